Context: an optimization exercise on an open-source flow, tuned for small area. The choices shown serve that exercise and are no tape-out recipe. RTL that was checked went through simulation tests only; none was proved equivalent to the original. Runs are listed by start time; runs that overlapped did not see each other's results, and the first one shown may already differ from the original design. Not every run is shown, and edits may drop behaviour that the tests do not exercise. Function not checked in runs 2 to 5 and 8: the RTL went through the layout flow alone. No driver is modelled on the clock port, so clocking that relies on it looks cheaper here than on a real chip.

<file path="flow/run.sh">
#!/bin/bash
# synth_recipe.tcl (not shown) runs the flow's synth.tcl, then flattens the netlist and writes it again
# the make line also repeats each setting of config.mk as NAME=value (left out here)
make -C /OpenROAD-flow-scripts/flow DESIGN_CONFIG=/design/flow/config.mk WORK_HOME=/design/flow/orfs CLKGATE_MAP_FILE= SYNTH_SCRIPT=/design/flow/synth_recipe.tcl finish
</file>
<file path="flow/config.mk">
export PLATFORM = sky130hd
export DESIGN_NAME = usb_tx
export DESIGN_NICKNAME = usb_tx
export VERILOG_FILES = /design/flow/design.v
export SDC_FILE = /design/flow/constraint.sdc
export NUM_CORES = 4
export LEC_CHECK = 0
export CAP_MARGIN = 20
export CORE_MARGIN = 2
export CORE_UTILIZATION = 40
export PLACE_DENSITY = 0.6
export SLEW_MARGIN = 20
</file>
<file path="flow/constraint.sdc">
create_clock -name core_clock -period 5.0 [get_ports {clk}]
set_input_delay 1.0000 -clock core_clock [delete_from_list [all_inputs] [get_ports {clk}]]
set_output_delay 1.0000 -clock core_clock [all_outputs]
set_load 0.01 [all_outputs]
</file>
<file path="flow/design.v">
module control_fsm
(
	input logic clk,
	input logic n_rst, 
	input logic [7:0] tx_packet_data,
	input logic [6:0] tx_packet_data_size,
	input logic [1:0] tx_packet,
	input logic rollover_flag8,
	input logic rollover_flag64,
	input logic rollover_flag512,
	input logic stuffing,
	input logic [15:0] calculated_crc,
	output logic timer_count_enable,
	output logic timer_clear,
	output logic timer_latch_packet_size,
	output logic crc_clear,
	output logic crc_shift,
	output logic get_tx_packet_data,
	output logic pts_shift,
	output logic pts_load,
	output logic [7:0] data_out,
	output logic eop
);
typedef enum logic [3:0] {IDLE, START_TRANSFER, SYNC_BYTE, LOAD_PID, DATA_PID, LOAD_DATA, SEND_BYTE, CRC0, CRC1, ACK_PID, NACK_PID, DELAY, EOP} State;
State state, next_state;
localparam tx_packet_IDLE 	    = 2'b00;
localparam tx_packet_DATA = 2'b01;
localparam tx_packet_SEND_ACK 	    = 2'b10;
localparam tx_packet_SEND_NACK 	    = 2'b11;
always_ff @(posedge clk, negedge n_rst) begin
	if (!n_rst) begin
		state <= IDLE;
	end else begin
		state <= next_state;
	end
end
always_comb begin
	next_state = state;
	case(state)
		IDLE: begin
			if(tx_packet != tx_packet_IDLE) next_state = START_TRANSFER;
		end
		START_TRANSFER: begin
			next_state = SYNC_BYTE;
		end
		SYNC_BYTE: begin
			if(rollover_flag64) next_state = LOAD_PID;
		end
		LOAD_PID: begin
			if (tx_packet == tx_packet_DATA) next_state = DATA_PID;
			else if (tx_packet == tx_packet_SEND_ACK) next_state = ACK_PID;
			else next_state = NACK_PID;
		end
		DATA_PID: begin
			if(rollover_flag64) next_state = LOAD_DATA;
		end
		LOAD_DATA: begin
			next_state = SEND_BYTE;
			if (rollover_flag512) next_state = CRC0;
		end
		SEND_BYTE: begin
			if (rollover_flag64) next_state = LOAD_DATA;
		end
		CRC0: begin 
			if (rollover_flag64) next_state = CRC1;
		end
		CRC1: begin 
			if (rollover_flag64) next_state = DELAY;
		end
		ACK_PID: begin 
			if (rollover_flag64) next_state = DELAY;
		end
		NACK_PID: begin 
			if (rollover_flag64) next_state = DELAY;
		end
		DELAY: begin
			if(rollover_flag8 || rollover_flag64) next_state = EOP;
		end
		EOP: begin
			next_state = IDLE;
		end
	endcase
	if (stuffing)
		next_state = state;
end
always_comb begin
	timer_count_enable = 1;
	timer_clear = 0;
	data_out = '0;
	eop = 0;
	get_tx_packet_data = 0;
	crc_clear = 0;
	crc_shift = 0;
	timer_latch_packet_size = 0;
	pts_load = 0;
	pts_shift = rollover_flag8 && !stuffing && state != IDLE;
	case(state)
		IDLE: begin
		end
		START_TRANSFER: begin
			pts_load = 1;
			data_out = 8'b10000000;
			timer_clear = 1;
			timer_latch_packet_size = 1;
		end
		SYNC_BYTE: begin
		end
		LOAD_PID: begin
			pts_load = 1;
			if (tx_packet == tx_packet_DATA) data_out = 8'b00111100;
			else if (tx_packet == tx_packet_SEND_ACK) data_out = 8'b10110100; 
			else data_out = 8'b10100101;
		end
		DATA_PID: begin
			if(rollover_flag64) begin 
				timer_clear = 1;
				get_tx_packet_data = 1;
			end
			crc_clear = 1;
		end
		LOAD_DATA: begin
			data_out = tx_packet_data;
			if(rollover_flag512) begin
				data_out = calculated_crc[7:0];
			end
			pts_load = 1;
		end
		SEND_BYTE: begin
			if(rollover_flag64 && !stuffing)
				get_tx_packet_data = 1;
			if(rollover_flag8)
				crc_shift = 1;
		end
		CRC0: begin 
			if(rollover_flag64) begin
				data_out = calculated_crc[15:8];
				pts_load = 1;
			end
		end
		CRC1: begin 
		end
		ACK_PID: begin 
			data_out = 8'b10110100;
		end
		NACK_PID: begin 
			data_out = 8'b10100101;
		end
		EOP: eop = 1;
	endcase
end
endmodule
module encoder
(
    input logic clk,
    input logic n_rst,
    input logic serial_in,
    input logic rollover_flag8,
	input logic rollover_flag64,
    input logic EOP,
    output logic dplus,
    output logic dminus
);
typedef enum {IDLE, ZERO1, ZERO2, ONE1, ONE2, EOP1, EOP2} State;
State state, next_state;
logic next_dplus, next_dminus;
always_ff @(posedge clk, negedge n_rst) begin
    if (!n_rst) begin
        state <= IDLE;
        dplus <= 1;
        dminus <= 0;
    end else begin
        state <= next_state;
        dplus <= next_dplus;
        dminus <= next_dminus;
    end
end
always_comb begin
    next_state = state;
    case(state)
        IDLE: begin
		if(rollover_flag8) begin
            	if (serial_in == 0)
                	next_state = ZERO1;
            	else
                	next_state = ONE1;
			end
        end
        ZERO1: begin
			next_state = IDLE;
        end
        ONE1: begin
			next_state = IDLE;
        end
        EOP1: begin
	    	if(rollover_flag8)
                 next_state = EOP2;
        end
        EOP2: begin
	    	if(rollover_flag8)
                 next_state = IDLE;
        end
    endcase
    if (EOP)
        next_state = EOP1;
end
always_comb begin
    next_dplus = !dminus;
    next_dminus = !dplus;
    case(state)
        IDLE: begin
			if(dplus == dminus) begin
				next_dplus = 1;
				next_dminus = 0;
			end
		end
        ZERO1: begin
            next_dplus = !dplus;
            next_dminus = !dminus;
        end
        ONE1: begin
            next_dplus = dplus;
            next_dminus = dminus;
        end
        EOP1: begin
            next_dplus = 0;
            next_dminus = 0;
        end
        EOP2: begin
            next_dplus = 0;
            next_dminus = 0;
        end
    endcase
end
endmodule
module bit_stuffer 
(
    input logic clk,
    input logic n_rst,
    input logic serial_in,
    input logic rollover_flag64,
    output logic stuffing,
    output logic stuffed_serial_out
);
typedef enum {IDLE, ONE1, ONE2, ONE3, ONE4, ONE5, ONE6, ZERO} State;
State state, next_state;
always_ff @(posedge clk, negedge n_rst) begin
    if(!n_rst) begin
        state <= IDLE;
    end else begin
        state <= next_state;
    end
end
always_comb begin
    next_state = state;
    case(state)
        IDLE: begin
            if (serial_in == 1 && rollover_flag64)
                next_state = ONE1;
        end
        ONE1: begin
            if (serial_in == 1 && rollover_flag64)
                next_state = ONE2;
        end
        ONE2: begin
            if (serial_in == 1 && rollover_flag64)
                next_state = ONE3;
        end
        ONE3: begin
            if (serial_in == 1 && rollover_flag64)
                next_state = ONE4;
        end
        ONE4: begin
            if (serial_in == 1 && rollover_flag64)
                next_state = ONE5;
        end
        ONE5: begin
            if (serial_in == 1 && rollover_flag64)
                next_state = ZERO;
        end
        ZERO: begin
            if(rollover_flag64)
                next_state = IDLE;
        end
    endcase
    if (serial_in == 0 && rollover_flag64) 
        next_state = IDLE;
end
always_comb begin
    stuffing = 0;
    stuffed_serial_out = serial_in;
    if (state == ZERO) begin
        stuffing = 1;
        stuffed_serial_out = 0;
    end
end
endmodule
module timer
(
    input logic clk,
    input logic n_rst,
    input logic count_enable,
    input logic [6:0] tx_packet_size,
    input logic latch_packet_size,
    input logic clear,
    output logic rollover_flag8,
    output logic rollover_flag64,
    output logic rollover_flag512
);
logic [6:0] saved_packet_size;
logic [3:0] counter8, counter64;
logic [6:0] counter512;
always_ff @(posedge clk, negedge n_rst) begin
	if(!n_rst)
		saved_packet_size <= '0;
	else begin
		saved_packet_size <= saved_packet_size;
		if(latch_packet_size)
			saved_packet_size <= tx_packet_size;
	end
end
flex_counter #(.NUM_CNT_BITS(4)) count8 (.clk(clk), .n_rst(n_rst),
    .clear(clear), .count_enable(count_enable), .rollover_val(4'd8),
    .count_out(counter8), .rollover_flag(rollover_flag8));
flex_counter #(.NUM_CNT_BITS(4)) count64 (.clk(clk), .n_rst(n_rst),
    .clear(clear), .count_enable(rollover_flag8), .rollover_val(4'd8),
    .count_out(counter64), .rollover_flag(rollover_flag64));
flex_counter #(.NUM_CNT_BITS(7)) count512 (.clk(clk), .n_rst(n_rst),
    .clear(clear), .count_enable(rollover_flag64), .rollover_val(saved_packet_size),
    .count_out(counter512), .rollover_flag(rollover_flag512));
endmodule
module pts_shift
(
	input wire clk,
	input wire n_rst,
	input wire shift_enable,
	input wire load_enable,
	input wire [7:0] parallel_in,
	output reg serial_out
);
flex_pts_sr #(.NUM_BITS(8), .SHIFT_MSB(0)) pts (.clk(clk), .n_rst(n_rst), .shift_enable(shift_enable), 
	.load_enable(load_enable), .parallel_in(parallel_in), .serial_out(serial_out));
endmodule
module flex_pts_sr
#(
	parameter NUM_BITS = 4,
	parameter SHIFT_MSB = 1
)
(
	input wire clk,
	input wire n_rst,
	input wire shift_enable,
	input wire load_enable,
	input wire [NUM_BITS-1:0] parallel_in,
	output reg serial_out
);
	reg [NUM_BITS - 1:0] next_state;
	reg [NUM_BITS - 1:0] out_state;
	always_comb begin
		if (load_enable == 1) begin
			next_state = parallel_in;
		end else if (shift_enable == 1 && load_enable == 0) begin
			if (SHIFT_MSB == 1) begin
				next_state = {out_state[NUM_BITS - 2:0], 1'b1};
			end else begin
				next_state = {1'b1, out_state[NUM_BITS - 1:1]};
			end
		end else begin
			next_state = out_state;
		end
	end
	always_comb begin
		if (SHIFT_MSB == 1) begin
			serial_out = out_state[NUM_BITS - 1];
		end else begin
			serial_out = out_state[0];
		end
	end
	always_ff @(posedge clk, negedge n_rst) begin
		if (n_rst == 0) begin
			out_state <= '1;
		end else begin
			out_state <= next_state;
		end
	end
endmodule
module flex_counter
#(
parameter NUM_CNT_BITS = 4
)
(
input logic clk,
input logic n_rst,
input logic clear,
input logic count_enable,
input logic [(NUM_CNT_BITS - 1):0] rollover_val,
output logic [(NUM_CNT_BITS - 1):0] count_out,
output logic rollover_flag
);
logic [(NUM_CNT_BITS - 1):0] next_count_out;
logic next_rollover_flag;
always_ff @(posedge clk, negedge n_rst) begin
	if(!n_rst) begin
		count_out <= '0;
                rollover_flag <= '0;
	end
	else begin
		count_out <= next_count_out;
                rollover_flag <= next_rollover_flag;
	end
end
always_comb begin
	next_rollover_flag = 1'b0; 
	next_count_out = count_out;
	if (clear) begin
		next_count_out = '0;
		next_rollover_flag = '0;
	end
	else if (count_enable) begin
		next_count_out = count_out + 1;
		if(count_out == rollover_val)
			next_count_out = 1;
		next_rollover_flag = 0;
		if(count_out == rollover_val - 1)
			next_rollover_flag = 1'b1;
	end        
end
endmodule
module crc_generator_16bit (
	input wire clk,
	input wire nRst,
	input wire din,
	input wire shiftEn,
	input wire clear,
	output reg [15:0] crc
);
wire xor1, xor2, xor3;
assign xor3 = din ^ crc[15];
assign xor2 = crc[14] ^ xor3;
assign xor1 = crc[1] ^ xor3;
always_ff @(posedge clk, negedge nRst) begin
	if (nRst == 1'b0) begin
		crc <= '0;
	end else begin
		if (clear == 1'b1) begin
			crc <= '0;
		end else begin
			if (shiftEn == 1'b1) begin
				crc[15] <= xor2;
				crc[14] <= crc[13];
				crc[13] <= crc[12];
				crc[12] <= crc[11];
				crc[11] <= crc[10];
				crc[10] <= crc[9];
				crc[9]  <= crc[8];
				crc[8]  <= crc[7];
				crc[7]  <= crc[6];
				crc[6]  <= crc[5];
				crc[5]  <= crc[4];
				crc[4]  <= crc[3];
				crc[3]  <= crc[2];
				crc[2]  <= xor1;
				crc[1]  <= crc[0];
				crc[0]  <= xor3;
			end else begin
				crc <= crc;
			end
		end
	end
end
endmodule
module usb_tx
(
	input logic clk,
	input logic n_rst, 
	input logic [7:0] tx_packet_data,
	input logic [6:0] tx_packet_data_size,
	input logic [1:0] tx_packet,
	output logic tx_status,
	output logic get_tx_packet_data,
	output logic dplus_out,
	output logic dminus_out
);
logic rollover_flag8, rollover_flag64, rollover_flag512, timer_count_enable, timer_clear, timer_latch_packet_size, crc_clear, crc_shift;
logic pts_shift_en, pts_load, pts_serial_out, stuffing, stuffed_serial_out;
logic [15:0] calculated_crc;
logic [7:0] fsm_data_out;
control_fsm fsm (.clk(clk), .n_rst(n_rst),  .tx_packet_data(tx_packet_data), .tx_packet_data_size(tx_packet_data_size), 
	.tx_packet(tx_packet), .rollover_flag8(rollover_flag8), .rollover_flag64(rollover_flag64), .rollover_flag512(rollover_flag512), 
	.stuffing(stuffing), .calculated_crc(calculated_crc), .timer_count_enable(timer_count_enable), .timer_clear(timer_clear), 
	.timer_latch_packet_size(timer_latch_packet_size), .crc_clear(crc_clear), .crc_shift(crc_shift), 
	.get_tx_packet_data(get_tx_packet_data), .pts_shift(pts_shift_en), .pts_load(pts_load), .data_out(fsm_data_out), .eop(tx_status));
encoder encoder (.clk(clk), .n_rst(n_rst), .serial_in(stuffed_serial_out), .rollover_flag8(rollover_flag8), .rollover_flag64(rollover_flag64), .EOP(tx_status), .dplus(dplus_out), .dminus(dminus_out));
bit_stuffer bit_stuffer(.clk(clk), .n_rst(n_rst), .serial_in(pts_serial_out), .rollover_flag64(rollover_flag64), .stuffing(stuffing), .stuffed_serial_out(stuffed_serial_out));
timer timer (.clk(clk), .n_rst(n_rst), .count_enable(timer_count_enable), .tx_packet_size(tx_packet_data_size), 
	.latch_packet_size(timer_latch_packet_size), .clear(timer_clear), .rollover_flag8(rollover_flag8), 
	.rollover_flag64(rollover_flag64), .rollover_flag512(rollover_flag512));
pts_shift pts_shift (.clk(clk), .n_rst(n_rst), .shift_enable(pts_shift_en), .load_enable(pts_load), .parallel_in(fsm_data_out), .serial_out(pts_serial_out));
crc_generator_16bit crc (.clk(clk), .nRst(n_rst), .din(pts_serial_out), .shiftEn(crc_shift), .clear(crc_clear), .crc(calculated_crc));
endmodule
</file>
==> summary.txt, run 1 <==
outcome: no timing/DRC/antenna violations
Top Metal Used: met4
final worst-path cycle share: 66.3%
most common cell in the netlist: nand2_1
Die Ht: 98.2 um
clock latency (worst-skew pair): 340 ps
Top FF cell, synth: dfrtp_1
CP Launch Type: flop
Synth area leaders: dfrtp_1 37%, dfstp_2 6.7%, nand2_1 5.7%, nor2_1 3.9%, a21oi_1 3.2%
met2 WL: 3.56 mm
worst-path fanout max: 15
total wire length: 7.57 mm
root buf cell: clkbuf_8
RSZ-0062 raised after global routing: no
largest net degree at the start of global routing: 62
boundary pin count: 23
GRT Resource Usage Total: 16.6%
Worst Setup End Kind: output pin
EDFF count, synth: 0
Placer Congestion: 0.888
Num CTS Buffers: 9
syn avg cell area: 9.03 um^2
nets: 435
core area: 8680 um^2
Cell variety after synth: 62
Slew HR: 39.4%
antenna-violating nets left: 0
starting density of the core: 40.9%
initial antenna violation count: 0
clk slew on worst S/H paths: 70 ps
clk_skew: 5.06 ps
Routed WL per cell: 14.6 um
area leader, netlist: dfrtp_1
Mapped Nets: 421
hold crit path type: reg -> reg
Clock H-tree levels: 3
final hold vios: 0
Clock Sinks: 61
min cycle time layout: 3310 ps
clock buffer depth: 2
sequential fraction of the synthesis area: 43.3%
post-cts sizing count: 0
Detail Placement HPWL: 5.18 mm
max_cap viols: 0
Die W: 98.2 um
DRC: 0
Slew @ Worst Pin: 908 ps
GRT overflow: 0
vias: 2,846
Initial DRC Count: 124
Post-synth ARST share: 100%
Critical Path RT: 4000 ps
#FFs+latches synth: 61
drt via density: 5.47
most common library cells after synthesis: 54 x nand2_1, 52 x dfrtp_1, 37 x nor2_1
Finish-stage setup viols: 0
global-route wire length before repair: 13.1 mm
Detailed Routing Iterations Pass 1: 4
final core utilization: 46.1%
CTS tree: yes
Netlist Area Pre-Place: 3550 um^2
Mapped Cells: 393
Site Rows: 34
YS warnings: 8
# Post-CTS Setup Buffers: 0
WL met3: 237 um
area share of the largest cell type after synthesis: 36.7%
hold_buf cts: 0
Slew Viols, Final: 0
kind of critical path: reg -> out
Worst Path Arrival: 2310 ps
port bufs: 22
Setup TNS: 0 ps
Die Area: 9640 um^2
number of global-route vias before repair: 2,707
Layout area overhead: 12.8%
fmax: 302 MHz
met1 wire length: 3.64 mm
layout cells sized above 1: 10.9%
diodes inserted: 0
worst hold slack: 500 ps
logic make-up after synthesis:
logic type	count (synthesis)	synth area share, %
multiplexers	19	5.64
adder cells (fa/ha/maj)	9	3.17
XOR/XNOR	21	5.18
flip-flops	61	43.3
buffers and inverters	37	4.51
AND/OR/NAND/NOR	151	21.2
AO/OA/AOI/OAI	95	17.0
through the flow:
step / cells / area, um^2 / setup WS (ps)
floorplan: 393 / 3550 / 2830
global placement: 504 / 3810 / 1870
detailed placement: 504 / 3810 / 1820
CTS: 520 / 3990 / 1440
global route: 520 / 4000 / 1500
finish: 520 / 4000 / 1690
registers in the layout, summed over array words and instances, names as in the netlist, 3 cells and up:
name                      cells
crc.crc                      16
pts_shift.pts.out_state       8
timer.count512.count_out      7
timer.saved_packet_size       7
fsm.state                     4
timer.count64.count_out       4
timer.count8.count_out        4
bit_stuffer.state             3
encoder.state                 3
per-layer routing:
metal	vias up	global-route usage (%)
li1	1421	-
met1	1361	22.3
met2	51	27.0
met3	13	2.86
met4	0	6.43
met5	-	0
cell usage in the layout, fill, tap and decap left out, types with 10 or more instances in the layout:
cell	netlist	routed
nor2_1	37	37
a21oi_1	23	23
xnor2_1	11	11
clkbuf_8	0	11
o21ai_0	18	18
clkdlybuf4s50_1	0	21
nand2_1	54	54
mux2i_1	11	11
xor2_1	10	10
inv_1	15	15
o21ai_1	16	16
dfrtp_1	52	51
path summary, 6_finish.rpt:
kind,from,endpoint,slack [ps],depth (start not counted)
max,fsm.state[2],tx_status,1690,3
min,pts_shift.pts.out_state[2],pts_shift.pts.out_state[2],500,2
max reg2reg,fsm.state[3],pts_shift.pts.out_state[3],2720,4
min reg2reg,pts_shift.pts.out_state[2],pts_shift.pts.out_state[2],500,2
max in group asynchronous,n_rst,fsm.state[1],3630,2
min in group asynchronous,n_rst,encoder.dminus,820,2
final cells by class:
class / instances / area [um^2]
clock buffers: 12 / 155
clock inverters: 4 / 22.5
fillers: 872 / 4680
inverters: 16 / 60.1
multi-input cells: 295 / 1860
flip-flops and latches: 61 / 1540
well taps: 108 / 135
repair buffers: 24 / 230
worst max-delay path, stage by stage (launching register included):
cell	delay, ps
dfrtp_1	670
nand2b_1	240
nor3b_1	450
clkdlybuf4s50_1	620
Power of run 1 is not shown: the default activity estimate is doubtful for this run.
==> run 2, diff against run 1 <==
==> flow/design.v (replaced) <==
module usb_tx
(
	input logic clk,
	input logic n_rst,
	input logic [7:0] tx_packet_data,
	input logic [6:0] tx_packet_data_size,
	input logic [1:0] tx_packet,
	output logic tx_status,
	output logic get_tx_packet_data,
	output logic dplus_out,
	output logic dminus_out
);
localparam logic [3:0] S_IDLE  = 4'd0,  S_START = 4'd1, S_SYNC  = 4'd2, S_LPID = 4'd3,
                       S_DPID  = 4'd4,  S_LDATA = 4'd5, S_SEND  = 4'd6, S_CRC0 = 4'd7,
                       S_WAIT  = 4'd8,  S_DELAY = 4'd9, S_EOP   = 4'd10;
logic [3:0] st, st_n;
logic [5:0] ph;         
logic       pre;        
logic [6:0] saved;      
logic [6:0] rem;        
logic       f512;
logic [2:0] bs;         
logic [7:0] pts;
logic [15:0] crc;
logic [1:0] es;         
logic       dp, dm;
wire f8       = ~pre & (ph[2:0] == 3'd1);
wire f64      = ~pre & (ph == 6'd2);
wire stuffing = bs[2] & bs[1];
wire ser      = pts[0];
wire in_start = (st == S_START);
wire in_dpid  = (st == S_DPID);
wire in_send  = (st == S_SEND);
wire clr      = in_start | (in_dpid & f64);
always_comb begin
	st_n = st;
	case (st)
		S_IDLE:  if (tx_packet != 2'b00) st_n = S_START;
		S_START: st_n = S_SYNC;
		S_SYNC:  if (f64) st_n = S_LPID;
		S_LPID:  st_n = (tx_packet == 2'b01) ? S_DPID : S_WAIT;
		S_DPID:  if (f64) st_n = S_LDATA;
		S_LDATA: st_n = f512 ? S_CRC0 : S_SEND;
		S_SEND:  if (f64) st_n = S_LDATA;
		S_CRC0:  if (f64) st_n = S_WAIT;
		S_WAIT:  if (f64) st_n = S_DELAY;
		S_DELAY: if (f8 | f64) st_n = S_EOP;
		S_EOP:   st_n = S_IDLE;
		default: st_n = 'x;
	endcase
	if (stuffing) st_n = st;
end
logic       load;
logic [7:0] dout;
always_comb begin
	load = 1'b0;
	dout = 'x;
	case (st)
		S_START: begin load = 1'b1; dout = 8'b10000000; end
		S_LPID:  begin load = 1'b1;
			if (tx_packet == 2'b01) dout = 8'b00111100;
			else if (tx_packet == 2'b10) dout = 8'b10110100;
			else dout = 8'b10100101;
		end
		S_LDATA: begin load = 1'b1; dout = f512 ? crc[7:0] : tx_packet_data; end
		S_CRC0:  begin load = f64; dout = crc[15:8]; end
		default: ;
	endcase
end
wire shift = f8 & ~stuffing & (st != S_IDLE);
assign tx_status = (st == S_EOP);
assign get_tx_packet_data = f64 & (in_dpid | (in_send & ~stuffing));
assign dplus_out = dp;
assign dminus_out = dm;
always_ff @(posedge clk, negedge n_rst) begin
	if (!n_rst) begin
		st <= S_IDLE;
		ph <= 6'd1;
		pre <= 1'b1;
		saved <= '0;
		rem <= '0;
		f512 <= 1'b0;
		bs <= '0;
		pts <= '1;
		crc <= '0;
		es <= 2'd0;
		dp <= 1'b1;
		dm <= 1'b0;
	end else begin
		st <= st_n;
		if (clr) begin
			ph <= 6'd1;
			pre <= 1'b1;
		end else begin
			ph <= ph + 6'd1;
			pre <= pre & ~ph[1];
		end
		if (in_start) saved <= tx_packet_data_size;
		if (in_dpid & f64) rem <= saved;
		else if (f64) rem <= ((rem == 7'd0) ? saved : rem) - 7'd1;
		f512 <= f64 & ~in_dpid & (rem == 7'd1) & (saved != 7'd0);
		if (f64) bs <= (~ser | stuffing) ? 3'd0 : bs + 3'd1;
		if (load) pts <= dout;
		else if (shift) pts <= {1'b1, pts[7:1]};
		if (in_dpid) crc <= '0;
		else if (in_send & f8)
			crc <= {crc[14] ^ ser ^ crc[15], crc[13:2], crc[1] ^ ser ^ crc[15], crc[0], ser ^ crc[15]};
		case (es)
			2'd0: begin
				if (dp == dm) begin dp <= 1'b1; dm <= 1'b0; end
				if (f8 & ~(ser & ~stuffing)) es <= 2'd1;
			end
			2'd1: begin dp <= ~dp; dm <= ~dm; es <= 2'd0; end
			2'd2: begin dp <= 1'b0; dm <= 1'b0; if (f8) es <= 2'd3; end
			2'd3: begin dp <= 1'b0; dm <= 1'b0; if (f8) es <= 2'd0; end
		endcase
		if (tx_status) es <= 2'd2;
	end
end
endmodule
--- a/flow/config.mk
+++ b/flow/config.mk
@@ -7,2 +7,3 @@
 export LEC_CHECK = 0
+export ABC_AREA = 1
 export CAP_MARGIN = 20
==> summary.txt, run 2 <==
Fillers: 822 (-5.7%)
root buf cell: clkbuf_8
starting density of the core: 40.8% (-0.072 points)
# Post-CTS Setup Buffers: 0 (unchanged)
outcome: no timing/DRC/antenna violations
FF/Latch Area: 1440 um^2 (-6.4%)
Largest Register: crc
hold_sp: pts[2]
clock buffer depth: 2 (unchanged)
final hold vios: 0 (unchanged)
most common cell in the netlist: nand2_1
Top FF cell, synth: dfrtp_1
Synth area leaders: dfrtp_1 35%, nand2_1 12%, dfstp_2 8.8%, inv_1 7.2%, o21ai_0 5.6%
drt via density: 4.95 (-9.5%)
CP Cell Sequence: inv_1 -> ha_1 -> inv_1 -> nor3_2 -> nand2_2 -> a211oi_1 -> clkdlybuf4s50_1
Worst Path Arrival: 2320 ps (about the same)
layout cells sized above 1: 11.1% (+0.16 points)
Mapped Nets: 459 (+9.0%)
RSZ-0062 raised after global routing: no
post-cts sizing count: 0 (unchanged)
EDFF count, synth: 0 (unchanged)
core area: 8090 um^2 (-6.7%)
Worst path max stage delay: 600 ps (-70 ps)
Num CTS Buffers: 9 (unchanged)
boundary pin count: 23 (unchanged)
nets: 486 (+12%)
Clock H-tree levels: 3 (unchanged)
final worst-path cycle share: 66.4% (+0.14 points)
biggest regs: crc x16, pts x8
worst-path fanout max: 14 (-1)
RR Startpoint: ph[0]
largest net degree at the start of global routing: 58 (-6.5%)
worst hold slack: 471 ps (-29.5 ps)
Finish-stage setup viols: 0 (unchanged)
number of global-route vias before repair: 2,624 (-3.1%)
Site Rows: 33 (-2.9%)
YS warnings: 1 (-7)
Critical R2R Capture: pts[0]
Worst Setup End Kind: output pin
global-route wire length before repair: 12.2 mm (-6.6%)
diodes inserted: 0 (unchanged)
hold crit path type: reg -> reg
Die W: 94.9 um (-3.4%)
Crit-path slowest cell: clkdlybuf4s50_1
Critical Path End: get_tx_packet_data
Slew HR: 53.0% (+14 points)
clock latency (worst-skew pair): 340 ps (about the same)
port bufs: 22 (unchanged)
vias: 2,799 (-1.7%)
Cell variety after synth: 39 (-37%)
clk slew on worst S/H paths: 70 ps (about the same)
max reg flops: 16 (unchanged)
Layout area overhead: 15.4%
Mapped Cells: 428 (+8.9%)
GRT overflow: 0 (unchanged)
Initial DRC Count: 169 (+36%)
Slew Viols, Final: 0 (unchanged)
Die Area: 9000 um^2 (-6.6%)
fmax: 301 MHz (-0.21%)
syn avg cell area: 7.72 um^2 (-15%)
worst reg-to-reg path cell count: 11 (+7)
multi-input logic area: 1570 um^2 (-15%)
pre-CTS worst setup slack: 2010 ps (+193 ps)
commonest non-fill, non-tap cells in the layout: 102 x nand2_1, 63 x inv_1, 46 x dfrtp_1
Placer Congestion: 0.805 (-9.4%)
kind of critical path: reg -> out
Die Ht: 94.9 um (-3.4%)
Routed WL per cell: 12.7 um (-13%)
worst path buffer plus inverter count: 3 (+2)
CP Launch Type: flop
CTS tree: yes
GRT Resource Usage Total: 17.6% (+0.95 points)
hold_buf cts: 0 (unchanged)
most common cell after layout, fill and taps aside: nand2_1
total wire length: 7.16 mm (-5.5%)
Netlist Area Pre-Place: 3300 um^2 (-6.9%)
initial antenna violation count: 0 (unchanged)
Levels on crit path: 7 (+4)
Detailed Routing Iterations Pass 1: 4 (unchanged)
area share of the largest cell type after synthesis: 34.8% (-1.8 points)
CP most frequent cell: inv_1
final worst slack: 1680 ps (-6.87 ps)
most common library cells after synthesis: 102 x nand2_1, 63 x inv_1, 46 x dfrtp_1
Critical Path RT: 4000 ps (about the same)
Post-synth ARST share: 100% (unchanged)
Clock Sinks: 57 (-6.6%)
antenna-violating nets left: 0 (unchanged)
Slew @ Worst Pin: 705 ps (-203 ps)
min cycle time layout: 3320 ps (+6.87 ps)
max_cap viols: 0 (unchanged)
DRC: 0 (unchanged)
crit path from: ph[0]
sequential fraction of the synthesis area: 43.6% (+0.26 points)
area leader, netlist: dfrtp_1
CP top delay family: buffers and inverters
Setup TNS: 0 ps (unchanged)
reg2reg setup slack: 2940 ps (+220 ps)
#FFs+latches synth: 57 (-6.6%)
Detail Placement HPWL: 5.14 mm (-0.90%)
clk_skew: 8.41 ps (+3.35 ps)
==> run 2: cell types whose count changed after synthesis, sizes merged, moves of 9 or more <==
cell / change
a21oi: -9
inv: +53
mux2i: -10
nand2: +51
nand2b: -9
nand3: +27
o21ai: +13
xnor2: -10
==> run 2: routing by layer <==
layer	vias up	part of all wire, %	wire [um]	GRT usage (%)
li1	1446	-	-	-
met2	53	46	3320	27.4
met1	1296	49	3480	24.3
met3	4	4.1	297	2.95
met5	-	0	0	0
met4	0	0.78	56	7.25
==> run 2: stage by stage <==
stage,instance area (um^2),cells,utilization [%]
2_1_floorplan,3300,428,-
3_3_place_gp,3620,549,44.8
3_5_place_dp,3620,549,44.8
4_1_cts,3800,565,47.0
5_1_grt,3810,565,47.1
6_report,3810,565,47.1
==> run 2: kinds of logic after synthesis <==
kind of cell	count (synthesis)	share of synthesized area [%]
adders and majority gates	12	4.55
AOI/OAI and AO/OA	85	15.1
buffers and inverters	77	8.98
muxes	2	0.644
and+or+nand+nor	188	25.3
DFF	57	43.6
xor gates and xnor gates	7	1.86
==> run 2: tightest hold or removal path, cell delays in order, from the launching register on <==
cell and delay, ps:
dfstp_2 370, nand2_1 50, nand2_1 50
==> run 2: area by class of cell <==
type                            instances  area share [%]
Clock buffer                           12            3.54
Clock inverter                          4            1.18
Inverter                               70            6.92
Multi-Input combinational cell        294            41.3
Sequential cell                        57            37.8
Tap cell                              105            3.45
Timing Repair Buffer                   23            5.84
==> run 2: worst min path at each step <==
stage                  end  cells after the start
floorplan            bs[0]                      1
global placement    pts[5]                      2
detailed placement  pts[2]                      2
CTS                 pts[2]                      2
global route        pts[2]                      2
finish              pts[2]                      2
Power of run 2 is not shown: the default activity estimate is doubtful for this run.
==> run 3, diff against run 2 <==
--- a/flow/config.mk
+++ b/flow/config.mk
@@ -10,4 +10,6 @@
 export CORE_MARGIN = 2
-export CORE_UTILIZATION = 40
-export PLACE_DENSITY = 0.6
+export CORE_UTILIZATION = 70
+export CTS_BUF_LIST = sky130_fd_sc_hd__clkbuf_2 sky130_fd_sc_hd__clkbuf_4
+export CTS_CLUSTER_SIZE = 30
+export PLACE_DENSITY = 0.85
 export SLEW_MARGIN = 20
==> summary.txt, run 3 <==
outcome: no timing/DRC/antenna violations
commonest non-fill, non-tap cells in the layout: 102 x nand2_1, 63 x inv_1, 46 x dfrtp_1
CP Launch Type: flop
GRT Resource Usage Total: 30.9% (+13 points)
Min-Delay Path Depth: 2 (unchanged)
Detail Placement HPWL: 5.46 mm (+6.2%)
Detailed Routing Iterations Pass 1: 7 (+3)
Worst path max stage delay: 570 ps (-30 ps)
Crit-path slowest cell: clkdlybuf4s50_1
Largest Register: crc
final worst-path cycle share: 65.3% (-1.1 points)
Synth area leaders: dfrtp_1 35%, nand2_1 12%, dfstp_2 8.8%, inv_1 7.2%, o21ai_0 5.6%
Fillers: 293 (-64%)
crit path from: ph[1]
YS warnings: 1 (unchanged)
WL met3: 502 um (+69%)
worst path buffer plus inverter count: 2 (-1)
met2 WL: 3.49 mm (+5.1%)
max_cap viols: 0 (unchanged)
Worst Path Arrival: 2270 ps (-50 ps)
Initial DRC Count: 274 (+62%)
met1 wire length: 3.20 mm (-8.0%)
GRT overflow: 0 (unchanged)
Clock H-tree levels: 3 (unchanged)
Netlist Area Pre-Place: 3300 um^2 (unchanged)
antenna-violating nets left: 0 (unchanged)
sequential fraction of the synthesis area: 43.6% (unchanged)
Die W: 72.7 um (-23%)
Layout area overhead: 11.1%
Routed WL per cell: 14.4 um (+14%)
hold crit path type: reg -> reg
drt via density: 5.73 (+16%)
CP Cell Sequence: ha_1 -> inv_1 -> nor3_2 -> nand2_2 -> a211oi_1 -> clkdlybuf4s50_1
worst-path fanout max: 14 (unchanged)
biggest regs: crc x16, pts x8
FF/Latch Area: 1440 um^2 (unchanged)
Finish-stage setup viols: 0 (unchanged)
final worst slack: 1730 ps (+53.8 ps)
area leader, netlist: dfrtp_1
root buf cell: clkbuf_4
Top FF cell, synth: dfrtp_1
clock latency (worst-skew pair): 410 ps (+70 ps)
RSZ-0062 raised after global routing: no
Die Area: 5280 um^2 (-41%)
global-route wire length before repair: 12.4 mm (+1.4%)
Post-synth ARST share: 100% (unchanged)
post-cts sizing count: 0 (unchanged)
most common library cells after synthesis: 102 x nand2_1, 63 x inv_1, 46 x dfrtp_1
Setup TNS: 0 ps (unchanged)
Slew HR: 51.6% (-1.4 points)
Slew @ Worst Pin: 726 ps (+21.2 ps)
Levels on crit path: 6 (-1)
starting density of the core: 74.3% (+34 points)
number of global-route vias before repair: 2,731 (+4.1%)
clock buffer depth: 2 (unchanged)
total wire length: 7.37 mm (+2.9%)
CP top delay family: buffers and inverters
# Post-CTS Setup Buffers: 0 (unchanged)
largest net degree at the start of global routing: 34 (-41%)
clk slew on worst S/H paths: 90 ps (+20 ps)
worst reg-to-reg path cell count: 12 (+1)
Top Metal Used: met4
Placer Congestion: 0.920 (+14%)
most common cell in the netlist: nand2_1
max reg flops: 16 (unchanged)
pre-CTS worst setup slack: 2170 ps (+165 ps)
min cycle time layout: 3270 ps (-53.8 ps)
clk_skew: 14.2 ps (+5.80 ps)
port bufs: 22 (unchanged)
Die Ht: 72.7 um (-23%)
CTS tree: yes
boundary pin count: 23 (unchanged)
vias: 2,934 (+4.8%)
Mapped Cells: 428 (unchanged)
Critical Path RT: 4000 ps (about the same)
initial antenna violation count: 0 (unchanged)
RR Startpoint: rem[6]
hold_buf cts: 0 (unchanged)
Mapped Nets: 459 (unchanged)
Site Rows: 24 (-27%)
most common cell after layout, fill and taps aside: nand2_1
nets: 486 (unchanged)
Clock Sinks: 57 (unchanged)
#FFs+latches synth: 57 (unchanged)
syn avg cell area: 7.72 um^2 (unchanged)
EDFF count, synth: 0 (unchanged)
hold_sp: pts[2]
diodes inserted: 0 (unchanged)
layout cells sized above 1: 11.3% (+0.22 points)
final hold vios: 0 (unchanged)
DRC: 0 (unchanged)
Worst Setup End Kind: output pin
area share of the largest cell type after synthesis: 34.8% (unchanged)
Slew Viols, Final: 0 (unchanged)
fmax: 306 MHz (+1.6%)
kind of critical path: reg -> out
multi-input logic area: 1570 um^2 (unchanged)
Num CTS Buffers: 9 (unchanged)
core area: 4440 um^2 (-45%)
Cell variety after synth: 39 (unchanged)
==> run 3: cell count changes in the layout (fill, tap and decap cells not counted) <==
cell | previous run | this run
clkbuf_8 | 9 | 0
bufinv_16 | 1 | 0
clkbuf_4 | 0 | 11
clkinv_1 | 0 | 2
clkbuf_1 | 3 | 0
==> run 3: per-layer routing <==
metal,global-route usage (%),vias up
met4,12.1,0
met1,41.3,1338
met5,0,-
met3,6.49,18
li1,-,1449
met2,49.7,129
==> run 3: cell type report <==
type                    instances  area share (%)
multi-input cells             294            42.9
clock buffers                  11            2.25
inverters                      70            7.19
flip-flops and latches         57            39.2
repair buffers                 23            6.07
well taps                      52            1.77
clock inverters                 5           0.613
==> run 3: kinds of logic (layout without fill, tap and decap cells) <==
group / after synthesis / in the layout / share of synthesized area [%]
simple gates: 188 / 188 / 25.3
compound gates: 85 / 85 / 15.1
buf+inv: 77 / 109 / 8.98
flops: 57 / 57 / 43.6
fa+ha+maj: 12 / 12 / 4.55
xor+xnor: 7 / 7 / 1.86
mux: 2 / 2 / 0.644
==> run 3: path summary, 6_finish.rpt <==
path / end / slack [ps]
setup / recovery: get_tx_packet_data / 1730
hold / removal: pts[2] / 480
setup reg to reg: rem[6] / 2930
hold reg to reg: pts[2] / 480
max in group asynchronous: ph[0] / 3520
min in group asynchronous: crc[1] / 620
==> run 3: through the flow <==
step | hold slack (ps) | std cells | utilization, % | area, um^2
global route | 496 | 512 | 82.6 | 3670
floorplan | 447 | 428 | - | 3300
finish | 477 | 512 | 82.6 | 3670
global placement | 459 | 496 | 80.1 | 3560
CTS | 476 | 512 | 82.4 | 3660
detailed placement | 461 | 496 | 80.1 | 3560
==> run 3: worst min-delay path, stage by stage (launching register included) <==
cell and delay, ps:
dfstp_2 380, nand2_1 60, nand2_1 50
Power of run 3 is not shown: the default activity estimate is doubtful for this run.
==> run 4, diff against run 3 <==
==> flow/flow/run.sh (new file) <==
#!/bin/bash
# Own flow: the standard layout, with every tool's output kept in a log here.
set -e
cp standard.sh synth_recipe.tcl config.mk flow/ 2>/dev/null || true
bash standard.sh > standard.log 2>&1
==> flow/flow/synth_recipe.tcl (new file) <==
proc synth {args} { yosys synth -nofsm -noshare {*}$args }
source $::env(SCRIPTS_DIR)/synth.tcl
# left out here: clear keep_hierarchy, flatten, clean up, hide names made inside functions, write 1_2_yosys.v
==> flow/flow/config.mk (new file) <==
export PLATFORM = sky130hd
export DESIGN_NAME = usb_tx
export DESIGN_NICKNAME = bench
export VERILOG_FILES = /design/flow/design.v
export SDC_FILE = /design/flow/constraint.sdc
export NUM_CORES = 4
export LEC_CHECK = 0
export ABC_AREA = 1
export CAP_MARGIN = 20
export CORE_MARGIN = 2
export CORE_UTILIZATION = 70
export CTS_BUF_LIST = sky130_fd_sc_hd__clkbuf_2 sky130_fd_sc_hd__clkbuf_4
export CTS_CLUSTER_SIZE = 30
export PLACE_DENSITY = 0.85
export SLEW_MARGIN = 20
==> flow/flow/standard.sh (new file) <==
#!/bin/bash
# The standard flow's own layout of this design, on the ORFS make targets given (by default finish). After
# finish it leaves the final layout's DEF at /design/flow/out/final.def.
set -euo pipefail
make -C /OpenROAD-flow-scripts/flow DESIGN_CONFIG=/design/flow/config.mk WORK_HOME=/design/flow/orfs CLKGATE_MAP_FILE= SYNTH_SCRIPT=/design/flow/synth_recipe.tcl ABC_AREA=1 CAP_MARGIN=20 CORE_MARGIN=2 CORE_UTILIZATION=70 'CTS_BUF_LIST=sky130_fd_sc_hd__clkbuf_2 sky130_fd_sc_hd__clkbuf_4' CTS_CLUSTER_SIZE=30 PLACE_DENSITY=0.85 SLEW_MARGIN=20 "${@:-finish}"
if [[ -f /design/flow/orfs/results/sky130hd/usb_tx/base/6_final.odb ]]; then
  : # left out here: write the final layout as DEF
fi
==> flow/standard.sh (new file) <==
#!/bin/bash
# synth_recipe.tcl (not shown) runs the flow's synth.tcl, then flattens the netlist and writes it again
# the make line also repeats each setting of config.mk as NAME=value (left out here)
make -C /OpenROAD-flow-scripts/flow DESIGN_CONFIG=/design/flow/config.mk WORK_HOME=/design/flow/orfs CLKGATE_MAP_FILE= SYNTH_SCRIPT=/design/flow/synth_recipe.tcl "${@:-finish}"
removed: flow/run.sh
==> summary.txt, run 4 <==
#FFs+latches synth: 57 (unchanged)
Critical Path RT: 4000 ps (about the same)
Die Area: 5280 um^2 (unchanged)
drt via density: 5.73 (unchanged)
antenna-violating nets left: 0 (unchanged)
final hold vios: 0 (unchanged)
clock latency (worst-skew pair): 410 ps (about the same)
min cycle time layout: 3270 ps (unchanged)
starting density of the core: 74.3% (unchanged)
Initial DRC Count: 274 (unchanged)
most common cell in the netlist: nand2_1
multi-input logic area: 1570 um^2 (unchanged)
biggest regs: crc x16, pts x8
YS warnings: 1 (unchanged)
Worst Path Arrival: 2270 ps (about the same)
Die Ht: 72.7 um (unchanged)
Worst Hold End: pts[2]
nets: 486 (unchanged)
Mapped Nets: 459 (unchanged)
worst reg-to-reg path cell count: 12 (unchanged)
outcome: no timing/DRC/antenna violations
global-route wire length before repair: 12.4 mm (unchanged)
most common cell after layout, fill and taps aside: nand2_1
max_cap viols: 0 (unchanged)
Clock Sinks: 57 (unchanged)
Slew Viols, Final: 0 (unchanged)
number of global-route vias before repair: 2,731 (unchanged)
GRT Max-Usage Layer: met2
most common library cells after synthesis: 102 x nand2_1, 63 x inv_1, 46 x dfrtp_1
GRT overflow: 0 (unchanged)
Mapped Cells: 428 (unchanged)
worst-path fanout max: 14 (unchanged)
Largest Register: crc
FF/Latch Area: 1440 um^2 (unchanged)
largest net degree at the start of global routing: 34 (unchanged)
Finish-stage setup viols: 0 (unchanged)
CP top delay family: buffers and inverters
Detail Placement HPWL: 5.46 mm (unchanged)
Placer Congestion: 0.920 (unchanged)
post-cts sizing count: 0 (unchanged)
met1 GRT Util: 41.3% (unchanged)
hold_buf cts: 0 (unchanged)
M3 GR Usage: 6.49% (unchanged)
hold crit path type: reg -> reg
vias: 2,934 (unchanged)
Worst Setup End Kind: output pin
sequential fraction of the synthesis area: 43.6% (unchanged)
Cell variety after synth: 39 (unchanged)
clk slew on worst S/H paths: 90 ps (about the same)
clk_skew: 14.2 ps (unchanged)
layout cells sized above 1: 11.3% (unchanged)
total wire length: 7.37 mm (unchanged)
Worst path max stage delay: 570 ps (about the same)
CTS tree: yes
reg2reg setup slack: 2930 ps (about the same)
clock buffer depth: 2 (unchanged)
GR Layer Usage met2: 49.7% (unchanged)
boundary pin count: 23 (unchanged)
root buf cell: clkbuf_4
CP Cell Sequence: ha_1 -> inv_1 -> nor3_2 -> nand2_2 -> a211oi_1 -> clkdlybuf4s50_1
RSZ-0062 raised after global routing: no
initial antenna violation count: 0 (unchanged)
Slew @ Worst Pin: 726 ps (unchanged)
Slew HR: 51.6% (unchanged)
Detailed Routing Iterations Pass 1: 7 (unchanged)
worst path buffer plus inverter count: 2 (unchanged)
Die W: 72.7 um (unchanged)
core area: 4440 um^2 (unchanged)
area leader, netlist: dfrtp_1
Setup TNS: 0 ps (unchanged)
diodes inserted: 0 (unchanged)
Top FF cell, synth: dfrtp_1
Netlist Area Pre-Place: 3300 um^2 (unchanged)
Synth area leaders: dfrtp_1 35%, nand2_1 12%, dfstp_2 8.8%, inv_1 7.2%, o21ai_0 5.6%
Post-synth ARST share: 100% (unchanged)
GRT Resource Usage Total: 30.9% (unchanged)
Routed WL per cell: 14.4 um (unchanged)
final worst-path cycle share: 65.3% (unchanged)
port bufs: 22 (unchanged)
hold_sp: pts[2]
DRC: 0 (unchanged)
RR Startpoint: rem[6]
max reg flops: 16 (unchanged)
fmax: 306 MHz (unchanged)
# Post-CTS Setup Buffers: 0 (unchanged)
Critical R2R Capture: rem[6]
Layout area overhead: 11.1% (unchanged)
Clock H-tree levels: 3 (unchanged)
syn avg cell area: 7.72 um^2 (unchanged)
EDFF count, synth: 0 (unchanged)
Num CTS Buffers: 9 (unchanged)
kind of critical path: reg -> out
commonest non-fill, non-tap cells in the layout: 102 x nand2_1, 63 x inv_1, 46 x dfrtp_1
Min-Delay Path Depth: 2 (unchanged)
area share of the largest cell type after synthesis: 34.8% (unchanged)
CP Launch Type: flop
Crit-path slowest cell: clkdlybuf4s50_1
Site Rows: 24 (unchanged)
Fillers: 293 (unchanged)
run 4: cell counts after synthesis:
Identical to the previous run, type by type.
run 4: how the worst max path moves through the flow:
stage | startpoint | cells past startpoint | slack [ps] | end
after detailed placement | ph[0] | 7 | 2170 | get_tx_packet_data
final | ph[1] | 6 | 1730 | get_tx_packet_data
after global placement | ph[0] | 7 | 2180 | get_tx_packet_data
after global routing | ph[1] | 6 | 1550 | get_tx_packet_data
after CTS | ph[0] | 7 | 1730 | get_tx_packet_data
after floorplan | ph[0] | 7 | 2590 | get_tx_packet_data
run 4: logic make-up (layout without fill, tap and decap cells):
family	count (synthesis)	in the layout	synth area share (%)
DFF	57	57	43.6
buffers and inverters	77	109	8.98
xor gates and xnor gates	7	7	1.86
and+or+nand+nor	188	188	25.3
adders and majority gates	12	12	4.55
AOI/OAI and AO/OA	85	85	15.1
muxes	2	2	0.644
run 4: area by class of cell:
type                       count  area share [%]
clock inverter                 5           0.613
tap                           52            1.77
timing repair buffer          23            6.07
multi-input combinational    294            42.9
sequential                    57            39.2
inverter                      70            7.19
clock buffer                  11            2.25
run 4: routing by layer:
layer / vias up / wire length (um)
li1: 1449 / -
met1: 1338 / 3200
met2: 129 / 3490
met3: 18 / 502
met4: 0 / 167
met5: - / 0
run 4: through the flow:
step | cells | area (um^2) | hold WS (ps) | setup WS [ps] | utilization [%]
global route | 512 | 3670 | 496 | 1550 | 82.6
detailed placement | 496 | 3560 | 461 | 2170 | 80.1
finish | 512 | 3670 | 477 | 1730 | 82.6
floorplan | 428 | 3300 | 447 | 2590 | -
global placement | 496 | 3560 | 459 | 2180 | 80.1
CTS | 512 | 3660 | 476 | 1730 | 82.4
run 4: worst reg2reg max path, cell delays in order (launching register included):
cell,delay (ps)
dfrtp_1,400
inv_1,70
nand3_1,90
nor2_1,100
a21oi_1,420
ha_1,300
nand3_1,90
nor2_1,220
nand2_1,80
nand2_1,70
nand2_1,40
nand2_1,50
nand2_1,40
Power of run 4 is not shown: the default activity estimate is doubtful for this run.
==> run 5, diff against run 4 <==
==> flow/flow/run.sh (replaced) <==
#!/bin/bash
# Own flow: the standard layout (standard.sh) with
#  - synthesis through flow/my_synth.tcl (area-oriented ABC mapping),
#  - the smallest buffer on every input and output port,
#  - a small clock tree (small buffers, no dummy loads).
# Each tool's full output goes to the ORFS logs under orfs/logs; make's output to standard.log.
set -e
F=$(pwd)/flow
export MY_ABC_SCRIPT=$F/area.abc
bash standard.sh \
  SYNTH_SCRIPT=$F/my_synth.tcl \
  "BUFFER_PORTS_ARGS=-buffer_cell sky130_fd_sc_hd__buf_1" \
  "CTS_ARGS=-sink_clustering_enable -repair_clock_nets -dont_use_dummy_load -sink_clustering_size 40 -sink_clustering_max_diameter 150 -buf_list sky130_fd_sc_hd__clkbuf_4 -root_buf sky130_fd_sc_hd__clkbuf_4" \
  finish > standard.log 2>&1
mkdir -p logs
cp -r orfs/logs/* logs/ 2>/dev/null || true
==> flow/flow/area.abc (new file) <==
strash
&get -n
&deepsyn -T 60
&put
dch -f
amap
strash
&get -n
&deepsyn -T 30
&put
dch -f
amap
==> flow/flow/my_synth.tcl (new file) <==
# The standard flow's synthesis script (synth_recipe.tcl) with one change: the technology
# mapping step runs an area-oriented ABC script (flow/area.abc) instead of
# ORFS's, so only the combinational logic differs; registers are untouched.
proc synth {args} { yosys synth -nofsm -noshare {*}$args }
proc abc {args} {
  set new {}
  set skip 0
  foreach a $args {
    if { $skip } { set skip 0; continue }
    if { $a eq "-script" } { set skip 1; continue }
    lappend new $a
  }
  yosys abc -script $::env(MY_ABC_SCRIPT) {*}$new
}
source $::env(SCRIPTS_DIR)/synth.tcl
# left out here: clear keep_hierarchy, flatten, clean up, hide names made inside functions, write 1_2_yosys.v
--- a/flow/config.mk
+++ b/flow/config.mk
@@ -7,3 +7,2 @@
 export LEC_CHECK = 0
-export ABC_AREA = 1
 export CAP_MARGIN = 20
@@ -11,4 +10,2 @@
 export CORE_UTILIZATION = 70
-export CTS_BUF_LIST = sky130_fd_sc_hd__clkbuf_2 sky130_fd_sc_hd__clkbuf_4
-export CTS_CLUSTER_SIZE = 30
 export PLACE_DENSITY = 0.85
removed: flow/flow/synth_recipe.tcl
removed: flow/flow/config.mk
removed: flow/flow/standard.sh
==> summary.txt, run 5 <==
outcome: no timing/DRC/antenna violations
multi-input logic area: 1250 um^2 (-21%)
Cell variety after synth: 33 (-15%)
Num CTS Buffers: 9 (unchanged)
clock buffer depth: 2 (unchanged)
number of global-route vias before repair: 2,390 (-12%)
area share of the largest cell type after synthesis: 40.0% (+5.2 points)
Site Rows: 23 (-4.2%)
total wire length: 6.44 mm (-13%)
Finish-stage setup viols: 0 (unchanged)
Top FF cell, synth: dfrtp_1
final worst-path cycle share: 78.6% (+13 points)
clk_skew: 26.1 ps (+11.9 ps)
nets: 391 (-20%)
Netlist Area Pre-Place: 2880 um^2 (-13%)
boundary pin count: 23 (unchanged)
# Post-CTS Setup Buffers: 0 (unchanged)
GRT overflow: 0 (unchanged)
Slew Viols, Final: 0 (unchanged)
most common library cells after synthesis: 51 x clkinv_1, 47 x nor2_1, 46 x dfrtp_1
Detailed Routing Iterations Pass 1: 5 (-2)
sequential fraction of the synthesis area: 50.0% (+6.4 points)
RR Startpoint: ph[0]
Synth area leaders: dfrtp_1 40%, dfstp_2 10%, clkinv_1 6.7%, nor2_1 6.1%, ha_1 5.2%
RSZ-0062 raised after global routing: no
Routed WL per cell: 15.8 um (+9.7%)
syn avg cell area: 8.83 um^2 (+14%)
FF/Latch Area: 1440 um^2 (unchanged)
biggest regs: crc x16, pts x8
post-route insts no fill: 408 (-20%)
Initial DRC Count: 360 (+31%)
initial antenna violation count: 0 (unchanged)
clk slew on worst S/H paths: 70 ps (-20 ps)
min cycle time layout: 3930 ps (+663 ps)
Worst Setup End Kind: output pin
Slew @ Worst Pin: 998 ps (+271 ps)
CP Launch Type: flop
Post-synth ARST share: 100% (unchanged)
commonest non-fill, non-tap cells in the layout: 51 x clkinv_1, 47 x nor2_1, 46 x dfrtp_1
Die Area: 4640 um^2 (-12%)
Mapped Cells: 326 (-24%)
Clock Sinks: 57 (unchanged)
Placer Congestion: 0.885 (-3.8%)
# placed instances: 399 (-20%)
post-cts sizing count: 0 (unchanged)
Worst Path Arrival: 2930 ps (+660 ps)
max reg flops: 16 (unchanged)
area leader, netlist: dfrtp_1
clock latency (worst-skew pair): 400 ps (about the same)
CTS tree: yes
port bufs: 22 (unchanged)
max_cap viols: 0 (unchanged)
kind of critical path: reg -> out
hold_buf cts: 0 (unchanged)
Detail Placement HPWL: 4.75 mm (-13%)
YS warnings: 1 (unchanged)
Slew HR: 32.8% (-19 points)
global-route wire length before repair: 10.6 mm (-15%)
fmax: 254 MHz (-17%)
final hold vios: 0 (unchanged)
core area: 3970 um^2 (-11%)
Fillers: 281 (-4.1%)
Mapped Nets: 357 (-22%)
hold_sp: ph[0]
#FFs+latches synth: 57 (unchanged)
Die W: 68.1 um (-6.3%)
most common cell in the netlist: clkinv_1
DRC: 0 (unchanged)
GRT Resource Usage Total: 31.2% (+0.26 points)
crit path from: ph[0]
Die Ht: 68.1 um (-6.3%)
hold crit path type: reg -> reg
Critical Path RT: 4000 ps (about the same)
diodes inserted: 0 (unchanged)
layout cells sized above 1: 6.15% (-5.2 points)
Setup TNS: 0 ps (unchanged)
starting density of the core: 72.5% (-1.9 points)
worst hold slack: 474 ps (-2.89 ps)
vias: 2,580 (-12%)
EDFF count, synth: 0 (unchanged)
antenna-violating nets left: 0 (unchanged)
most common cell after layout, fill and taps aside: clkinv_1
Largest Register: crc
largest net degree at the start of global routing: 58 (+71%)
worst-path fanout max: 8 (-6)
root buf cell: clkbuf_4
Clock H-tree levels: 3 (unchanged)
drt via density: 6.32 (+10%)
Layout area overhead: 7.70%
-- run 5: stage by stage --
step / setup slack (ps) / util [%] / area (um^2)
floorplan: 2080 / - / 2880
global placement: 1690 / 76.3 / 3030
detailed placement: 1550 / 76.3 / 3030
CTS: 1120 / 78.0 / 3100
global route: 822 / 78.0 / 3100
finish: 1070 / 78.0 / 3100
-- run 5: worst max-delay path, cell delays in order (launching register included) --
cell and delay, ps:
dfstp_2 390, clkinv_1 60, ha_1 130, nand4_1 100
nor3_1 570, clkinv_1 390, nor2_1 300, o21ai_0 170
o21ai_0 250, buf_1 180
-- run 5: logic make-up (layout without fill, tap and decap cells) --
family	count (synthesis)	count (layout)	synth area share, %
and+or+nand+nor	109	109	16.3
xor gates and xnor gates	1	1	0.304
AOI/OAI and AO/OA	96	96	21.5
DFF	57	57	50.0
adders and majority gates	12	12	5.22
buffers and inverters	51	83	6.65
-- run 5: metal layers --
metal | vias to the layer above | track usage (%) | part of all wire, %
met5 | - | 0 | 0
met4 | 0 | 13.5 | 1.9
met3 | 15 | 8.39 | 7.9
met2 | 135 | 49.5 | 48
met1 | 1214 | 40.3 | 42
li1 | 1216 | - | -
-- run 5: final cells by class --
type                       count  area share [%]
timing repair buffer          23            2.95
inverter                      51            6.18
tap                           50            2.02
multi-input combinational    218            40.2
clock buffer                   9            2.18
sequential                    57            46.5
-- run 5: final timing paths --
kind / endpoint / slack (ps) / cells past startpoint
min in group asynchronous: crc[9] / 730 / 2
max in group asynchronous: ph[3] / 3830 / 2
worst min-delay path: ph[0] / 470 / 1
worst max-delay path: get_tx_packet_data / 1070 / 9
worst max register to register: pts[3] / 2120 / 9
worst min register to register: ph[0] / 470 / 1
Power of run 5 is not shown: the default activity estimate is doubtful for this run.
==> run 6, diff against run 5 <==
--- a/flow/design.v
+++ b/flow/design.v
@@ -65,3 +65,3 @@
 		S_LDATA: begin load = 1'b1; dout = f512 ? crc[7:0] : tx_packet_data; end
-		S_CRC0:  begin load = f64; dout = crc[15:8]; end
+		S_CRC0:  begin load = f64; dout = crc[7:0]; end
 		default: ;
@@ -79,8 +79,4 @@
 		pre <= 1'b1;
-		saved <= '0;
-		rem <= '0;
-		f512 <= 1'b0;
 		bs <= '0;
 		pts <= '1;
-		crc <= '0;
 		es <= 2'd0;
@@ -97,6 +93,2 @@
 		end
-		if (in_start) saved <= tx_packet_data_size;
-		if (in_dpid & f64) rem <= saved;
-		else if (f64) rem <= ((rem == 7'd0) ? saved : rem) - 7'd1;
-		f512 <= f64 & ~in_dpid & (rem == 7'd1) & (saved != 7'd0);
 		if (f64) bs <= (~ser | stuffing) ? 3'd0 : bs + 3'd1;
@@ -104,5 +96,2 @@
 		else if (shift) pts <= {1'b1, pts[7:1]};
-		if (in_dpid) crc <= '0;
-		else if (in_send & f8)
-			crc <= {crc[14] ^ ser ^ crc[15], crc[13:2], crc[1] ^ ser ^ crc[15], crc[0], ser ^ crc[15]};
 		case (es)
@@ -119,2 +108,15 @@
 end
+wire       in_crc0 = (st == S_CRC0);
+wire       crc_en  = in_dpid | (f8 & (in_send | (in_crc0 & ~stuffing)));
+wire       cx      = in_send & (ser ^ crc[15]);
+wire       c0      = in_send ? (ser ^ crc[15]) : (in_crc0 & crc[15]);
+wire       rz   = (rem == 7'd0);
+wire [6:0] rsel = (in_dpid | (rz & f64)) ? saved : rem;
+always_ff @(posedge clk) begin
+	if (in_start) saved <= tx_packet_data_size;
+	rem <= rsel - {6'd0, f64 & ~in_dpid};
+	f512 <= f64 & ~in_dpid & (rem == 7'd1) & (saved != 7'd0);
+	if (crc_en)
+		crc <= {crc[14] ^ cx, crc[13:2], crc[1] ^ cx, crc[0], c0};
+end
 endmodule
==> flow/flow/run.sh (replaced) <==
#!/bin/bash
# Own flow: the standard layout (standard.sh) with
#  - synthesis through flow/my_synth.tcl (area-oriented ABC mapping, no hard adder cells),
#  - the smallest buffer on every input and output port,
#  - a small clock tree (flow/cts_args.txt: small buffers, no dummy loads).
# Each tool's full output goes to the ORFS logs under orfs/logs; make's output to standard.log.
set -e
F=$(pwd)/flow
export MY_ABC_SCRIPT=$F/area.abc
bash standard.sh \
  SYNTH_SCRIPT=$F/my_synth.tcl ADDER_MAP_FILE= \
  "BUFFER_PORTS_ARGS=-buffer_cell sky130_fd_sc_hd__buf_1" \
  "CTS_ARGS=$(cat $F/cts_args.txt)" \
  finish > standard.log 2>&1
mkdir -p logs
cp -r orfs/logs/* logs/ 2>/dev/null || true
==> flow/flow/cts_args.txt (new file) <==
-sink_clustering_enable -repair_clock_nets -dont_use_dummy_load -sink_clustering_size 60 -sink_clustering_max_diameter 400 -buf_list sky130_fd_sc_hd__clkbuf_8 -root_buf sky130_fd_sc_hd__clkbuf_8
--- a/flow/config.mk
+++ b/flow/config.mk
@@ -9,4 +9,4 @@
 export CORE_MARGIN = 2
-export CORE_UTILIZATION = 70
-export PLACE_DENSITY = 0.85
+export CORE_UTILIZATION = 85
+export PLACE_DENSITY = 0.95
 export SLEW_MARGIN = 20
==> summary.txt, run 6 <==
Top FF cell, synth: edfxtp_1
outcome: did not finish
YS warnings: 1 (unchanged)
Stop stage: 3_3_place_gp
Mapped Cells: 241 (-26%)
starting density of the core: 89.2% (+17 points)
most common cell in the netlist: nor2_1
most common library cells after synthesis: 40 x nor2_1, 39 x clkinv_1, 23 x edfxtp_1
syn avg cell area: 10.2 um^2 (+16%)
sequential fraction of the synthesis area: 61.6% (+12 points)
boundary pin count: 23 (unchanged)
Mapped Nets: 260 (-27%)
Cell variety after synth: 34 (+3.0%)
Die W: 57.8 um (-15%)
port bufs: 22 (unchanged)
Die Ht: 57.8 um (-15%)
area share of the largest cell type after synthesis: 28.1% (-12 points)
First Err: [ERROR GPL-0301] Utilization 100.776 % exceeds 100%.
EDFF count, synth: 23 (+23)
Post-synth ARST share: 45.6% (-54 points)
Netlist Area Pre-Place: 2460 um^2 (-15%)
#FFs+latches synth: 57 (unchanged)
area leader, netlist: edfxtp_1
Site Rows: 19 (-17%)
Synth area leaders: edfxtp_1 28%, dfrtp_1 15%, dfstp_2 12%, dfxtp_1 6.5%, nor2_1 6.1%
run 6: cell count changes after synthesis, sizes merged, moves of 10 or more:
cell	delta
clkinv	-12
edfxtp	+23
ha	-12
dfrtp	-31
nand2	-13
a21oi	-10
o21ai	-14
run 6: cell families after synthesis:
family | Yosys count | synth area share (%)
and+or+nand+nor | 82 | 14.9
DFF | 57 | 61.6
buffers and inverters | 39 | 5.95
AOI/OAI and AO/OA | 63 | 17.5
==> run 7, diff against run 6 <==
==> flow/flow/cts_args.txt (replaced) <==
-sink_clustering_enable -repair_clock_nets -dont_use_dummy_load -sink_clustering_size 40 -sink_clustering_max_diameter 150 -buf_list sky130_fd_sc_hd__clkbuf_4 -root_buf sky130_fd_sc_hd__clkbuf_4
--- a/flow/config.mk
+++ b/flow/config.mk
@@ -9,4 +9,4 @@
 export CORE_MARGIN = 2
-export CORE_UTILIZATION = 85
-export PLACE_DENSITY = 0.95
+export CORE_UTILIZATION = 70
+export PLACE_DENSITY = 0.85
 export SLEW_MARGIN = 20
==> summary.txt, run 7 <==
outcome: no timing/DRC/antenna violations
CP Cell Sequence: clkinv_1 -> nor2_1 -> clkinv_1 -> nor3_1 -> clkinv_1 -> nor2_1 -> clkinv_1 -> nor4_1 -> o22ai_1 -> o22ai_1 -> o2111ai_1 -> nand4b_1 -> nor2_1 -> a21oi_1 -> o22a_1
CTS tree: yes
Placer Congestion: 0.889
post-cts sizing count: 0
clock buffer depth: 2
starting density of the core: 73.1% (-16 points)
most common library cells after synthesis: 40 x nor2_1, 39 x clkinv_1, 23 x edfxtp_1
Post-synth ARST share: 45.6% (unchanged)
Die W: 63.3 um (+9.5%)
Layout area overhead: 8.96%
drt via density: 5.93
Worst path max stage delay: 480 ps
hold crit path type: reg -> reg
Finish-stage setup viols: 0
max reg flops: 16
Slew HR: 47.0%
CP top delay family: simple AND/OR/NAND/NOR gates
diodes inserted: 0
Worst Path Arrival: 3890 ps
global-route wire length before repair: 7.72 mm
Cell variety after synth: 34 (unchanged)
Die Ht: 63.3 um (+9.5%)
largest net degree at the start of global routing: 27
final hold vios: 0
DRC: 0
area share of the largest cell type after synthesis: 28.1% (unchanged)
post-route insts no fill: 319
# placed instances: 310
area leader, netlist: edfxtp_1
Slew Viols, Final: 0
biggest regs: crc x16, pts x8
core area: 3360 um^2
Worst Setup End Kind: flop
Clock Sinks: 57
Synth area leaders: edfxtp_1 28%, dfrtp_1 15%, dfstp_2 12%, dfxtp_1 6.5%, nor2_1 6.1%
RSZ-0062 raised after global routing: no
worst path buffer plus inverter count: 4
Die Area: 4000 um^2
YS warnings: 1 (unchanged)
worst reg-to-reg path cell count: 15
EDFF count, synth: 23 (unchanged)
most common cell in the netlist: nor2_1
kind of critical path: reg -> reg
boundary pin count: 23 (unchanged)
Slew @ Worst Pin: 787 ps
Levels on crit path: 15
total wire length: 4.45 mm
Largest Register: crc
# Post-CTS Setup Buffers: 0
CP Launch Type: flop
number of global-route vias before repair: 1,763
antenna-violating nets left: 0
worst-path fanout max: 7
Detail Placement HPWL: 3.22 mm
Num CTS Buffers: 9
max_cap viols: 0
layout cells sized above 1: 8.06%
syn avg cell area: 10.2 um^2 (unchanged)
Netlist Area Pre-Place: 2460 um^2 (unchanged)
commonest non-fill, non-tap cells in the layout: 40 x nor2_1, 39 x clkinv_1, 23 x edfxtp_1
GRT Resource Usage Total: 26.1%
Routed WL per cell: 13.9 um
Critical Path RT: 5280 ps
Setup TNS: 0 ps
Fillers: 236
Top FF cell, synth: edfxtp_1
vias: 1,891
initial antenna violation count: 0
clock latency (worst-skew pair): 400 ps
final worst-path cycle share: 72.2%
sequential fraction of the synthesis area: 61.6% (unchanged)
GRT overflow: 0
min cycle time layout: 3610 ps
hold_buf cts: 0
CP most frequent cell: clkinv_1
clk_skew: 20.6 ps
most common cell after layout, fill and taps aside: nor2_1
Detailed Routing Iterations Pass 1: 4
Clock H-tree levels: 3
Mapped Nets: 260 (unchanged)
clk slew on worst S/H paths: 90 ps
Site Rows: 21 (+2)
Min-Delay Path Depth: 0
port bufs: 22 (unchanged)
#FFs+latches synth: 57 (unchanged)
fmax: 277 MHz
worst hold slack: 399 ps
root buf cell: clkbuf_4
Initial DRC Count: 121
Crit-path slowest cell: nor3_1
nets: 294
Mapped Cells: 241 (unchanged)
==> run 7: cell counts after synthesis <==
Identical to the previous run, type by type.
==> run 7: final cells by class <==
type                       instances  area, um^2  share of cell area, %
clock buffer                       9        67.6                   2.52
inverter                          39         146                   5.46
multi-input combinational        145         802                   29.9
sequential                        57        1520                   56.6
tap                               46        57.6                   2.15
timing repair buffer              23        90.1                   3.36
==> run 7: worst paths after layout <==
kind | start | endpoint | slack (ps)
worst max register to register | ph[1] | rem[6] | 1390
worst min register to register | crc[8] | crc[9] | 400
worst min-delay path | crc[8] | crc[9] | 400
worst max-delay path | ph[1] | rem[6] | 1390
min in group asynchronous | n_rst | st[2] | 570
max in group asynchronous | n_rst | pts[3] | 4120
==> run 7: worst reg2reg max path: cells and delay by family, from the launching register on <==
kind | cells | cell delay, ps
and+or+nand+nor | 6 | 1610
buffers and inverters | 4 | 550
DFF | 1 | 390
AOI/OAI and AO/OA | 5 | 960
==> run 7: kinds of logic (layout without fill, tap and decap cells) <==
group	after synthesis	count (layout)	synth area share (%)
buffers and inverters	39	71	5.95
and+or+nand+nor	82	82	14.9
DFF	57	57	61.6
AOI/OAI and AO/OA	63	63	17.5
==> run 7: metrics by stage <==
| step | instance area [um^2] | setup WS, ps | utilization [%] |
|---|---|---|---|
| final | 2680 | 1390 | 79.7 |
| after global routing | 2680 | 844 | 79.7 |
| after floorplan | 2460 | 1970 | - |
| after CTS | 2670 | 1400 | 79.5 |
| after global placement | 2610 | 1520 | 77.5 |
| after detailed placement | 2610 | 1490 | 77.5 |
==> run 7: layer usage <==
metal | GRT usage (%) | share of wire (%)
met3 | 11.6 | 6.4
met2 | 37.5 | 46
met5 | 0 | 0
met4 | 11.7 | 1.8
met1 | 34.4 | 46
Power of run 7 is not shown: the default activity estimate is doubtful for this run.
==> run 8, diff against run 7 <==
--- a/flow/design.v
+++ b/flow/design.v
@@ -22,3 +22,4 @@
 logic [2:0] bs;         
-logic [7:0] pts;
+logic [7:1] ptsh;       
+logic       pts0;
 logic [15:0] crc;
@@ -29,3 +30,3 @@
 wire stuffing = bs[2] & bs[1];
-wire ser      = pts[0];
+wire ser      = pts0;
 wire in_start = (st == S_START);
@@ -80,3 +81,3 @@
 		bs <= '0;
-		pts <= '1;
+		pts0 <= 1'b1;
 		es <= 2'd0;
@@ -94,4 +95,4 @@
 		if (f64) bs <= (~ser | stuffing) ? 3'd0 : bs + 3'd1;
-		if (load) pts <= dout;
-		else if (shift) pts <= {1'b1, pts[7:1]};
+		if (load) pts0 <= dout[0];
+		else if (shift) pts0 <= ptsh[1];
 		case (es)
@@ -115,2 +116,4 @@
 always_ff @(posedge clk) begin
+	if (load) ptsh <= dout[7:1];
+	else if (shift) ptsh <= {1'b1, ptsh[7:2]};
 	if (in_start) saved <= tx_packet_data_size;
==> flow/flow/cts_args.txt (replaced) <==
-sink_clustering_enable -repair_clock_nets -dont_use_dummy_load -sink_clustering_size 60 -sink_clustering_max_diameter 500 -buf_list sky130_fd_sc_hd__clkbuf_16 -root_buf sky130_fd_sc_hd__clkbuf_16
--- a/flow/config.mk
+++ b/flow/config.mk
@@ -9,4 +9,4 @@
 export CORE_MARGIN = 2
-export CORE_UTILIZATION = 70
-export PLACE_DENSITY = 0.85
+export CORE_UTILIZATION = 76
+export PLACE_DENSITY = 0.9
 export SLEW_MARGIN = 20
==> summary.txt, run 8 <==
post-synthesis mux area share: 0% (unchanged)
root buf cell: clkbuf_16
CTS tree: yes
largest net degree at the start of global routing: 20 (-26%)
port bufs: 22 (unchanged)
Adder-Cell Fraction of Synth Area: 0% (unchanged)
Synth area leaders: edfxtp_1 37%, dfrtp_1 15%, dfxtp_1 6.5%, nor2_1 6.0%, clkinv_1 5.5%
total wire length: 6.13 mm (+38%)
clk slew on worst S/H paths: 40 ps (-50 ps)
Slew HR: 40.1% (-6.9 points)
GRT Resource Usage Total: 38.0% (+12 points)
max_cap viols: 0 (unchanged)
GRT overflow: 0 (unchanged)
final worst-path cycle share: 84.3% (+12 points)
starting density of the core: 80.2% (+7.1 points)
diodes inserted: 0 (unchanged)
Num CTS Buffers: 9 (unchanged)
Worst Setup End Kind: flop
max reg flops: 16 (unchanged)
Layout area overhead: 15.2%
RSZ-0062 raised after global routing: no
Largest Register: crc
Setup TNS: 0 ps (unchanged)
Top FF cell, synth: edfxtp_1
Fillers: 125 (-47%)
area share of the largest cell type after synthesis: 36.8% (+8.7 points)
Mapped Nets: 256 (-1.5%)
number of global-route vias before repair: 2,011 (+14%)
Die W: 60.8 um (-3.9%)
clock latency (worst-skew pair): 320 ps (-80 ps)
initial antenna violation count: 0 (unchanged)
Worst Path Arrival: 4420 ps (+530 ps)
YS warnings: 1 (unchanged)
CP Launch Type: flop
worst-path fanout max: 7 (unchanged)
Finish-stage setup viols: 0 (unchanged)
DRC: 0 (unchanged)
# placed instances: 304 (-1.9%)
commonest non-fill, non-tap cells in the layout: 39 x nor2_1, 36 x clkinv_1, 30 x edfxtp_1
Critical Path RT: 5210 ps (-70 ps)
syn avg cell area: 10.3 um^2 (+1.3%)
Initial DRC Count: 175 (+45%)
layout cells sized above 1: 5.58% (-2.5 points)
Die Ht: 60.8 um (-3.9%)
final core utilization: 92.4% (+13 points)
hold_buf cts: 0 (unchanged)
core area: 3050 um^2 (-9.2%)
simple-gate share of the synthesized area: 16.3% (+1.4 points)
Slew @ Worst Pin: 889 ps (+102 ps)
min cycle time layout: 4210 ps (+601 ps)
Site Rows: 20 (-4.8%)
outcome: no timing/DRC/antenna violations
vias: 2,029 (+7.3%)
post-route insts no fill: 313 (-1.9%)
Clock Sinks: 57 (unchanged)
Netlist Area Pre-Place: 2450 um^2 (-0.36%)
Detail Placement HPWL: 3.82 mm (+19%)
post-cts sizing count: 0 (unchanged)
Detailed Routing Iterations Pass 1: 11 (+7)
Slew Viols, Final: 0 (unchanged)
area leader, netlist: edfxtp_1
clk_skew: 13.8 ps (-6.71 ps)
Synth Area in Compound Gates: 14.9% (-2.6 points)
Routed WL per cell: 19.6 um (+41%)
fmax: 237 MHz (-14%)
Post-synth ARST share: 33.3% (-12 points)
Die Area: 3690 um^2 (-7.7%)
largest family of logic cells by synthesized area: simple AND/OR/NAND/NOR gates
Mapped Cells: 237 (-1.7%)
#FFs+latches synth: 57 (unchanged)
EDFF count, synth: 30 (+30%)
# Post-CTS Setup Buffers: 0 (unchanged)
Cell variety after synth: 34 (unchanged)
sequential fraction of the synthesis area: 62.9% (+1.3 points)
boundary pin count: 23 (unchanged)
most common cell in the netlist: nor2_1
nets: 290 (-1.4%)
final hold vios: 0 (unchanged)
Placer Congestion: 0.940 (+5.8%)
most common library cells after synthesis: 39 x nor2_1, 36 x clkinv_1, 30 x edfxtp_1
XOR/XNOR Fraction of Synth Area: 0.358% (+0.36 points)
most common cell after layout, fill and taps aside: nor2_1
antenna-violating nets left: 0 (unchanged)
kind of critical path: reg -> reg
clock buffer depth: 2 (unchanged)
global-route wire length before repair: 9.67 mm (+25%)
hold crit path type: reg -> reg
drt via density: 6.48 (+9.4%)
Clock H-tree levels: 3 (unchanged)
## run 8: changes by cell type in the layout (fill, tap and decap cells not counted), sizes merged, moves of 3 or more
cell,previous run,this run
o21ai,11,17
nor3,9,12
edfxtp,23,30
nand3,2,5
a221o,6,0
clkinv,39,36
or2,3,6
o22ai,14,5
dfstp,11,4
o221ai,5,2
## run 8: worst paths after layout
| check | from | end | slack (ps) | cells after the start |
|---|---|---|---|---|
| setup reg to reg | ph[1] | rem[6] | 790 | 17 |
| setup / recovery | ph[1] | rem[6] | 790 | 17 |
| hold reg to reg | crc[12] | crc[13] | 430 | 0 |
| hold / removal | crc[12] | crc[13] | 430 | 0 |
| min in group asynchronous | n_rst | st[0] | 620 | 1 |
| max in group asynchronous | n_rst | ph[0] | 4030 | 1 |
## run 8: layer usage
metal	wire length, um	part of all wire (%)	global-route usage [%]	vias to the layer above
li1	-	-	-	908
met1	2210	36	43.7	946
met2	3100	51	62.8	150
met3	598	9.8	12.2	25
met4	215	3.5	21.4	0
met5	0	0	0	-
## run 8: layout make-up
class,instances,area [um^2],share of cell area [%]
sequential,57,1540,54.6
multi-input combinational,144,773,27.4
clock buffer,9,225,7.98
inverter,36,135,4.79
timing repair buffer,23,91.3,3.24
tap,44,55.1,1.95
## run 8: critical path: stages, from the launching register on
cell	delay, ps
dfrtp_1	370
clkinv_1	110
nor2_1	180
nand3_1	110
nor4_1	500
nand2b_1	180
o21ai_0	740
clkinv_1	360
o22ai_1	320
nand2_1	150
clkinv_1	110
nand2_1	90
clkinv_1	80
nand2_1	90
or2_0	240
nor2_1	190
a21oi_1	100
a22o_1	200
## run 8: metrics by stage
step	area, um^2	setup WS, ps	hold WS (ps)
floorplan	2450	1760	386
global placement	2590	1430	403
detailed placement	2590	1260	406
CTS	2820	844	430
global route	2820	473	433
finish	2820	787	427
## run 8: cells by family after synthesis
logic type,Yosys count
and+or+nand+nor,88
buffers and inverters,36
DFF,57
xor gates and xnor gates,1
AOI/OAI and AO/OA,55
Power of run 8 is not shown: the default activity estimate is doubtful for this run.
==> run 9, diff against run 8 <==
--- a/flow/design.v
+++ b/flow/design.v
@@ -116,4 +116,4 @@
 always_ff @(posedge clk) begin
-	if (load) ptsh <= dout[7:1];
-	else if (shift) ptsh <= {1'b1, ptsh[7:2]};
+	ptsh <= ({7{load}} & dout[7:1]) | ({7{~load & shift}} & {1'b1, ptsh[7:2]}) |
+	        ({7{~load & ~shift}} & ptsh);
 	if (in_start) saved <= tx_packet_data_size;
==> flow/flow/cts_args.txt (replaced) <==
-sink_clustering_enable -repair_clock_nets -dont_use_dummy_load -buf_list sky130_fd_sc_hd__clkbuf_2 -root_buf sky130_fd_sc_hd__clkbuf_4
--- a/flow/config.mk
+++ b/flow/config.mk
@@ -9,4 +9,4 @@
 export CORE_MARGIN = 2
-export CORE_UTILIZATION = 76
-export PLACE_DENSITY = 0.9
+export CORE_UTILIZATION = 70
+export PLACE_DENSITY = 0.85
 export SLEW_MARGIN = 20
==> summary.txt, run 9 <==
clock latency (worst-skew pair): 400 ps (+80 ps)
Synth area leaders: edfxtp_1 29%, dfrtp_1 16%, dfxtp_1 13%, nor2_1 7.0%, clkinv_1 5.9%
starting density of the core: 72.3% (-8.0 points)
Die W: 62.2 um (+2.4%)
core area: 3280 um^2 (+7.6%)
drt via density: 5.97 (-8.0%)
GRT Resource Usage Total: 26.9% (-11 points)
most common cell in the netlist: nor2_1
Detail Placement HPWL: 3.39 mm (-11%)
final worst-path cycle share: 80.2% (-4.1 points)
port bufs: 22 (unchanged)
Detailed Routing Iterations Pass 1: 7 (-4)
Finish-stage setup viols: 0 (unchanged)
layout cells sized above 1: 5.86% (+0.28 points)
worst-path fanout max: 6 (-1)
Clock H-tree levels: 3 (unchanged)
Slew HR: 40.2% (+0.11 points)
max reg flops: 16 (unchanged)
Adder-Cell Fraction of Synth Area: 0% (unchanged)
Slew Viols, Final: 0 (unchanged)
diodes inserted: 0 (unchanged)
Critical Path RT: 4000 ps (-1210 ps)
antenna-violating nets left: 0 (unchanged)
Clock Sinks: 57 (unchanged)
Netlist Area Pre-Place: 2370 um^2 (-3.1%)
fmax: 250 MHz (+5.1%)
max_cap viols: 0 (unchanged)
CP Cell Sequence: clkinv_1 -> nand2_1 -> nor3_1 -> or3_1 -> nor2_1 -> o21ai_0 -> nor2_1 -> clkinv_1 -> o21ai_0 -> o221ai_1 -> nor3_1 -> buf_1
post-synthesis mux area share: 0% (unchanged)
CP Launch Type: flop
Placer Congestion: 0.936 (-0.41%)
sequential fraction of the synthesis area: 62.0% (-0.93 points)
nets: 294 (+1.4%)
clk slew on worst S/H paths: 70 ps (+30 ps)
final worst slack: 992 ps (+205 ps)
largest family of logic cells by synthesized area: simple AND/OR/NAND/NOR gates
min cycle time layout: 4010 ps (-205 ps)
Setup TNS: 0 ps (unchanged)
area share of the largest cell type after synthesis: 29.1% (-7.7 points)
root buf cell: clkbuf_4
#FFs+latches synth: 57 (unchanged)
simple-gate share of the synthesized area: 16.2% (-0.11 points)
largest net degree at the start of global routing: 20 (unchanged)
Worst Path Arrival: 3010 ps (-1410 ps)
clk_skew: 17.8 ps (+3.95 ps)
Die Ht: 62.2 um (+2.4%)
clock buffer depth: 2 (unchanged)
Worst path max stage delay: 440 ps (-300 ps)
number of global-route vias before repair: 1,847 (-8.2%)
most common library cells after synthesis: 44 x nor2_1, 37 x clkinv_1, 23 x edfxtp_1
Initial DRC Count: 183 (+4.6%)
hold_buf cts: 0 (unchanged)
hold crit path type: reg -> reg
area leader, netlist: edfxtp_1
Synth Area in Compound Gates: 15.6% (+0.69 points)
total wire length: 4.64 mm (-24%)
Num CTS Buffers: 9 (unchanged)
initial antenna violation count: 0 (unchanged)
Slew @ Worst Pin: 889 ps (-0.462 ps)
Crit-path slowest cell: dfrtp_1
syn avg cell area: 9.89 um^2 (-4.3%)
Worst Setup End Kind: output pin
Layout area overhead: 9.44%
most common cell after layout, fill and taps aside: nor2_1
CP top delay family: simple AND/OR/NAND/NOR gates
Post-synth ARST share: 33.3% (unchanged)
CTS tree: yes
commonest non-fill, non-tap cells in the layout: 44 x nor2_1, 37 x clkinv_1, 23 x edfxtp_1
YS warnings: 1 (unchanged)
kind of critical path: reg -> out
outcome: no timing/DRC/antenna violations
Site Rows: 21 (+5.0%)
Mapped Nets: 259 (+1.2%)
post-cts sizing count: 0 (unchanged)
# Post-CTS Setup Buffers: 0 (unchanged)
final hold vios: 0 (unchanged)
Cell variety after synth: 32 (-5.9%)
boundary pin count: 23 (unchanged)
DRC: 0 (unchanged)
pre-CTS worst setup slack: 1490 ps (+228 ps)
RSZ-0062 raised after global routing: no
Top FF cell, synth: edfxtp_1
vias: 1,903 (-6.2%)
GRT overflow: 0 (unchanged)
XOR/XNOR Fraction of Synth Area: 0.369% (+0.011 points)
worst path buffer plus inverter count: 3 (-1)
Mapped Cells: 240 (+1.3%)
EDFF count, synth: 23 (-23%)
Routed WL per cell: 14.5 um (-26%)
global-route wire length before repair: 7.91 mm (-18%)
Largest Register: crc
Die Area: 3870 um^2 (+4.8%)
[run 9: changes by cell type after synthesis, moves of 3 or more]
cell | before | now
nor2_1 | 39 | 44
a21oi_1 | 11 | 4
o21ai_0 | 17 | 21
edfxtp_1 | 30 | 23
dfxtp_1 | 8 | 15
or2_0 | 6 | 3
a222oi_1 | 2 | 5
nand2_1 | 14 | 22
nor3_1 | 12 | 9
[run 9: cells by family (layout without fill, tap and decap cells)]
family | Yosys count | after routing
AO/OA/AOI/OAI | 55 | 55
XOR/XNOR | 1 | 1
buffers and inverters | 37 | 70
flip-flops | 57 | 57
AND/OR/NAND/NOR | 90 | 90
[run 9: routing by layer]
metal	wire (um)	vias up	global-route usage [%]
met2	2240	96	43.2
met1	1920	876	33.6
met4	110	0	17.5
met3	374	10	5.07
li1	-	921	-
met5	0	-	0
[run 9: area by class of cell]
cell class / instances / area (um^2)
Fill cell: 229 / 687
Sequential cell: 57 / 1470
Timing Repair Buffer: 24 / 98.8
Multi-Input combinational cell: 146 / 763
Clock buffer: 9 / 67.6
Tap cell: 46 / 57.6
Inverter: 37 / 139
[run 9: through the flow]
step / util [%] / hold slack, ps / instance area [um^2] / instances
6_report: 79.1 / 420 / 2600 / 319
5_1_grt: 79.1 / 425 / 2600 / 319
4_1_cts: 79.0 / 421 / 2600 / 319
3_5_place_dp: 77.0 / 406 / 2530 / 310
3_3_place_gp: 77.0 / 401 / 2530 / 310
2_1_floorplan: - / 400 / 2370 / 240
[run 9: final timing paths]
path | start | endpoint | slack (ps) | depth (start not counted)
max reg2reg | ph[1] | rem[6] | 1580 | 18
min | crc[12] | crc[13] | 420 | 0
max | st[3] | get_tx_packet_data | 990 | 12
min in group asynchronous | n_rst | bs[1] | 540 | 1
min reg2reg | crc[12] | crc[13] | 420 | 0
max in group asynchronous | n_rst | pre | 4110 | 1
Power of run 9 is not shown: the default activity estimate is doubtful for this run.
==> run 10, diff against run 9 <==
--- a/flow/flow/run.sh
+++ b/flow/flow/run.sh
@@ -9,2 +9,4 @@
 export MY_ABC_SCRIPT=$F/area.abc
+export MY_CLK_BUF=sky130_fd_sc_hd__clkbuf_8
+export MY_CLK_N=4
 bash standard.sh \
@@ -12,3 +14,3 @@
   "BUFFER_PORTS_ARGS=-buffer_cell sky130_fd_sc_hd__buf_1" \
-  "CTS_ARGS=$(cat $F/cts_args.txt)" \
+  "CTS_ARGS=$(cat $F/cts_args.txt)" PRE_CTS_TCL=$F/pre_cts.tcl \
   finish > standard.log 2>&1
==> flow/flow/cts_args.txt (replaced) <==
-clk_nets clk -dont_use_dummy_load -buf_list sky130_fd_sc_hd__clkbuf_4 -root_buf sky130_fd_sc_hd__clkbuf_4
==> flow/flow/pre_cts.tcl (new file) <==
# Clock distribution for this small design: the register clock pins are split
# into MY_CLK_N groups by position (k-means), and one clock buffer per group,
# placed at the group's centre, drives that group. The clock port drives only
# these buffers, so CTS finds no register sinks on its net and adds nothing.
set block [ord::get_db_block]
set db [ord::get_db]
set clknet [$block findNet clk]
set master [$db findMaster $::env(MY_CLK_BUF)]
set k $::env(MY_CLK_N)
set sinks {}
foreach it [$clknet getITerms] {
  set bb [[$it getInst] getBBox]
  lappend sinks [list $it [expr { ([$bb xMin] + [$bb xMax]) / 2.0 }] [expr { ([$bb yMin] + [$bb yMax]) / 2.0 }]]
}
set sinks [lsort -real -index 1 $sinks]
set n [llength $sinks]
# initial centres: spread along x
set cx {}; set cy {}
for { set j 0 } { $j < $k } { incr j } {
  set s [lindex $sinks [expr { int(($j + 0.5) * $n / $k) }]]
  lappend cx [lindex $s 1]; lappend cy [lindex $s 2]
}
for { set iter 0 } { $iter < 20 } { incr iter } {
  set asg {}
  foreach s $sinks {
    set best 0; set bd 1e30
    for { set j 0 } { $j < $k } { incr j } {
      set d [expr { abs([lindex $s 1] - [lindex $cx $j]) + abs([lindex $s 2] - [lindex $cy $j]) }]
      if { $d < $bd } { set bd $d; set best $j }
    }
    lappend asg $best
  }
  for { set j 0 } { $j < $k } { incr j } {
    set sx 0; set sy 0; set m 0
    foreach s $sinks a $asg {
      if { $a == $j } { set sx [expr { $sx + [lindex $s 1] }]; set sy [expr { $sy + [lindex $s 2] }]; incr m }
    }
    if { $m > 0 } { lset cx $j [expr { $sx / $m }]; lset cy $j [expr { $sy / $m }] }
  }
}
for { set j 0 } { $j < $k } { incr j } {
  set inst [odb::dbInst_create $block $master clkbuf_root_$j]
  set net [odb::dbNet_create $block clk_root_$j]
  $net setSigType CLOCK
  set m 0
  foreach s $sinks a $asg {
    if { $a == $j } {
      set it [lindex $s 0]
      $it disconnect
      $it connect $net
      incr m
    }
  }
  [$inst findITerm A] connect $clknet
  [$inst findITerm X] connect $net
  $inst setLocation [expr { int([lindex $cx $j]) }] [expr { int([lindex $cy $j]) }]
  $inst setPlacementStatus PLACED
  puts "Inserted clock buffer clkbuf_root_$j ($::env(MY_CLK_BUF)) driving $m register clock pins"
}
detailed_placement
==> summary.txt, run 10 <==
outcome: no timing/DRC/antenna violations
sequential fraction of the synthesis area: 62.0% (unchanged)
syn avg cell area: 9.89 um^2 (unchanged)
DRC: 0 (unchanged)
Layout area overhead: 9.86%
Die Ht: 62.2 um (unchanged)
design area: 2610 um^2 (+0.39%)
GRT Resource Usage Total: 26.1% (-0.84 points)
Synth area leaders: edfxtp_1 29%, dfrtp_1 16%, dfxtp_1 13%, nor2_1 7.0%, clkinv_1 5.9%
kind of critical path: reg -> out
final worst-path cycle share: 81.9% (+1.8 points)
layout cells sized above 1: 5.17% (-0.69 points)
number of global-route vias before repair: 1,880 (+1.8%)
fmax: 244 MHz (-2.1%)
hold crit path type: reg -> reg
commonest non-fill, non-tap cells in the layout: 44 x nor2_1, 37 x clkinv_1, 23 x edfxtp_1
clock latency (worst-skew pair): 430 ps (+30 ps)
Setup TNS: 0 ps (unchanged)
Netlist Area Pre-Place: 2370 um^2 (unchanged)
post-cts sizing count: 0 (unchanged)
Die W: 62.2 um (unchanged)
Detail Placement HPWL: 3.39 mm (unchanged)
hold_buf cts: 0 (unchanged)
nets: 292 (-0.68%)
clk slew on worst S/H paths: 100 ps (+30 ps)
initial antenna violation count: 0 (unchanged)
CP Cell Sequence: clkinv_1 -> nand2_1 -> nor3_1 -> or3_1 -> nor2_1 -> o21ai_0 -> nor2_1 -> clkinv_1 -> o21ai_0 -> o221ai_1 -> nor3_1 -> buf_1
Crit-path slowest cell: dfrtp_1
Finish-stage setup viols: 0 (unchanged)
area share of the largest cell type after synthesis: 29.1% (unchanged)
Cell variety after synth: 32 (unchanged)
antenna-violating nets left: 0 (unchanged)
max_cap viols: 0 (unchanged)
clk_skew: 12.4 ps (-5.42 ps)
Worst Path Arrival: 3100 ps (+90 ps)
total wire length: 4.72 mm (+1.8%)
max reg flops: 16 (unchanged)
min cycle time layout: 4100 ps (+87.7 ps)
Slew Viols, Final: 0 (unchanged)
final hold vios: 0 (unchanged)
most common cell in the netlist: nor2_1
Slew @ Worst Pin: 867 ps (-21.6 ps)
Slew HR: 41.7% (+1.5 points)
Num CTS Buffers: 3 (-6)
placed cell area: 2530 um^2 (unchanged)
core area: 3280 um^2 (unchanged)
diodes inserted: 0 (unchanged)
Post-synth ARST share: 33.3% (unchanged)
Critical Path RT: 4000 ps (about the same)
Worst Setup End Kind: output pin
CP Launch Type: flop
Top FF cell, synth: edfxtp_1
global-route wire length before repair: 8.03 mm (+1.6%)
Mapped Cells: 240 (unchanged)
vias: 1,882 (-1.1%)
CTS tree: yes
Site Rows: 21 (unchanged)
worst-path fanout max: 6 (unchanged)
Detailed Routing Iterations Pass 1: 5 (-2)
area leader, netlist: edfxtp_1
Initial DRC Count: 148 (-19%)
port bufs: 22 (unchanged)
Mapped Nets: 259 (unchanged)
post-route insts no fill: 317 (-0.63%)
Placer Congestion: 0.936 (unchanged)
# placed instances: 310 (unchanged)
most common library cells after synthesis: 44 x nor2_1, 37 x clkinv_1, 23 x edfxtp_1
starting density of the core: 72.3% (unchanged)
EDFF count, synth: 23 (unchanged)
drt via density: 5.94 (-0.48%)
RSZ-0062 raised after global routing: no
# Post-CTS Setup Buffers: 0 (unchanged)
Largest Register: crc
#FFs+latches synth: 57 (unchanged)
largest net degree at the start of global routing: 20 (unchanged)
Die Area: 3870 um^2 (unchanged)
YS warnings: 1 (unchanged)
Worst path max stage delay: 450 ps (about the same)
GRT overflow: 0 (unchanged)
Routed WL per cell: 14.9 um (+2.4%)
most common cell after layout, fill and taps aside: nor2_1
boundary pin count: 23 (unchanged)
[run 10: changes by cell type in the layout (fill, tap and decap cells not counted), sizes merged]
cell and delta:
clkbuf -2
[run 10: kinds of logic after synthesis]
group                     synth area share (%)
AOI/OAI and AO/OA                         15.6
xor gates and xnor gates                 0.369
buffers and inverters                     5.85
DFF                                       62.0
and+or+nand+nor                           16.2
[run 10: cell type report, clock buffers not listed]
type | instances | area (um^2)
flip-flops and latches | 57 | 1470
multi-input cells | 146 | 763
fillers | 223 | 677
inverters | 37 | 139
repair buffers | 24 | 98.8
well taps | 46 | 57.6
plain buffers | 4 | 55.1
[run 10: path summary, 6_finish.rpt]
path	startpoint	endpoint	slack (ps)	depth (start not counted)
max	st[3]	get_tx_packet_data	900	12
min	crc[10]	crc[11]	410	0
max reg2reg	ph[1]	rem[6]	1520	18
min reg2reg	crc[10]	crc[11]	410	0
max in group asynchronous	n_rst	pre	4140	1
min in group asynchronous	n_rst	st[0]	500	1
[run 10: routing by layer]
metal	GRT usage (%)	part of all wire [%]
met1	33.0	43
met2	45.9	50
met3	4.71	5.0
met4	8.06	2.1
met5	0	0
[run 10: worst max-delay path: cells and delay by family, from the launching register on]
family | cells | cell delay [ps]
AO/OA/AOI/OAI | 3 | 450
buffers and inverters | 3 | 490
flip-flops | 1 | 450
AND/OR/NAND/NOR | 6 | 1270
[run 10: stage by stage]
stage	utilization [%]	hold WS [ps]	setup WS, ps
floorplan	-	400	1860
global placement	77.0	401	1660
detailed placement	77.0	406	1490
CTS	79.4	427	988
global route	79.4	413	730
finish	79.4	410	904
Power of run 10 is not shown: the default activity estimate is doubtful for this run.
==> run 11, diff against run 10 <==
--- a/flow/flow/run.sh
+++ b/flow/flow/run.sh
@@ -10,3 +10,4 @@
 export MY_CLK_BUF=sky130_fd_sc_hd__clkbuf_8
-export MY_CLK_N=4
+export MY_CLK_N=3
+export MY_CLK_ROOT=sky130_fd_sc_hd__clkbuf_1
 bash standard.sh \
--- a/flow/flow/pre_cts.tcl
+++ b/flow/flow/pre_cts.tcl
@@ -3,3 +3,4 @@
 # placed at the group's centre, drives that group. The clock port drives only
-# these buffers, so CTS finds no register sinks on its net and adds nothing.
+# these buffers (through one root buffer if MY_CLK_ROOT is set), so CTS finds
+# no register sinks on its net and adds nothing.
 set block [ord::get_db_block]
@@ -59,2 +60,19 @@
 }
+if { [info exists ::env(MY_CLK_ROOT)] && $::env(MY_CLK_ROOT) ne "" } {
+  # one root buffer between the clock port and the group buffers
+  set rinst [odb::dbInst_create $block [$db findMaster $::env(MY_CLK_ROOT)] clkbuf_root]
+  set rnet [odb::dbNet_create $block clk_root]
+  $rnet setSigType CLOCK
+  foreach it [$clknet getITerms] {
+    $it disconnect
+    $it connect $rnet
+  }
+  [$rinst findITerm A] connect $clknet
+  [$rinst findITerm X] connect $rnet
+  set sx 0; set sy 0
+  for { set j 0 } { $j < $k } { incr j } { set sx [expr { $sx + [lindex $cx $j] }]; set sy [expr { $sy + [lindex $cy $j] }] }
+  $rinst setLocation [expr { int($sx / $k) }] [expr { int($sy / $k) }]
+  $rinst setPlacementStatus PLACED
+  puts "Inserted root clock buffer clkbuf_root ($::env(MY_CLK_ROOT))"
+}
 detailed_placement
==> summary.txt, run 11 <==
Cell variety after synth: 32 (unchanged)
Die Ht: 62.2 um (unchanged)
YS warnings: 1 (unchanged)
Die Area: 3870 um^2 (unchanged)
GRT overflow: 0 (unchanged)
Layout area overhead: 8.49%
post-synthesis mux area share: 0% (unchanged)
Mapped Cells: 240 (unchanged)
area share of the largest cell type after synthesis: 29.1% (unchanged)
Adder-Cell Fraction of Synth Area: 0% (unchanged)
min cycle time layout: 4170 ps (+74.4 ps)
most common library cells after synthesis: 44 x nor2_1, 37 x clkinv_1, 23 x edfxtp_1
Initial DRC Count: 120 (-19%)
vias: 1,872 (-0.53%)
Fillers: 231 (+3.6%)
max reg flops: 16 (unchanged)
diodes inserted: 0 (unchanged)
clock latency (worst-skew pair): 530 ps (+100 ps)
CP top delay family: simple AND/OR/NAND/NOR gates
antenna-violating nets left: 0 (unchanged)
Detailed Routing Iterations Pass 1: 5 (unchanged)
Worst path max stage delay: 460 ps (about the same)
clk slew on worst S/H paths: 120 ps (+20 ps)
Largest Register: crc
Die W: 62.2 um (unchanged)
core area: 3280 um^2 (unchanged)
Worst Setup End Kind: output pin
final hold vios: 0 (unchanged)
Slew @ Worst Pin: 909 ps (+41.9 ps)
RSZ-0062 raised after global routing: no
XOR/XNOR Fraction of Synth Area: 0.369% (unchanged)
Worst Path Arrival: 3170 ps (+70 ps)
drt via density: 5.96 (+0.42%)
most common cell after layout, fill and taps aside: nor2_1
worst path buffer plus inverter count: 3 (unchanged)
worst hold slack: 392 ps (-17.7 ps)
Slew Viols, Final: 0 (unchanged)
CP Cell Sequence: clkinv_1 -> nand2_1 -> nor3_1 -> or3_1 -> nor2_1 -> o21ai_0 -> nor2_1 -> clkinv_1 -> o21ai_0 -> o221ai_1 -> nor3_1 -> buf_1
fmax: 240 MHz (-1.8%)
EDFF count, synth: 23 (unchanged)
Routed WL per cell: 14.6 um (-1.8%)
sequential fraction of the synthesis area: 62.0% (unchanged)
multi-input logic area: 763 um^2 (unchanged)
Detail Placement HPWL: 3.39 mm (unchanged)
#FFs+latches synth: 57 (unchanged)
Critical Path RT: 4000 ps (about the same)
Mapped Nets: 259 (unchanged)
area leader, netlist: edfxtp_1
initial antenna violation count: 0 (unchanged)
Netlist Area Pre-Place: 2370 um^2 (unchanged)
final worst-path cycle share: 83.4% (+1.5 points)
CP Launch Type: flop
Site Rows: 21 (unchanged)
RR Startpoint: ph[1]
Placer Congestion: 0.936 (unchanged)
number of global-route vias before repair: 1,812 (-3.6%)
Critical R2R Capture: rem[6]
total wire length: 4.60 mm (-2.7%)
global-route wire length before repair: 7.81 mm (-2.8%)
Slew HR: 38.8% (-2.8 points)
max_cap viols: 0 (unchanged)
DRC: 0 (unchanged)
Crit-path slowest cell: dfrtp_1
GRT Resource Usage Total: 24.5% (-1.6 points)
port bufs: 22 (unchanged)
layout cells sized above 1: 3.73% (-1.4 points)
commonest non-fill, non-tap cells in the layout: 44 x nor2_1, 37 x clkinv_1, 23 x edfxtp_1
Finish-stage setup viols: 0 (unchanged)
boundary pin count: 23 (unchanged)
# Post-CTS Setup Buffers: 0 (unchanged)
largest family of logic cells by synthesized area: simple AND/OR/NAND/NOR gates
Top FF cell, synth: edfxtp_1
crit path from: st[3]
FF/Latch Area: 1470 um^2 (unchanged)
nets: 289 (-1.0%)
worst-path fanout max: 6 (unchanged)
most common cell in the netlist: nor2_1
largest net degree at the start of global routing: 22 (+10%)
hold_buf cts: 0 (unchanged)
Post-synth ARST share: 33.3% (unchanged)
Synth area leaders: edfxtp_1 29%, dfrtp_1 16%, dfxtp_1 13%, nor2_1 7.0%, clkinv_1 5.9%
simple-gate share of the synthesized area: 16.2% (unchanged)
outcome: no timing/DRC/antenna violations
Setup TNS: 0 ps (unchanged)
Synth Area in Compound Gates: 15.6% (unchanged)
worst reg-to-reg path cell count: 18 (unchanged)
starting density of the core: 72.3% (unchanged)
clk_skew: 17.5 ps (+5.16 ps)
syn avg cell area: 9.89 um^2 (unchanged)
hold crit path type: in -> async
reg2reg setup slack: 1560 ps (+40 ps)
post-cts sizing count: 0 (unchanged)
kind of critical path: reg -> out
[run 11: cell counts after synthesis]
Identical to the previous run, type by type.
[run 11: area by class of cell]
| class | count | share of cell area [%] |
|---|---|---|
| Buffer | 4 | 1.75 |
| Inverter | 37 | 5.39 |
| Multi-Input combinational cell | 146 | 29.6 |
| Sequential cell | 57 | 57.1 |
| Tap cell | 46 | 2.24 |
| Timing Repair Buffer | 24 | 3.84 |
[run 11: cell families (layout without fill, tap and decap cells)]
family,Yosys count,count (layout)
AOI/OAI and AO/OA,55,55
xor gates and xnor gates,1,1
buffers and inverters,37,65
DFF,57,57
and+or+nand+nor,90,90
[run 11: worst register-to-register path: cells and delay by family (launching register included)]
kind | cells | cell delay [ps]
AND/OR/NAND/NOR | 9 | 1140
AO/OA/AOI/OAI | 4 | 970
flip-flops | 1 | 420
buffers and inverters | 5 | 770
[run 11: worst max path at each step]
| stage | endpoint | slack, ps | depth (start not counted) |
|---|---|---|---|
| after global routing | get_tx_packet_data | 650 | 12 |
| final | get_tx_packet_data | 830 | 12 |
| after CTS | get_tx_packet_data | 1480 | 12 |
| after detailed placement | get_tx_packet_data | 1490 | 12 |
| after floorplan | get_tx_packet_data | 1860 | 11 |
| after global placement | get_tx_packet_data | 1660 | 12 |
[run 11: layer usage]
| metal | vias to the layer above | share of wire, % | global-route usage, % |
|---|---|---|---|
| met1 | 885 | 43 | 33.5 |
| met2 | 73 | 50 | 43.2 |
| met5 | - | 0 | 0 |
| met4 | 0 | 1.6 | 5.56 |
| li1 | 906 | - | - |
| met3 | 8 | 5.6 | 2.17 |
[run 11: through the flow]
| stage | utilization (%) | cell area (um^2) | setup slack (ps) | instances |
|---|---|---|---|---|
| detailed placement | 77.0 | 2530 | 1490 | 310 |
| global placement | 77.0 | 2530 | 1660 | 310 |
| global route | 78.4 | 2570 | 649 | 314 |
| floorplan | - | 2370 | 1860 | 240 |
| CTS | 78.4 | 2570 | 1480 | 314 |
| finish | 78.4 | 2570 | 830 | 314 |
Power of run 11 is not shown: the default activity estimate is doubtful for this run.
==> run 12, diff against run 11 <==
--- a/flow/flow/run.sh
+++ b/flow/flow/run.sh
@@ -10,3 +10,3 @@
 export MY_CLK_BUF=sky130_fd_sc_hd__clkbuf_8
-export MY_CLK_N=3
+export MY_CLK_N=4
 export MY_CLK_ROOT=sky130_fd_sc_hd__clkbuf_1
==> summary.txt, run 12 <==
outcome: no timing/DRC/antenna violations
Post-synth ARST share: 33.3% (unchanged)
Slew @ Worst Pin: 861 ps (-48.0 ps)
final worst-path cycle share: 84.9% (+1.5 points)
post-cts sizing count: 0 (unchanged)
Initial DRC Count: 125 (+4.2%)
#FFs+latches synth: 57 (unchanged)
Slew HR: 42.0% (+3.2 points)
Detailed Routing Iterations Pass 1: 5 (unchanged)
core area: 3280 um^2 (unchanged)
clk slew on worst S/H paths: 110 ps (about the same)
fmax: 235 MHz (-1.8%)
GRT overflow: 0 (unchanged)
RSZ-0062 raised after global routing: no
# Post-CTS Setup Buffers: 0 (unchanged)
initial antenna violation count: 0 (unchanged)
commonest non-fill, non-tap cells in the layout: 44 x nor2_1, 37 x clkinv_1, 23 x edfxtp_1
largest net degree at the start of global routing: 20 (-9.1%)
clock latency (worst-skew pair): 600 ps (+70 ps)
post-route insts no fill: 315 (+0.32%)
Layout area overhead: 9.07%
nets: 290 (+0.35%)
clk_skew: 27.2 ps (+9.68 ps)
Largest Register: crc
Critical Path RT: 4000 ps (about the same)
number of global-route vias before repair: 1,843 (+1.7%)
FF/Latch Area: 1470 um^2 (unchanged)
hold crit path type: in -> async
total wire length: 4.69 mm (+2.2%)
Site Rows: 21 (unchanged)
max reg flops: 16 (unchanged)
Setup TNS: 0 ps (unchanged)
Worst Path Arrival: 3250 ps (+80 ps)
YS warnings: 1 (unchanged)
Placer Congestion: 0.936 (unchanged)
most common cell after layout, fill and taps aside: nor2_1
Fillers: 226 (-2.2%)
Slew Viols, Final: 0 (unchanged)
max_cap viols: 0 (unchanged)
global-route wire length before repair: 8.00 mm (+2.5%)
CP Launch Type: flop
syn avg cell area: 9.89 um^2 (unchanged)
worst-path fanout max: 6 (unchanged)
kind of critical path: reg -> out
Synth area leaders: edfxtp_1 29%, dfrtp_1 16%, dfxtp_1 13%, nor2_1 7.0%, clkinv_1 5.9%
vias: 1,860 (-0.64%)
Netlist Area Pre-Place: 2370 um^2 (unchanged)
final hold vios: 0 (unchanged)
DRC: 0 (unchanged)
boundary pin count: 23 (unchanged)
Top FF cell, synth: edfxtp_1
starting density of the core: 72.3% (unchanged)
multi-input logic area: 763 um^2 (unchanged)
layout cells sized above 1: 4.09% (+0.36 points)
area leader, netlist: edfxtp_1
port bufs: 22 (unchanged)
worst reg-to-reg path cell count: 18 (unchanged)
worst hold slack: 325 ps (-67.0 ps)
sequential fraction of the synthesis area: 62.0% (unchanged)
drt via density: 5.90 (-0.96%)
min cycle time layout: 4250 ps (+76.4 ps)
Die Area: 3870 um^2 (unchanged)
hold_buf cts: 0 (unchanged)
Finish-stage setup viols: 0 (unchanged)
diodes inserted: 0 (unchanged)
most common cell in the netlist: nor2_1
Mapped Cells: 240 (unchanged)
final core utilization: 78.8% (+0.42 points)
# placed instances: 310 (unchanged)
area share of the largest cell type after synthesis: 29.1% (unchanged)
Worst Setup End Kind: output pin
Die W: 62.2 um (unchanged)
Routed WL per cell: 14.9 um (+1.8%)
Mapped Nets: 259 (unchanged)
antenna-violating nets left: 0 (unchanged)
most common library cells after synthesis: 44 x nor2_1, 37 x clkinv_1, 23 x edfxtp_1
EDFF count, synth: 23 (unchanged)
Cell variety after synth: 32 (unchanged)
Die Ht: 62.2 um (unchanged)
Detail Placement HPWL: 3.39 mm (unchanged)
GRT Resource Usage Total: 25.1% (+0.65 points)
## run 12: cell counts after synthesis
No cell type changed its count.
## run 12: kinds of logic (layout without fill, tap and decap cells)
group	Yosys count	in the layout	synth area share (%)
AOI/OAI and AO/OA	55	55	15.6
xor gates and xnor gates	1	1	0.369
buffers and inverters	37	66	5.85
DFF	57	57	62.0
and+or+nand+nor	90	90	16.2
## run 12: per-stage QoR
step	cell area (um^2)	worst slack, ps
detailed placement	2530	1490
finish	2590	754
global placement	2530	1660
floorplan	2370	1860
global route	2590	539
CTS	2590	1450
## run 12: final timing paths
kind                              start                  to  slack (ps)
worst max-delay path              st[3]  get_tx_packet_data         750
worst min-delay path              n_rst               st[2]         330
worst max register to register    ph[1]              rem[6]        1490
worst min register to register  crc[10]             crc[11]         400
max in group asynchronous         n_rst                 pre        4320
min in group core_clock         crc[10]             crc[11]         400
## run 12: layer usage
layer	track usage (%)	vias up	share of wire [%]
met5	0	-	0
met4	3.89	0	1.8
met1	33.2	874	42
li1	-	909	-
met3	2.17	9	5.9
met2	46.5	68	50
## run 12: final cells by class
type                    instances  area share [%]
plain buffers                   5            2.27
flip-flops and latches         57            56.8
repair buffers                 24            3.82
well taps                      46            2.22
multi-input cells             146            29.5
inverters                      37            5.36
## run 12: critical path, stage by stage (launching register included)
cell and delay (ps):
dfrtp_1 460, clkinv_1 170, nand2_1 180, nor3_1 110, or3_1 400, nor2_1 180
o21ai_0 170, nor2_1 180, clkinv_1 140, o21ai_0 110, o221ai_1 160, nor3_1 210
buf_1 180
Power of run 12 is not shown: the default activity estimate is doubtful for this run.
==> run 13, diff against run 12 <==
--- a/flow/design.v
+++ b/flow/design.v
@@ -16,4 +16,4 @@
 logic [3:0] st, st_n;
-logic [5:0] ph;         
-logic       pre;        
+logic [5:0] q;          
+logic       act;        
 logic [6:0] saved;      
@@ -22,4 +22,5 @@
 logic [2:0] bs;         
-logic [7:1] ptsh;       
-logic       pts0;
+logic [7:1] nptsh;      
+wire  [7:1] ptsh = ~nptsh;
+logic       npts0;      
 logic [15:0] crc;
@@ -27,5 +28,6 @@
 logic       dp, dm;
-wire f8       = ~pre & (ph[2:0] == 3'd1);
-wire f64      = ~pre & (ph == 6'd2);
+wire f8       = act & (q[2:0] == 3'd0);
+wire f64      = act & (q == 6'd1);
 wire stuffing = bs[2] & bs[1];
+wire pts0     = ~npts0;
 wire ser      = pts0;
@@ -78,6 +80,6 @@
 		st <= S_IDLE;
-		ph <= 6'd1;
-		pre <= 1'b1;
+		q <= 6'd0;
+		act <= 1'b0;
 		bs <= '0;
-		pts0 <= 1'b1;
+		npts0 <= 1'b0;
 		es <= 2'd0;
@@ -88,11 +90,11 @@
 		if (clr) begin
-			ph <= 6'd1;
-			pre <= 1'b1;
+			q <= 6'd0;
+			act <= 1'b0;
 		end else begin
-			ph <= ph + 6'd1;
-			pre <= pre & ~ph[1];
+			q <= q + 6'd1;
+			act <= act | q[0];
 		end
 		if (f64) bs <= (~ser | stuffing) ? 3'd0 : bs + 3'd1;
-		if (load) pts0 <= dout[0];
-		else if (shift) pts0 <= ptsh[1];
+		if (load) npts0 <= ~dout[0];
+		else if (shift) npts0 <= ~ptsh[1];
 		case (es)
@@ -116,4 +118,4 @@
 always_ff @(posedge clk) begin
-	ptsh <= ({7{load}} & dout[7:1]) | ({7{~load & shift}} & {1'b1, ptsh[7:2]}) |
-	        ({7{~load & ~shift}} & ptsh);
+	nptsh <= ~(({7{load}} & dout[7:1]) | ({7{~load & shift}} & {1'b1, ptsh[7:2]}) |
+	           ({7{~load & ~shift}} & ptsh));
 	if (in_start) saved <= tx_packet_data_size;
--- a/flow/flow/run.sh
+++ b/flow/flow/run.sh
@@ -2,5 +2,7 @@
 # Own flow: the standard layout (standard.sh) with
-#  - synthesis through flow/my_synth.tcl (area-oriented ABC mapping, no hard adder cells),
+#  - synthesis through flow/my_synth.tcl (area-oriented ABC mapping, best of several seeds,
+#    no hard adder cells),
 #  - the smallest buffer on every input and output port,
-#  - a small clock tree (flow/cts_args.txt: small buffers, no dummy loads).
+#  - a small clock tree built before CTS by flow/pre_cts.tcl (a root buffer and one
+#    buffer per group of registers); CTS (flow/cts_args.txt) then finds nothing to add.
 # Each tool's full output goes to the ORFS logs under orfs/logs; make's output to standard.log.
@@ -8,3 +10,4 @@
 F=$(pwd)/flow
-export MY_ABC_SCRIPT=$F/area.abc
+export MY_ABC_SEEDS="1 2 3 4 5 6 7 8"
+export MY_ABC_TIME=20
 export MY_CLK_BUF=sky130_fd_sc_hd__clkbuf_8
==> flow/flow/my_synth.tcl (replaced) <==
# The standard flow's synthesis script (synth_recipe.tcl) with one change: the technology
# mapping step runs an area-oriented ABC script instead of ORFS's, once per
# seed in MY_ABC_SEEDS, and keeps the smallest result. Only the combinational
# logic differs; the registers are mapped before this step and are untouched.
proc synth {args} { yosys synth -nofsm -noshare {*}$args }
proc abc {args} {
  set new {}
  set skip 0
  set lib ""
  set prev ""
  foreach a $args {
    if { $prev eq "-liberty" && $lib eq "" } { set lib $a }
    set prev $a
    if { $skip } { set skip 0; continue }
    if { $a eq "-script" } { set skip 1; continue }
    lappend new $a
  }
  yosys design -save pre_abc
  set best 1e30
  foreach sd $::env(MY_ABC_SEEDS) {
    yosys design -load pre_abc
    set f [file join $::env(OBJECTS_DIR) area_$sd.abc]
    set fh [open $f w]
    puts $fh "strash\n&get -n\n&deepsyn -T $::env(MY_ABC_TIME) -S $sd\n&put\ndch -f\namap"
    close $fh
    yosys abc -script $f {*}$new
    set s [tee -q -s result.string stat -liberty $lib]
    if { [regexp {Chip area for module '[^']*': ([0-9.]+)} $s -> area] } {
      puts "ABC seed $sd: area $area"
      if { $area < $best } {
        set best $area
        yosys design -save best_abc
      }
    }
  }
  puts "ABC best area $best"
  yosys design -load best_abc
}
source $::env(SCRIPTS_DIR)/synth.tcl
# left out here: clear keep_hierarchy, flatten, clean up, hide names made inside functions, write 1_2_yosys.v
removed: flow/flow/area.abc
==> summary.txt, run 13 <==
# Post-CTS Setup Buffers: 0 (unchanged)
Finish-stage setup viols: 0 (unchanged)
Post-synth ARST share: 33.3% (unchanged)
Die W: 61.6 um (-0.94%)
Synth area leaders: edfxtp_1 30%, dfrtp_1 19%, dfxtp_1 13%, nor2_1 6.9%, clkinv_1 4.0%
clk slew on worst S/H paths: 90 ps (-20 ps)
syn avg cell area: 10.2 um^2 (+2.7%)
Slew HR: 31.8% (-10 points)
sequential fraction of the synthesis area: 63.1% (+1.1 points)
max reg flops: 16 (unchanged)
RSZ-0062 raised after global routing: no
EDFF count, synth: 23 (unchanged)
Cell variety after synth: 32 (unchanged)
Placer Congestion: 0.909 (-2.9%)
min cycle time layout: 4050 ps (-197 ps)
clk_skew: 15.1 ps (-12.1 ps)
GRT overflow: 0 (unchanged)
YS warnings: 1 (unchanged)
layout cells sized above 1: 2.34% (-1.7 points)
Netlist Area Pre-Place: 2330 um^2 (-2.0%)
clock latency (worst-skew pair): 600 ps (about the same)
global-route wire length before repair: 7.09 mm (-11%)
most common cell in the netlist: nor2_1
pre-CTS worst setup slack: 1380 ps (-110 ps)
drt via density: 5.92 (+0.26%)
Detailed Routing Iterations Pass 1: 4 (-1)
placed cell area: 2460 um^2 (-2.6%)
#FFs+latches synth: 57 (unchanged)
area share of the largest cell type after synthesis: 29.7% (+0.59 points)
final worst-path cycle share: 81.0% (-3.9 points)
max_cap viols: 0 (unchanged)
Setup TNS: 0 ps (unchanged)
Worst Path Arrival: 3050 ps (-200 ps)
initial antenna violation count: 0 (unchanged)
commonest non-fill, non-tap cells in the layout: 43 x nor2_1, 25 x clkinv_1, 23 x edfxtp_1
Crit-path slowest cell: nor4_1
antenna-violating nets left: 0 (unchanged)
most common cell after layout, fill and taps aside: nor2_1
Detail Placement HPWL: 3.00 mm (-11%)
starting density of the core: 75.0% (+2.7 points)
Die Ht: 61.6 um (-0.94%)
Mapped Nets: 248 (-4.2%)
port bufs: 22 (unchanged)
hold crit path type: in -> async
Die Area: 3800 um^2 (-1.9%)
Top FF cell, synth: edfxtp_1
outcome: no timing/DRC/antenna violations
DRC: 0 (unchanged)
post-cts sizing count: 0 (unchanged)
worst-path fanout max: 8 (+2)
hold_buf cts: 0 (unchanged)
vias: 1,776 (-4.5%)
number of global-route vias before repair: 1,671 (-9.3%)
core area: 3100 um^2 (-5.5%)
final worst slack: 950 ps (+197 ps)
RR Startpoint: q[0]
Site Rows: 20 (-4.8%)
worst reg-to-reg path cell count: 17 (-1)
Critical R2R Capture: rem[6]
Slew @ Worst Pin: 1010 ps (+153 ps)
area leader, netlist: edfxtp_1
largest net degree at the start of global routing: 20 (unchanged)
Routed WL per cell: 14.2 um (-5.0%)
Slew Viols, Final: 0 (unchanged)
Mapped Cells: 229 (-4.6%)
diodes inserted: 0 (unchanged)
reg2reg setup slack: 1190 ps (-300 ps)
Critical Path RT: 4000 ps (about the same)
Worst Setup End Kind: output pin
total wire length: 4.25 mm (-9.5%)
kind of critical path: reg -> out
design area: 2520 um^2 (-2.5%)
nets: 277 (-4.5%)
GRT Resource Usage Total: 24.4% (-0.76 points)
most common library cells after synthesis: 43 x nor2_1, 25 x clkinv_1, 23 x edfxtp_1
CP Cell Sequence: clkinv_1 -> nor4_1 -> nor2_1 -> o21a_1 -> or2_0 -> a21oi_1 -> buf_1
boundary pin count: 23 (unchanged)
final hold vios: 0 (unchanged)
CP Launch Type: flop
fmax: 247 MHz (+4.9%)
Worst path max stage delay: 880 ps (+420 ps)
worst hold slack: 335 ps (+9.79 ps)
Largest Register: crc
Initial DRC Count: 140 (+12%)
Layout area overhead: 8.50%
==> run 13: worst max path at each step <==
stage | start | end | slack, ps | cells after the start
2_1_floorplan | q[0] | rem[6] | 1870 | 17
3_3_place_gp | q[0] | rem[6] | 1580 | 17
3_5_place_dp | q[0] | rem[6] | 1380 | 17
4_1_cts | q[0] | rem[6] | 1270 | 17
5_1_grt | q[0] | get_tx_packet_data | 740 | 7
6_report | q[0] | get_tx_packet_data | 950 | 7
==> run 13: critical path: cells and delay by family (launching register included) <==
family | cells | cell delay (ps)
flip-flops | 1 | 400
AO/OA/AOI/OAI | 2 | 400
buffers and inverters | 2 | 290
AND/OR/NAND/NOR | 3 | 1350
==> run 13: cell families (layout without fill, tap and decap cells) <==
kind of cell / Yosys count / after routing / share of synthesized area (%)
simple gates: 87 / 87 / 16.1
compound gates: 60 / 60 / 16.7
flops: 57 / 57 / 63.1
buf+inv: 25 / 52 / 4.03
==> run 13: through the flow <==
stage | utilization (%) | instances
3_5_place_dp | 79.4 | 295
4_1_cts | 81.3 | 300
3_3_place_gp | 79.4 | 295
6_report | 81.3 | 300
5_1_grt | 81.3 | 300
2_1_floorplan | - | 229
==> run 13: layout make-up <==
class,instances,area (um^2)
timing repair buffer,22,83.8
inverter,25,93.8
multi-input combinational,147,764
sequential,57,1470
fill,203,579
tap,44,55.1
buffer,5,58.8
==> run 13: metal layers <==
| metal | GRT usage (%) | vias to the layer above | routed length, um |
|---|---|---|---|
| met1 | 34.3 | 814 | 1950 |
| met3 | 2.31 | 14 | 244 |
| met2 | 39.7 | 71 | 1920 |
| met5 | 0 | - | 0 |
| li1 | - | 877 | - |
| met4 | 8.81 | 0 | 133 |
Power of run 13 is not shown: the default activity estimate is doubtful for this run.
==> run 14, diff against run 13 <==
--- a/flow/flow/run.sh
+++ b/flow/flow/run.sh
@@ -13,3 +13,3 @@
 export MY_CLK_BUF=sky130_fd_sc_hd__clkbuf_8
-export MY_CLK_N=4
+export MY_CLK_N=3
 export MY_CLK_ROOT=sky130_fd_sc_hd__clkbuf_1
--- a/flow/config.mk
+++ b/flow/config.mk
@@ -9,4 +9,4 @@
 export CORE_MARGIN = 2
-export CORE_UTILIZATION = 70
-export PLACE_DENSITY = 0.85
+export CORE_UTILIZATION = 74
+export PLACE_DENSITY = 0.88
 export SLEW_MARGIN = 20
==> summary.txt, run 14 <==
outcome: no timing/DRC/antenna violations
Worst Setup End Kind: output pin
design area: 2510 um^2 (-0.55%)
layout cells sized above 1: 1.96% (-0.38 points)
Worst Path Arrival: 2860 ps (-190 ps)
Synth area leaders: edfxtp_1 30%, dfrtp_1 19%, dfxtp_1 13%, nor2_1 6.9%, clkinv_1 4.0%
final core utilization: 82.9% (+1.6 points)
WL met3: 267 um (+9.4%)
diodes inserted: 0 (unchanged)
Slew Viols, Final: 0 (unchanged)
clock latency (worst-skew pair): 490 ps (-110 ps)
starting density of the core: 76.8% (+1.9 points)
# Post-CTS Setup Buffers: 0 (unchanged)
DRC: 0 (unchanged)
drt via density: 5.79 (-2.3%)
worst-path fanout max: 8 (unchanged)
met2 WL: 1.74 mm (-9.3%)
Fillers: 179 (-12%)
Top Metal Used: met4
area leader, netlist: edfxtp_1
antenna-violating nets left: 0 (unchanged)
Placer Congestion: 0.924 (+1.7%)
Slew @ Worst Pin: 950 ps (-63.9 ps)
Top FF cell, synth: edfxtp_1
Site Rows: 20 (unchanged)
Layout area overhead: 7.91%
max_cap viols: 0 (unchanged)
commonest non-fill, non-tap cells in the layout: 43 x nor2_1, 25 x clkinv_1, 23 x edfxtp_1
GRT Resource Usage Total: 23.1% (-1.3 points)
GRT overflow: 0 (unchanged)
number of global-route vias before repair: 1,535 (-8.1%)
hold crit path type: in -> async
initial antenna violation count: 0 (unchanged)
area share of the largest cell type after synthesis: 29.7% (unchanged)
most common cell in the netlist: nor2_1
Slew HR: 36.1% (+4.3 points)
most common cell after layout, fill and taps aside: nor2_1
Die Ht: 60.1 um (-2.6%)
final worst-path cycle share: 77.2% (-3.8 points)
Routed WL per cell: 12.9 um (-8.7%)
Critical Path RT: 4000 ps (about the same)
clk slew on worst S/H paths: 100 ps (about the same)
post-cts sizing count: 0 (unchanged)
Post-synth ARST share: 33.3% (unchanged)
Mapped Cells: 229 (unchanged)
EDFF count, synth: 23 (unchanged)
fmax: 259 MHz (+4.9%)
Finish-stage setup viols: 0 (unchanged)
Mapped Nets: 248 (unchanged)
multi-input logic area: 764 um^2 (unchanged)
CP Launch Type: flop
syn avg cell area: 10.2 um^2 (unchanged)
final hold vios: 0 (unchanged)
core area: 3030 um^2 (-2.4%)
min cycle time layout: 3860 ps (-188 ps)
hold_buf cts: 0 (unchanged)
port bufs: 22 (unchanged)
Setup TNS: 0 ps (unchanged)
Cell variety after synth: 32 (unchanged)
Largest Register: crc
met1 wire length: 1.83 mm (-6.3%)
placed cell area: 2460 um^2 (unchanged)
kind of critical path: reg -> out
sequential fraction of the synthesis area: 63.1% (unchanged)
boundary pin count: 23 (unchanged)
Detailed Routing Iterations Pass 1: 4 (unchanged)
FF/Latch Area: 1470 um^2 (unchanged)
clk_skew: 3.45 ps (-11.6 ps)
total wire length: 3.87 mm (-9.0%)
Die Area: 3610 um^2 (-5.1%)
most common library cells after synthesis: 43 x nor2_1, 25 x clkinv_1, 23 x edfxtp_1
max reg flops: 16 (unchanged)
Die W: 60.1 um (-2.6%)
nets: 276 (-0.36%)
Netlist Area Pre-Place: 2330 um^2 (unchanged)
Initial DRC Count: 95 (-32%)
RSZ-0062 raised after global routing: no
vias: 1,730 (-2.6%)
Detail Placement HPWL: 2.87 mm (-4.5%)
YS warnings: 1 (unchanged)
largest net degree at the start of global routing: 22 (+10%)
#FFs+latches synth: 57 (unchanged)
global-route wire length before repair: 6.51 mm (-8.2%)
[run 14: area by class of cell]
class	instances	share of cell area [%]
multi-input cells	147	30.5
inverters	25	3.74
repair buffers	22	3.34
plain buffers	4	1.79
flip-flops and latches	57	58.5
well taps	44	2.19
[run 14: path summary, 6_finish.rpt]
kind	startpoint	to	slack, ps	cells past startpoint
min	n_rst	q[3]	440	1
min in group core_clock	crc[10]	crc[11]	440	0
max in group asynchronous	n_rst	dp	4220	1
max reg2reg	q[0]	rem[6]	1330	17
min reg2reg	crc[10]	crc[11]	440	0
max	q[0]	get_tx_packet_data	1140	7
[run 14: kinds of logic (layout without fill, tap and decap cells)]
group / Yosys count / count (layout) / synth area share (%)
buf+inv: 25 / 51 / 4.03
compound gates: 60 / 60 / 16.7
flops: 57 / 57 / 63.1
simple gates: 87 / 87 / 16.1
[run 14: metal layers]
metal | up-vias | GRT usage [%]
met2 | 61 | 36.6
met1 | 785 | 34.1
met4 | 0 | 4.13
li1 | 879 | -
met3 | 5 | 3.90
met5 | - | 0
[run 14: stage by stage]
step / setup WS (ps) / hold slack (ps) / cells
final: 1140 / 436 / 299
after global routing: 817 / 440 / 299
after CTS: 1390 / 415 / 299
after detailed placement: 1390 / 405 / 295
after global placement: 1570 / 402 / 295
after floorplan: 1870 / 386 / 229
[run 14: worst max-delay path, cell delays in order, from the launching register on]
cell	delay [ps]
dfrtp_1	400
clkinv_1	100
nor4_1	830
nor2_1	170
o21a_1	150
or2_0	290
a21oi_1	250
buf_1	170
Power of run 14 is not shown: the default activity estimate is doubtful for this run.
==> run 15, diff against run 14 <==
--- a/flow/flow/run.sh
+++ b/flow/flow/run.sh
@@ -10,5 +10,5 @@
 F=$(pwd)/flow
-export MY_ABC_SEEDS="1 2 3 4 5 6 7 8"
-export MY_ABC_TIME=20
-export MY_CLK_BUF=sky130_fd_sc_hd__clkbuf_8
+export MY_ABC_SEEDS="1 2 3 4 5 6 7 8 9 10 11 12 13 14 15 16 17 18 19 20 21 22 23 24"
+export MY_ABC_TIME=3
+export MY_CLK_BUF=sky130_fd_sc_hd__buf_6
 export MY_CLK_N=3
==> summary.txt, run 15 <==
# Post-CTS Setup Buffers: 0 (unchanged)
worst-path fanout max: 7 (-1)
initial antenna violation count: 0 (unchanged)
GRT overflow: 0 (unchanged)
area share of the largest cell type after synthesis: 29.6% (-0.096 points)
kind of critical path: reg -> reg
Critical Path RT: 5380 ps (+1380 ps)
Placer Congestion: 0.998 (+8.0%)
Adder-Cell Fraction of Synth Area: 0% (unchanged)
global-route wire length before repair: 6.68 mm (+2.5%)
starting density of the core: 77.1% (+0.25 points)
post-cts sizing count: 0 (unchanged)
Finish-stage setup viols: 0 (unchanged)
layout cells sized above 1: 1.94% (-0.023 points)
most common library cells after synthesis: 38 x nor2_1, 25 x clkinv_1, 23 x edfxtp_1
Mapped Cells: 232 (+1.3%)
XOR/XNOR Fraction of Synth Area: 0% (unchanged)
RR Startpoint: q[0]
clk_skew: 20.6 ps (+17.2 ps)
Synth Area in Compound Gates: 15.9% (-0.80 points)
largest family of logic cells by synthesized area: simple AND/OR/NAND/NOR gates
max_cap viols: 0 (unchanged)
CP most frequent cell: clkinv_1
RSZ-0062 raised after global routing: no
Slew @ Worst Pin: 764 ps (-186 ps)
Slew Viols, Final: 0 (unchanged)
post-synthesis mux area share: 0% (unchanged)
syn avg cell area: 10.1 um^2 (-0.97%)
final worst-path cycle share: 70.5% (-6.7 points)
design area: 2510 um^2 (unchanged)
sequential fraction of the synthesis area: 62.9% (-0.20 points)
Setup TNS: 0 ps (unchanged)
simple-gate share of the synthesized area: 17.2% (+1.0 points)
Mapped Nets: 251 (+1.2%)
Worst Setup End Kind: flop
#FFs+latches synth: 57 (unchanged)
Site Rows: 20 (unchanged)
core area: 3030 um^2 (unchanged)
Initial DRC Count: 107 (+13%)
Die W: 60.2 um (+0.15%)
diodes inserted: 0 (unchanged)
CP Cell Sequence: and2_0 -> nor2_1 -> nand4_1 -> clkinv_1 -> nand3_1 -> o21ai_0 -> clkinv_1 -> o22ai_1 -> nand2_1 -> clkinv_1 -> nand2_1 -> clkinv_1 -> nand2_1 -> clkinv_1 -> nand2_1 -> clkinv_1 -> nand2_1 -> o22ai_1 -> a21oi_1
Netlist Area Pre-Place: 2330 um^2 (+0.32%)
EDFF count, synth: 23 (unchanged)
Post-synth ARST share: 33.3% (unchanged)
Detailed Routing Iterations Pass 1: 4 (unchanged)
Detail Placement HPWL: 2.99 mm (+4.3%)
worst reg-to-reg path cell count: 19 (+2)
Die Area: 3620 um^2 (+0.30%)
most common cell after layout, fill and taps aside: nor2_1
drt via density: 5.86 (+1.2%)
Slew HR: 48.5% (+12 points)
vias: 1,769 (+2.3%)
outcome: no timing/DRC/antenna violations
Crit-path slowest cell: o21ai_0
max reg flops: 16 (unchanged)
boundary pin count: 23 (unchanged)
Layout area overhead: 7.56%
Worst Path Arrival: 3910 ps (+1050 ps)
area leader, netlist: edfxtp_1
total wire length: 4.08 mm (+5.6%)
Top FF cell, synth: edfxtp_1
worst path buffer plus inverter count: 6 (+4)
nets: 279 (+1.1%)
most common cell in the netlist: nor2_1
CP Launch Type: flop
min cycle time layout: 3520 ps (-337 ps)
clock latency (worst-skew pair): 480 ps (about the same)
YS warnings: 1 (unchanged)
hold crit path type: in -> async
Die Ht: 60.2 um (+0.15%)
GRT Resource Usage Total: 24.1% (+0.99 points)
Cell variety after synth: 31 (-3.1%)
clk slew on worst S/H paths: 120 ps (+20 ps)
final hold vios: 0 (unchanged)
hold_buf cts: 0 (unchanged)
Worst path max stage delay: 630 ps (-200 ps)
Routed WL per cell: 13.5 um (+4.6%)
number of global-route vias before repair: 1,498 (-2.4%)
CP top delay family: compound AO/OA/AOI/OAI gates
port bufs: 22 (unchanged)
Levels on crit path: 19 (+12)
DRC: 0 (unchanged)
largest net degree at the start of global routing: 22 (unchanged)
Largest Register: crc
antenna-violating nets left: 0 (unchanged)
crit path from: q[0]
commonest non-fill, non-tap cells in the layout: 38 x nor2_1, 25 x clkinv_1, 23 x edfxtp_1
placed cell area: 2470 um^2 (+0.30%)
Synth area leaders: edfxtp_1 30%, dfrtp_1 19%, dfxtp_1 13%, nor2_1 6.1%, o21ai_0 4.1%
fmax: 284 MHz (+9.5%)
[run 15: final cells by class]
cell class                 instances  area [um^2]
tap                               44         55.1
inverter                          25         93.8
buffer                             4         37.5
timing repair buffer              22         83.8
sequential                        57         1470
fill                             182          518
multi-input combinational        150          772
[run 15: metrics by stage]
step,hold WS (ps),setup WS (ps),util (%),std cells
after floorplan,392,2070,-,232
after global placement,402,1850,81.6,298
after detailed placement,405,1600,81.6,298
after CTS,416,1540,82.9,302
after global routing,436,1080,82.9,302
final,431,1480,82.9,302
[run 15: logic make-up after synthesis]
| kind of cell | count (synthesis) |
|---|---|
| DFF | 57 |
| AOI/OAI and AO/OA | 60 |
| and+or+nand+nor | 90 |
| buffers and inverters | 25 |
[run 15: worst paths after layout]
kind	to	slack, ps
hold reg to reg	crc[11]	430
setup / recovery	rem[6]	1480
hold / removal	bs[2]	430
setup reg to reg	rem[6]	1480
max in group asynchronous	dp	4210
min in group core_clock	crc[11]	430
[run 15: routing by layer]
metal | GRT usage, % | up-vias | share of wire (%)
met3 | 2.16 | 8 | 6.2
met2 | 39.3 | 72 | 46
met5 | 0 | - | 0
met4 | 3.81 | 0 | 0.98
met1 | 36.1 | 790 | 46
li1 | - | 899 | -
Power of run 15 is not shown: the default activity estimate is doubtful for this run.
==> run 16, diff against run 15 <==
--- a/flow/flow/run.sh
+++ b/flow/flow/run.sh
@@ -10,5 +10,5 @@
 F=$(pwd)/flow
-export MY_ABC_SEEDS="1 2 3 4 5 6 7 8 9 10 11 12 13 14 15 16 17 18 19 20 21 22 23 24"
-export MY_ABC_TIME=3
-export MY_CLK_BUF=sky130_fd_sc_hd__buf_6
+export MY_ABC_SEEDS="1 2 3 4 5 6 7 8 4:3 5:3 9:3 10:3 15:3 17:3"
+export MY_ABC_TIME=20
+export MY_CLK_BUF=sky130_fd_sc_hd__clkbuf_8
 export MY_CLK_N=3
--- a/flow/flow/my_synth.tcl
+++ b/flow/flow/my_synth.tcl
@@ -19,7 +19,11 @@
   set best 1e30
-  foreach sd $::env(MY_ABC_SEEDS) {
+  # each entry of MY_ABC_SEEDS is SEED or SEED:SECONDS (default MY_ABC_TIME)
+  foreach run $::env(MY_ABC_SEEDS) {
+    set parts [split $run :]
+    set sd [lindex $parts 0]
+    set t [expr { [llength $parts] > 1 ? [lindex $parts 1] : $::env(MY_ABC_TIME) }]
     yosys design -load pre_abc
-    set f [file join $::env(OBJECTS_DIR) area_$sd.abc]
+    set f [file join $::env(OBJECTS_DIR) area_${sd}_$t.abc]
     set fh [open $f w]
-    puts $fh "strash\n&get -n\n&deepsyn -T $::env(MY_ABC_TIME) -S $sd\n&put\ndch -f\namap"
+    puts $fh "strash\n&get -n\n&deepsyn -T $t -S $sd\n&put\ndch -f\namap"
     close $fh
@@ -28,3 +32,3 @@
     if { [regexp {Chip area for module '[^']*': ([0-9.]+)} $s -> area] } {
-      puts "ABC seed $sd: area $area"
+      puts "ABC seed $sd ($t s): area $area"
       if { $area < $best } {
==> summary.txt, run 16 <==
YS warnings: 1 (unchanged)
Setup TNS: 0 ps (unchanged)
fmax: 259 MHz (-8.7%)
EDFF count, synth: 23 (unchanged)
post-route insts no fill: 299 (-0.99%)
# placed instances: 295 (-1.0%)
Detailed Routing Iterations Pass 1: 4 (unchanged)
Mapped Cells: 229 (-1.3%)
# Post-CTS Setup Buffers: 0 (unchanged)
Worst Setup End Kind: output pin
Die Ht: 60.1 um (-0.15%)
max_cap viols: 0 (unchanged)
Mapped Nets: 248 (-1.2%)
most common library cells after synthesis: 43 x nor2_1, 25 x clkinv_1, 23 x edfxtp_1
most common cell after layout, fill and taps aside: nor2_1
clk slew on worst S/H paths: 100 ps (-20 ps)
final worst-path cycle share: 77.2% (+6.7 points)
Fillers: 179 (-1.6%)
worst-path fanout max: 8 (+1)
number of global-route vias before repair: 1,535 (+2.5%)
most common cell in the netlist: nor2_1
post-synthesis mux area share: 0% (unchanged)
total wire length: 3.87 mm (-5.3%)
hold crit path type: in -> async
CP Launch Type: flop
clock latency (worst-skew pair): 490 ps (about the same)
final hold vios: 0 (unchanged)
nets: 276 (-1.1%)
Worst Path Arrival: 2860 ps (-1050 ps)
antenna-violating nets left: 0 (unchanged)
area share of the largest cell type after synthesis: 29.7% (+0.096 points)
vias: 1,730 (-2.2%)
core area: 3030 um^2 (unchanged)
Layout area overhead: 7.91%
commonest non-fill, non-tap cells in the layout: 43 x nor2_1, 25 x clkinv_1, 23 x edfxtp_1
Routed WL per cell: 12.9 um (-4.4%)
DRC: 0 (unchanged)
starting density of the core: 76.8% (-0.25 points)
drt via density: 5.79 (-1.2%)
Post-synth ARST share: 33.3% (unchanged)
Site Rows: 20 (unchanged)
outcome: no timing/DRC/antenna violations
largest family of logic cells by synthesized area: compound AO/OA/AOI/OAI gates
design area: 2510 um^2 (unchanged)
hold_buf cts: 0 (unchanged)
Critical Path RT: 4000 ps (-1380 ps)
Largest Register: crc
global-route wire length before repair: 6.51 mm (-2.5%)
Synth area leaders: edfxtp_1 30%, dfrtp_1 19%, dfxtp_1 13%, nor2_1 6.9%, clkinv_1 4.0%
Netlist Area Pre-Place: 2330 um^2 (-0.32%)
GRT Max-Usage Layer: met2
Die Area: 3610 um^2 (-0.30%)
largest net degree at the start of global routing: 22 (unchanged)
Cell variety after synth: 32 (+3.2%)
GRT overflow: 0 (unchanged)
initial antenna violation count: 0 (unchanged)
met1 GRT Util: 34.1% (-2.1 points)
boundary pin count: 23 (unchanged)
kind of critical path: reg -> out
Placer Congestion: 0.924 (-7.4%)
clk_skew: 3.45 ps (-17.2 ps)
max reg flops: 16 (unchanged)
sequential fraction of the synthesis area: 63.1% (+0.20 points)
GRT Resource Usage Total: 23.1% (-0.99 points)
port bufs: 22 (unchanged)
Top FF cell, synth: edfxtp_1
XOR/XNOR Fraction of Synth Area: 0% (unchanged)
simple-gate share of the synthesized area: 16.1% (-1.0 points)
syn avg cell area: 10.2 um^2 (+0.98%)
min cycle time layout: 3860 ps (+337 ps)
Slew HR: 36.1% (-12 points)
M3 GR Usage: 3.90% (+1.7 points)
Initial DRC Count: 95 (-11%)
final worst slack: 1140 ps (-337 ps)
placed cell area: 2460 um^2 (-0.30%)
Detail Placement HPWL: 2.87 mm (-4.1%)
#FFs+latches synth: 57 (unchanged)
GR Layer Usage met2: 36.6% (-2.6 points)
Slew Viols, Final: 0 (unchanged)
layout cells sized above 1: 1.96% (+0.023 points)
RSZ-0062 raised after global routing: no
Die W: 60.1 um (-0.15%)
area leader, netlist: edfxtp_1
pre-CTS worst setup slack: 1390 ps (-219 ps)
Adder-Cell Fraction of Synth Area: 0% (unchanged)
Synth Area in Compound Gates: 16.7% (+0.80 points)
Slew @ Worst Pin: 950 ps (+186 ps)
diodes inserted: 0 (unchanged)
reg2reg setup slack: 1330 ps (-150 ps)
Finish-stage setup viols: 0 (unchanged)
post-cts sizing count: 0 (unchanged)
run 16: changes by cell type after synthesis, sizes merged, moves of 3 or more:
cell,before,now
nor2,38,43
o21a,1,4
o22ai,12,9
nor3,12,3
o21ai,19,16
run 16: kinds of logic after synthesis:
kind of cell           after synthesis
AND/OR/NAND/NOR                     87
AO/OA/AOI/OAI                       60
flip-flops                          57
buffers and inverters               25
run 16: per-layer routing:
metal	vias up	routed length, um
li1	879	-
met1	785	1830
met2	61	1740
met3	5	267
met4	0	29
met5	-	0
run 16: area by class of cell:
cell class,count,area [um^2],share of cell area (%)
flip-flops and latches,57,1470,58.5
multi-input cells,147,764,30.5
repair buffers,22,83.8,3.34
plain buffers,4,45.0,1.79
well taps,44,55.1,2.19
inverters,25,93.8,3.74
run 16: worst paths after layout:
path	from	cells past startpoint	endpoint
hold / removal	n_rst	1	q[3]
setup reg to reg	q[0]	17	rem[6]
hold reg to reg	crc[10]	0	crc[11]
setup / recovery	q[0]	7	get_tx_packet_data
min in group core_clock	crc[10]	0	crc[11]
max in group asynchronous	n_rst	1	dp
run 16: critical path: stages (launching register included):
cell and delay [ps]:
dfrtp_1 400, clkinv_1 100, nor4_1 830, nor2_1 170
o21a_1 150, or2_0 290, a21oi_1 250, buf_1 170
run 16: through the flow:
stage	util (%)	hold slack [ps]
detailed placement	81.4	405
global route	82.9	440
finish	82.9	436
global placement	81.4	402
floorplan	-	386
CTS	82.9	415
Power of run 16 is not shown: the default activity estimate is doubtful for this run.

port drivers added, routing unchanged:
The flow's constraints put no driver on any port. The routed layouts listed below were extracted and timed again, unchanged, in two steps. Step 1: set_driving_cell puts a clkbuf_16 on clk and a buf_2 on each other input, an assumption about the parent block. Step 2 times the ports against the registers' clock, not the clock port: input delays grow and output delays shrink by t, the midpoint of the rising clock arrivals with the driver on. a / b / c = ideal ports / drivers / drivers and shift; a / b = the first two.
run | shift t [ns] | setup WS [ns] | worst register clock-pin slew, ns
run 1 | 0.368 | 1.686 / 1.653 / 2.021 | 0.07 / 0.07
run 2 | 0.365 | 1.679 / 1.650 / 2.016 | 0.07 / 0.07
run 3 | 0.429 | 1.733 / 1.710 / 2.140 | 0.10 / 0.10
run 4 | 0.429 | 1.733 / 1.710 / 2.140 | 0.10 / 0.10
run 5 | 0.413 | 1.070 / 1.045 / 1.458 | 0.09 / 0.09
run 7 | 0.415 | 1.389 / 1.389 / 1.389 | 0.09 / 0.09
run 8 | 0.349 | 0.787 / 0.787 / 0.787 | 0.05 / 0.05
run 9 | 0.412 | 0.992 / 0.966 / 1.378 | 0.09 / 0.09
run 10 | 0.448 | 0.904 / 0.881 / 1.329 | 0.10 / 0.10
run 11 | 0.547 | 0.830 / 0.806 / 1.353 | 0.12 / 0.12
run 12 | 0.611 | 0.754 / 0.730 / 1.341 | 0.11 / 0.11
run 13 | 0.611 | 0.950 / 0.929 / 1.189 | 0.09 / 0.09
run 14 | 0.517 | 1.138 / 1.114 / 1.330 | 0.11 / 0.11
run 15 | 0.488 | 1.475 / 1.457 / 1.475 | 0.12 / 0.12
run 16 | 0.517 | 1.138 / 1.114 / 1.330 | 0.11 / 0.11
After both steps setup and hold are still met in every run listed.
